What follows belongs to an exercise in optimizing a design on an open flow for small area; a production flow would make more cautious choices.
Where RTL was checked, it was by simulation tests only, not by an equivalence proof against the original.
The runs stand in the order in which they began. Some may have run side by side, so a run need not build on the results above it, and the first need not be the original design.
Not every run is shown, and edits may drop behaviour that the tests do not exercise.
Only the layout flow was run in runs 9 and 10; the RTL was not checked for function there.
The clock cells of runs 4 to 14 come from the design's own scripts or RTL, not from TritonCTS.
The clock input has no modelled driver; a real chip could not lean on it and would need a root buffer or a full tree.
No activity file was given, so power comes from the tool's default toggle rates.

===== design/flow/design.v =====
`timescale 1ns / 1ps
module topTM1638(input clk_50M,
input wire rst,
output wire clk,
output wire stb,
output wire dio,
input wire [7:0] gio,
input wire [7:0] phut,
input wire [7:0] giay
						);
wire [3:0] ones1,tens1,hundreds1 ;
wire [3:0] ones2,tens2,hundreds2 ;
wire [3:0] ones3,tens3,hundreds3 ;
HexBcd   	hex_bcd1 (giay,ones1,tens1,hundreds1);
HexBcd 		hex_bcd2 (phut,ones2,tens2,hundreds2);
HexBcd 		hex_bcd3 (gio,ones3,tens3,hundreds3);
TM1638 tm (8'b11111111,ones1,tens1,4'd15,ones2,tens2,4'd15,ones3,tens3,clk_50M,rst,
							clk,
							stb,
							dio
							);
endmodule
module add3(in,out);
input [3:0] in;
output [3:0] out;
reg [3:0] out;
always @ (in)
case (in)
4'b0000: out <= 4'b0000;
4'b0001: out <= 4'b0001;
4'b0010: out <= 4'b0010;
4'b0011: out <= 4'b0011;
4'b0100: out <= 4'b0100;
4'b0101: out <= 4'b1000;
4'b0110: out <= 4'b1001;
4'b0111: out <= 4'b1010;
4'b1000: out <= 4'b1011;
4'b1001: out <= 4'b1100;
default: out <= 4'b0000;
endcase
endmodule
module HexBcd(
input [7:0] hex,
output wire [3:0] ones,
output wire [3:0] tens,
output wire [3:0] hundreds
);
wire [3:0] c1,c2,c3,c4,c5,c6,c7;
wire [3:0] d1,d2,d3,d4,d5,d6,d7;
assign d1 = {1'b0,hex[7:5]};
assign d2 = {c1[2:0],hex[4]};
assign d3 = {c2[2:0],hex[3]};
assign d4 = {c3[2:0],hex[2]};
assign d5 = {c4[2:0],hex[1]};
assign d6 = {1'b0,c1[3],c2[3],c3[3]};
assign d7 = {c6[2:0],c4[3]};
add3 m1(d1,c1);
add3 m2(d2,c2);
add3 m3(d3,c3);
add3 m4(d4,c4);
add3 m5(d5,c5);
add3 m6(d6,c6);
add3 m7(d7,c7);
assign ones = {c5[2:0],hex[0]};
assign tens = {c7[2:0],c5[3]};
assign hundreds = {c6[3],c7[3]};
endmodule
module TM1638(
input wire [7:0] led ,  
input wire [3:0] seg7,seg6,seg5,seg4,seg3,seg2,seg1,seg0 , 
input clkinput,
input rst,
output reg clk,
output reg stb,
output reg dio
);
function [7:0] sseg;
input [3:0] hex;
begin
case (hex)
4'h0: sseg[7:0] = 8'b0111111;
4'h1: sseg[7:0] = 8'b0000110;
4'h2: sseg[7:0] = 8'b1011011;
4'h3: sseg[7:0] = 8'b1001111;
4'h4: sseg[7:0] = 8'b1100110;
4'h5: sseg[7:0] = 8'b1101101;
4'h6: sseg[7:0] = 8'b1111101;
4'h7: sseg[7:0] = 8'b0000111;
4'h8: sseg[7:0] = 8'b1111111;
4'h9: sseg[7:0] = 8'b1101111;
4'hA: sseg[7:0] = 8'b1110111;
4'hB: sseg[7:0] = 8'b1111100;
4'hC: sseg[7:0] = 8'b1011000;
4'hD: sseg[7:0] = 8'b1011110;
4'hE: sseg[7:0] = 8'b1111001;
default : sseg[7:0] = 8'b0000000;  
endcase
end
endfunction
integer cs;
reg [7:0] command1, command2, command3;
wire [127:0] leddata;  
reg [127:0] leddatahold;
assign leddata[0*8+7:0*8+0] = sseg(seg0);
assign leddata[2*8+7:2*8+0] = sseg(seg1);
assign leddata[4*8+7:4*8+0] = sseg(seg2);
assign leddata[6*8+7:6*8+0] = sseg(seg3);
assign leddata[8*8+7:8*8+0] = sseg(seg4);
assign leddata[10*8+7:10*8+0] = sseg(seg5);
assign leddata[12*8+7:12*8+0] = sseg(seg6);
assign leddata[14*8+7:14*8+0] = sseg(seg7);
assign leddata[1*8+7:1*8+0] = led[0] ;
assign leddata[3*8+7:3*8+0] = led[1] ;
assign leddata[5*8+7:5*8+0] = led[2] ;
assign leddata[7*8+7:7*8+0] = led[3] ;
assign leddata[9*8+7:9*8+0] = led[4] ;
assign leddata[11*8+7:11*8+0] = led[5] ;
assign leddata[13*8+7:13*8+0] = led[6] ;
assign leddata[15*8+7:15*8+0] = led[7] ;
always @(posedge clkinput)
begin
if (rst)
begin
clk = 1 ;
stb = 1 ;
dio = 0 ;
cs = 0 ;
end
else
begin
if (cs==0)
begin
stb = 0;  
command1 =8'h40; command2 =8'hC0;command3 =8'h8F;
leddatahold=leddata ;
end
else if ((cs >=1)&&(cs<=16))
begin
dio = command1[0];
clk = ~clk ;
if (clk) command1=command1>>1 ;
end
else if (cs==17)
stb = 1;  
else if (cs==18)
stb = 0;  
else if ((cs >=19)&&(cs<=34))
begin
dio = command2[0];
clk = ~clk ;
if (clk) command2=command2>>1 ;
end
else if ((cs >=35)&&(cs<=290))
begin
dio = leddatahold[0];
clk = ~clk ;
if (clk) leddatahold=leddatahold>>1 ;
end
else if (cs==291)
stb = 1;  
else if (cs==292)
stb = 0;  
else if ((cs >=293)&&(cs<=308))
begin
dio = command3[0];
clk = ~clk ;
if (clk) command3=command3>>1 ;
end
else if (cs==309)
stb = 1;  
else if (cs==310)
cs = -1 ;  
cs=cs+1;
end
end
endmodule

===== design/flow/run.sh =====
#!/bin/bash
# synth_recipe.tcl (not shown) runs the flow's synth.tcl, then flattens the netlist and writes it again
# the make line also repeats each setting of config.mk as NAME=value (left out here)
make -C /OpenROAD-flow-scripts/flow DESIGN_CONFIG=/design/flow/config.mk WORK_HOME=/design/flow/orfs CLKGATE_MAP_FILE= SYNTH_SCRIPT=/design/flow/synth_recipe.tcl finish

===== design/flow/config.mk =====
export PLATFORM = sky130hd
export DESIGN_NAME = topTM1638
export DESIGN_NICKNAME = topTM1638
export VERILOG_FILES = /design/flow/design.v
export SDC_FILE = /design/flow/constraint.sdc
export NUM_CORES = 4
export LEC_CHECK = 0
export CAP_MARGIN = 20
export CORE_MARGIN = 2
export CORE_UTILIZATION = 40
export PLACE_DENSITY = 0.6
export SLEW_MARGIN = 20

===== design/flow/constraint.sdc =====
create_clock -name core_clock -period 10.0 [get_ports {clk_50M}]
set_input_delay 2.0000 -clock core_clock [delete_from_list [all_inputs] [get_ports {clk_50M}]]
set_output_delay 2.0000 -clock core_clock [all_outputs]
set_load 0.01 [all_outputs]

==> results of run 1 <==
[where the power goes]
group	switching (mW)	internal [mW]	total, mW
sequential	0.0157	0.880	0.896
combinational	0.218	0.144	0.362
clock	0.295	0.372	0.667
total	0.530	1.40	1.93
[routing by layer]
| layer | GRT usage (%) | share of wire, % | vias to the layer above |
|---|---|---|---|
| met5 | 0 | 0 | - |
| met4 | 3.60 | 0.79 | 0 |
| met3 | 2.92 | 3.5 | 15 |
| met2 | 22.7 | 43 | 163 |
| met1 | 23.7 | 52 | 3936 |
| li1 | - | - | 4170 |
[worst max-delay path by stage]
stage / to
floorplan: tm.leddatahold[0]
global placement: tm.leddatahold[115]
detailed placement: tm.leddatahold[115]
CTS: tm.leddatahold[115]
global route: tm.leddatahold[20]
finish: tm.leddatahold[115]
[cells in the mapped netlist (5+ instances only)]
cell type  number  share of area, %
ha_1           37               4.2
buf_1           5              0.17
nor4_1         13              0.74
a31oi_1        30               1.7
nor3b_1        12              0.82
and3b_1         8              0.64
nor4bb_1        9              0.82
o221ai_1        5              0.40
a21o_1          8              0.55
a221oi_1        5              0.40
a211oi_1        9              0.61
mux2i_1        13               1.2
inv_1          35               1.2
nand3_1        22               1.0
buf_2          34               1.5
dfxtp_1        35               6.4
or3_1          13              0.74
edfxtp_1      144                39
nand4_1         8              0.46
nor3_1         24               1.1
clkbuf_1       40               1.4
a22o_1         10              0.80
nand2b_1       38               2.2
nand3b_1        8              0.55
xnor2_1        15               1.2
nand2_1        79               2.7
o21ai_0        70               3.2
mux2_2          5              0.51
nor2_1         83               2.8
and2_1         92               5.2
o21a_1         16               1.1
nor2b_1        28               1.6
and3_1         12              0.68
a21oi_1        70               3.2
xor2_1          6              0.48
a311oi_1        8              0.64
[registers in the layout (all words and copies together), names as in the netlist]
name and count:
tm.command3 8, tm.clk 1, tm.command2 8, tm.dio 1, tm.cs 32, tm.command1 7, tm.leddatahold 121, tm.stb 1
[cells by family (layout without fill, tap and decap cells)]
logic type	Yosys count	in the layout	synth area share, %
multiplexers	18	18	1.70
AND/OR/NAND/NOR	477	477	24.2
buffers and inverters	117	103	4.43
AO/OA/AOI/OAI	299	299	18.1
adder cells (fa/ha/maj)	37	37	4.21
flip-flops	179	179	45.7
XOR/XNOR	21	21	1.67
[final cells by class]
type                       count  area, um2  share of cell area [%]
inverter                      36        135                    1.12
clock buffer                  18        429                    3.57
clock inverter                14        151                    1.26
multi-input combinational    852       5520                    45.9
tap                          341        427                    3.55
sequential                   179       5020                    41.8
timing repair buffer          35        333                    2.77
[critical path, delay by kind of cell]
kind | cells | cell delay (ns)
AOI/OAI and AO/OA | 5 | 1.70
adders and majority gates | 1 | 0.26
buffers and inverters | 1 | 0.94
and+or+nand+nor | 3 | 0.78
[stage by stage]
step                      hold slack, ns  std cells  utilization, %  power [mW]  cell area (um2)
after floorplan                    0.462       1148               -        1.20            11000
after global placement             0.484       1443            42.4        1.27            11400
after detailed placement           0.489       1443            42.4        1.27            11400
after CTS                          0.506       1475            44.6        1.94            12000
after global routing               0.511       1475            44.6        2.03            12000
final                              0.506       1475            44.6        1.93            12000
==> impl_results.md, run 1 <==
* Outcome: timing/DRC/antenna clean
* Starting Density at 40.8%
* Pleak at 4.17 nW
* CP most frequent cell: a21oi_1
* Syn Area/Cell at approximately 9.6 um2
* Yosys reg bits at 179
* Slew @ Worst Pin at 0.954 ns
* Most frequent cells in the layout: edfxtp_1 (144), and2_1 (92), nor2_1 (83)
* # setup viols final at 0
* Most common cell after layout, fill and taps aside: edfxtp_1
* Max-slew violation count at 0
* H-tree levels at 4
* Asr flop ratio synth at 0%
* Peak VDD IR at 0.000137 V
* Worst Setup Start Kind: primary input
* Root Driver: clkbuf_16
* GRT Total Usage at 15.6%
* # Post-CTS Setup Buffers at 0
* Layout cells sized above 1 at 5.47%
* Post-Place Worst Slack at 4.11 ns
* YS warnings at 2
* Post-cts hold buffer count at 0
* Worst r2r path cells at 7
* Worst Setup End Kind: register
* Post-synthesis instance total at 1148
* Core region area at around 0.027 mm2
* PD cells at approximately 160 mW/mm2
* Seq/Total Area, Yosys at between 40% and 50%
* HP Class: register to register
* Final-report hold violation count at 0
* Drt drc at 0
* Critical path, cell by cell: clkdlybuf4s50_1 -> or3b_2 -> o21a_1 -> o221ai_1 -> nor2_1 -> a21oi_1 -> ha_1 -> nor4_1 -> a2111oi_0 -> a21oi_1
* Clock tree buffer depth at 2
* Hold_sp: tm.command3[4]
* Post-route setup TNS at 0 ns
* Global-route wire length before repair at ~37 mm
* Maxcap violations at 0
* DIE HEIGHT at 170 um
* Crit Path Max Fanout at 25
* 1st-pass router iterations at 5
* ANT nets after route at 0
* Vias in the first global route at roughly 7500
* Mapped cell area at 0.0110 mm2
* Max stage delay on crit path at 0.94 ns
* Synth unique cells at 82
* WL final at 21.8 mm
* Syn_nets at about 1200
* First DRT Iteration DRCs at between 800 and 900
* Via Count at 8284
* Reg-to-reg critical path startpoint: tm.cs[11]
* Row count at 60
* Vias per cell at 5.62
* Global route total overflow at 0
* Crit path kind: primary input to register
* Cts bufs inserted at 17
* CTS sink cnt at 179
* Diodes inserted at 0
* CP max-delay cell: clkdlybuf4s50_1
* Setup crit start: giay[4]
* Reg-to-reg endpoint: tm.leddatahold[20]
* Fin crit share at 55.4%
* Initial antenna violation count at 0
* Largest net degree at the start of global routing at 84
* Total I/O pin count at 29
* Wire per inst at 14.8 um
* Die W at around 170 um
* Hold endpoint: tm.command3[3]
* Die Area at 0.0288 mm2
* CTS resizes at 0
* Fill cells at 2513
* Placed wire-length estimate at 13.6 mm
* Worst EP arrival at 5.69 ns
* R2R Setup Slk at 5.79 ns
* Skew-Pair Late Insertion Delay at 0.44 ns
* Min Tclk post-route at 5.54 ns
* CTS tree: done
* Post-synth EDFFs at 144
* P&R area growth vs syn at 9.31%
* Post-synth top flop: edfxtp_1
* Slew margin rel. at a little over a third
* Clock skew at 0.0186 ns
* Gpl congestion at 0.815
* Layout Nets at 1184
* CTS clk-pin slew, worst paths at 0.06 ns
* Hold path depth at 1
* IO buf count at 28
* Max Clock Freq at 181 MHz
* WP data required at 10.16 ns
* RSZ-0062 raised after global routing: false
* Final setup margin at roughly 4.5 ns
==> run 2, diff against run 1 <==
==> design/flow/design.v (replaced) <==
`timescale 1ns / 1ps
module topTM1638(input clk_50M,
input wire rst,
output wire clk,
output wire stb,
output wire dio,
input wire [7:0] gio,
input wire [7:0] phut,
input wire [7:0] giay
);
reg [8:0] e;
reg [7:0] h, m, s;
wire low = ~e[8] & ~e[7] & ~e[6] & ~e[5];    
wire e20 = low & e[4] & e[2];
always @(posedge clk_50M) begin
  if (rst) e <= 9'd220;
  else if (e20) e <= 9'd222;
  else e <= e + 9'd1;
  if ((low & ~e20) | (e == 9'd220)) begin
    h <= gio; m <= phut; s <= giay;
  end
end
wire [2:0] d = e[7:5];
wire [2:0] b = e[3:1];
reg [7:0] v;
always @* case (d)
  3'd0, 3'd1: v = h;
  3'd3, 3'd4: v = m;
  default:    v = s;
endcase
wire tens  = (d == 3'd0) | (d == 3'd3) | (d == 3'd6);
wire blank = (d == 3'd2) | (d == 3'd5);
function [3:0] add3(input [3:0] x);
  add3 = (x > 4'd4) ? x + 4'd3 : x;
endfunction
wire [3:0] c1 = add3({1'b0, v[7:5]});
wire [3:0] c2 = add3({c1[2:0], v[4]});
wire [3:0] c3 = add3({c2[2:0], v[3]});
wire [3:0] c4 = add3({c3[2:0], v[2]});
wire [3:0] c5 = add3({c4[2:0], v[1]});
wire [3:0] c6 = add3({1'b0, c1[3], c2[3], c3[3]});
wire [3:0] c7 = add3({c6[2:0], c4[3]});
wire [3:0] digit = tens ? {c7[2:0], c5[3]} : {c5[2:0], v[0]};
reg [6:0] seg;
always @* case (digit)
  4'd0: seg = 7'h3F; 4'd1: seg = 7'h06; 4'd2: seg = 7'h5B; 4'd3: seg = 7'h4F;
  4'd4: seg = 7'h66; 4'd5: seg = 7'h6D; 4'd6: seg = 7'h7D; 4'd7: seg = 7'h07;
  4'd8: seg = 7'h7F; default: seg = 7'h6F;
endcase
wire segbit  = ~blank & (b != 3'd7) & seg[b];
wire databit = e[4] ? (b == 3'd0) : segbit;
wire [7:0] el = e[7:0];
wire gap = (e == 9'd0) | (e == 9'd1) | (e == 9'd18) | (e == 9'd19) | (e == 9'd20)
         | (e == 9'd220) | (e == 9'd221) | (e == 9'd238) | (e == 9'd239);
wire cmdbit = (e >= 9'd2 && e <= 9'd9) | (e >= 9'd16 && e <= 9'd20)
            | (e == 9'd234) | (e == 9'd235) | (e >= 9'd252 && e <= 9'd255);
assign clk = e[0] | gap;
assign stb = (e == 9'd0) | (e == 9'd18) | (e == 9'd19) | (e == 9'd220) | (e == 9'd238);
assign dio = e[8] ? databit : cmdbit;
endmodule
==> run 2 against run 1 <==
- worst setup slack worse by 4.0 ns
- clock power down 81%
- wire length down 65%
- hold slack better by 0.039 ns
- still clean
- critical path depth up 20
- final cell count down 67%
- synthesized area down 72%
- die area down 71%
- first-iteration DRC count down 83%
==> impl_results.md, run 2 <==
* P&R area growth vs syn at 22.0% (was 9.31%)
* CP max-delay cell: a2111oi_0 (was clkdlybuf4s50_1)
* Max stage delay on crit path at 0.67 ns (was 0.94 ns)
* Final core occ at 51.0% (was 44.6%)
* HP Class: register to register (unchanged)
* Most common cell after layout, fill and taps aside: nor2_1 (was edfxtp_1)
* First DRT Iteration DRCs at 145 (was 874)
* Die Area at 0.00837 mm2 (was 0.0288 mm2)
* Max-slew violation count at 0 (unchanged)
* Post-DP Area at 0.00349 mm2 (was 0.0114 mm2)
* Syn Area/Cell at 8.65 um2 (was 9.58 um2)
* Delay-heaviest family, CP: compound AO/OA/AOI/OAI gates (unchanged)
* Combinational fraction of design power at 67.2% (was 18.8%)
* Layout cells sized above 1 at 16.7% (was 5.47%)
* Via Count at 2924 (was 8284)
* Wire per inst at 15.7 um (was 14.8 um)
* Seq/Total Area, Yosys at 29.4% (was 45.7%)
* Post-synthesis instance total at 354 (was 1148)
* Vias per cell at 5.99 (was 5.62)
* Clock power share at 13.4% (was 34.7%)
* Worst EP arrival at 7.49 ns (was 5.69 ns)
* Min Tclk post-route at 9.49 ns (was 5.54 ns)
* Layout Nets at 433 (was 1184)
* Fill cells at 676 (was 2513)
* PD cells at 250 mW/mm2 (was 160 mW/mm2)
* WL final at 7.67 mm (was 21.8 mm)
* Crit path kind: register to output port (was primary input to register)
* Area leader, netlist: edfxtp_1 (unchanged)
* Maxcap violations at 0 (unchanged)
* Most numerous cell in the Yosys netlist: nor2_1 (was edfxtp_1)
* Global route total overflow at 0 (unchanged)
* Cts bufs inserted at 5 (was 17)
* Placed wire-length estimate at 5.75 mm (was 13.6 mm)
* Sw Pwr at 0.396 mW (was 0.530 mW)
* IO buf count at 28 (unchanged)
* Peak VDD IR at 0.000107 V (was 0.000137 V)
* YS warnings at 1 (was 2)
* CTS clk-pin slew, worst paths at 0.07 ns (was 0.06 ns)
* Slew margin rel. at 51.9% (was 36.2%)
* Pleak at 1.42 nW (was 4.17 nW)
* Post-synth top area share at 23.5% (was 39.3%)
* Worst Setup End Kind: output port (was register)
* WP data required at 8.00 ns (was 10.16 ns)
* Fin area at 0.00374 mm2 (was 0.0120 mm2)
* 1st-pass router iterations at 4 (was 5)
* Core region area at 0.00733 mm2 (was 0.0270 mm2)
* Synth top area cells: edfxtp_1 (24%), ha_1 (7.8%), dfxtp_1 (5.9%), nor2_1 (4.4%), nand2_1 (3.9%) (was edfxtp_1 (39%), dfxtp_1 (6.4%), and2_1 (5.2%), ha_1 (4.2%), a21oi_1 (3.2%))
* Synth top cells by count: nor2_1 (36), nand2_1 (32), edfxtp_1 (24) (was edfxtp_1 (144), and2_1 (92), nor2_1 (83))
* Most frequent cells in the layout: nor2_1 (35), nand2_1 (31), clkdlybuf4s50_1 (28) (was edfxtp_1 (144), and2_1 (92), nor2_1 (83))
* Drt drc at 0 (unchanged)
* Mapped cell area at 0.00306 mm2 (was 0.0110 mm2)
* GRT Total Usage at 18.3% (was 15.6%)
* Synth unique cells at 76 (was 82)
* H-tree levels at 2 (was 4)
* Max reg flops at 9 (was 121)
* Global-route wire length before repair at 12.6 mm (was 37.4 mm)
* Outcome: timing/DRC/antenna clean (unchanged)
* CP most frequent cell: ha_1 (was a21oi_1)
* DIE HEIGHT at 91.5 um (was 170 um)
* Crit Path Max Fanout at 18 (was 25)
* Starting Density at 41.8% (was 40.8%)
* Post-cts hold buffer count at 0 (unchanged)
* Post-synth top flop: edfxtp_1 (unchanged)
* Internal power at 0.537 mW (was 1.40 mW)
* Reg power frac at 19.4% (was 46.5%)
* Vias in the first global route at 2670 (was 7472)
* ANT nets after route at 0 (unchanged)
* Root Driver: clkbuf_8 (was clkbuf_16)
* CTS tree: done (unchanged)
* Max Clock Freq at 105 MHz (was 181 MHz)
* Asr flop ratio synth at 0% (unchanged)
* Total I/O pin count at 29 (unchanged)
* Initial antenna violation count at 0 (unchanged)
* Fin crit share at 94.9% (was 55.4%)
* Gpl congestion at 0.920 (was 0.815)
* Clock skew at 0.00434 ns (was 0.0186 ns)
* Final-report hold violation count at 0 (unchanged)
* Skew-Pair Late Insertion Delay at 0.28 ns (was 0.44 ns)
* Diodes inserted at 0 (unchanged)
* Clock tree buffer depth at 2 (unchanged)
* Slew @ Worst Pin at 0.704 ns (was 0.954 ns)
* Worst Setup Start Kind: register (was primary input)
* Syn_nets at 399 (was 1211)
* Worst Path Buf+Inv at 3 (was 1)
* Die W at 91.5 um (was 170 um)
* Yosys reg bits at 33 (was 179)
* Largest net degree at the start of global routing at 25 (was 84)
* # setup viols final at 0 (unchanged)
* CTS sink cnt at 33 (was 179)
* Post-synth EDFFs at 24 (was 144)
* Row count at 31 (was 60)
* Switching Fraction at 42.5% (was 27.5%)
## run 2: cell count changes in the layout (fill, tap and decap cells not counted), sizes merged, moves of 25 or more
cell,previous run,this run
nor2,83,36
dfxtp,35,9
nor2b,28,3
nand2b,38,0
o21ai,71,16
nand2,79,33
a21oi,70,17
and2,92,9
edfxtp,144,24
## run 2: power by group through the flow
stage	sequential (mW)	combinational (mW)	clock, mW
final	0.181	0.626	0.125
after global routing	0.183	0.703	0.133
after CTS	0.181	0.580	0.129
after detailed placement	0.184	0.575	0
after global placement	0.184	0.569	0
after floorplan	0.176	0.458	0
## run 2: layer usage
| metal | GRT usage (%) | vias up | routed length, um |
|---|---|---|---|
| met5 | 0 | - | 0 |
| met4 | 6.06 | 0 | 122 |
| met3 | 2.32 | 10 | 349 |
| met2 | 29.6 | 77 | 3660 |
| met1 | 25.1 | 1405 | 3530 |
| li1 | - | 1432 | - |
## run 2: cell families after synthesis
logic type / after synthesis / share of synthesized area, %
mux: 16 / 5.88
compound gates: 106 / 26.0
flops: 33 / 29.4
buf+inv: 34 / 4.58
simple gates: 134 / 23.0
fa+ha+maj: 19 / 7.76
xor+xnor: 12 / 3.43
## run 2: final timing paths
path	start	end	slack (ns)	cells after the start
max	e[5]	dio	0.51	30
min	e[0]	e[0]	0.55	1
max reg2reg	e[2]	m[0]	8.08	5
min reg2reg	e[0]	e[0]	0.55	1
## run 2: final cells by class
cell class	count	area [um2]	area share, %
Timing Repair Buffer	41	390	10.4
Inverter	20	75.1	2.01
Multi-Input combinational cell	287	2120	56.9
Sequential cell	33	907	24.3
Clock inverter	3	46.3	1.24
Clock buffer	5	68.8	1.84
Tap cell	99	124	3.32
## run 2: worst register-to-register path, cell delays in order (launching register included)
cell and delay [ns]:
dfxtp_1 0.61, nand3_1 0.20, nor2_1 0.24, a22oi_1 0.11
nor3_2 0.11, buf_4 0.32
## run 2: repair_timing
action | 4_1_cts | 5_1_grt
resized for setup | 3 | 21
gates cloned | 0 | 0
setup buffers | 0 | 3
setup endpoints to repair | 1 | 1
## run 2: per-stage QoR
step,hold slack (ns),power (mW),setup TNS [ns],instances,setup slack [ns]
3_3_place_gp,0.532,0.753,0,477,0.458
2_1_floorplan,0.478,0.635,0,354,1.61
6_report,0.545,0.932,0,488,0.514
3_5_place_dp,0.530,0.758,0,477,0.101
4_1_cts,0.547,0.890,0,485,0.0132
5_1_grt,0.597,1.02,-0.0479,488,-0.0479
==> run 3, diff against run 2 <==
==> design/flow/design.v (replaced) <==
`timescale 1ns / 1ps
module topTM1638(input clk_50M,
input wire rst,
output wire clk,
output wire stb,
output reg dio,
input wire [7:0] gio,
input wire [7:0] phut,
input wire [7:0] giay
);
reg [8:0] a;
reg [7:0] h, m, s;
wire tail = a[8] & ~a[7] & ~a[6] & ~a[5];    
wire cs0  = tail & a[4] & a[2];              
wire [2:0] d = a[7:5];
wire [2:0] b = a[3:1];
reg [7:0] v;
always @* case (d)
  3'd0, 3'd1: v = h;
  3'd3, 3'd4: v = m;
  default:    v = s;
endcase
wire tens  = (d == 3'd0) | (d == 3'd3) | (d == 3'd6);
wire blank = (d == 3'd2) | (d == 3'd5);
function [3:0] add3(input [3:0] x);
  add3 = (x > 4'd4) ? x + 4'd3 : x;
endfunction
wire [3:0] c1 = add3({1'b0, v[7:5]});
wire [3:0] c2 = add3({c1[2:0], v[4]});
wire [3:0] c3 = add3({c2[2:0], v[3]});
wire [3:0] c4 = add3({c3[2:0], v[2]});
wire [3:0] c5 = add3({c4[2:0], v[1]});
wire [3:0] c6 = add3({1'b0, c1[3], c2[3], c3[3]});
wire [3:0] c7 = add3({c6[2:0], c4[3]});
wire [3:0] digit = tens ? {c7[2:0], c5[3]} : {c5[2:0], v[0]};
reg [6:0] seg;
always @* case (digit)
  4'd0: seg = 7'h3F; 4'd1: seg = 7'h06; 4'd2: seg = 7'h5B; 4'd3: seg = 7'h4F;
  4'd4: seg = 7'h66; 4'd5: seg = 7'h6D; 4'd6: seg = 7'h7D; 4'd7: seg = 7'h07;
  4'd8: seg = 7'h7F; default: seg = 7'h6F;
endcase
wire segbit  = ~blank & (b != 3'd7) & seg[b];
wire databit = a[4] ? (b == 3'd0) : segbit;
wire [7:0] al = a[7:0];
wire cmdbit = (al >= 8'd2 && al <= 8'd9) | (al >= 8'd16 && al <= 8'd19)
            | (al == 8'd234) | (al == 8'd235) | (al >= 8'd252);
always @(posedge clk_50M) begin
  if (rst) a <= 9'd276;
  else if (cs0) a <= 9'd478;
  else a <= a + 9'd1;
  if (tail) begin
    h <= gio; m <= phut; s <= giay;
  end
  if (rst) dio <= 1'b0;
  else if (!cs0) dio <= a[8] ? cmdbit : databit;
end
assign stb = (a == 9'd257) | (a == 9'd275) | (a == 9'd276) | (a == 9'd495);
assign clk = ~a[0] | stb;
endmodule
==> design/flow/flow/run.sh (new file) <==
#!/bin/bash
# Own layout flow: the standard ORFS flow (standard.sh), changed only in
#  - synthesis: the standard flow's synthesis script, but ABC maps the logic with an
#    area-oriented script (flow/abc.script) and Yosys's adder extraction is off
#    (half-adder cells would hide the logic from ABC);
#  - port buffers: the smallest buffer, sky130_fd_sc_hd__buf_1;
#  - clock tree: small clock buffers, no dummy loads;
#  - power recovery (downsizing of non-critical gates) after global routing.
# Each step's full output goes to a log file in this folder.
set -euo pipefail
W=$PWD
{
  head -n 1 "$W/synth_recipe.tcl"
  echo 'proc abc {args} { set i [lsearch -exact $args -script]; if {$i >= 0} { lset args [expr {$i + 1}] $::env(MY_ABC_SCRIPT) }; yosys abc {*}$args }'
  tail -n +2 "$W/synth_recipe.tcl"
} > "$W/my_synth.tcl"
sed -e "s#$W/synth_recipe.tcl#$W/my_synth.tcl#" "$W/standard.sh" > "$W/my_standard.sh"
export MY_ABC_SCRIPT="$W/flow/abc.script"
export ADDER_MAP_FILE=
export BUFFER_PORTS_ARGS="-buffer_cell sky130_fd_sc_hd__buf_1"
export CTS_ARGS="-sink_clustering_enable -repair_clock_nets -buf_list sky130_fd_sc_hd__clkbuf_4 -dont_use_dummy_load"
export RECOVER_POWER=100
bash "$W/my_standard.sh" synth > "$W/log_synth.txt" 2>&1
bash "$W/my_standard.sh" finish > "$W/log_finish.txt" 2>&1
==> design/flow/flow/abc.script (new file) <==
strash; &get -n; &deepsyn -T 30; &put; dch -f; map -a
==> design/flow/standard.sh (new file) <==
#!/bin/bash
# synth_recipe.tcl (not shown) runs the flow's synth.tcl, then flattens the netlist and writes it again
# the make line also repeats each setting of config.mk as NAME=value (left out here)
make -C /OpenROAD-flow-scripts/flow DESIGN_CONFIG=/design/flow/config.mk WORK_HOME=/design/flow/orfs CLKGATE_MAP_FILE= SYNTH_SCRIPT=/design/flow/synth_recipe.tcl "${@:-finish}"
removed: design/flow/run.sh
==> run 3 against run 2 <==
- still clean
- synthesized cell count is 39% lower
- global-route usage is 3.4 points lower
- via count is 49% lower
- total power is 53% lower
- wire length is 56% lower
- core utilization is 4.8 points lower
- register-to-register slack worse by 2.1 ns
- count of clock-buffer cells in the layout stayed put
- largest power group unchanged
- highest routed layer unchanged
==> impl_results.md, run 3 <==
* Combinational fraction of design power at 43.6% (was 67.2%)
* RSZ-0062 raised after global routing: false
* Via Count at 1498 (was 2924)
* Reg power frac at 42.2% (was 19.4%)
* CTS sink cnt at 34 (was 33)
* Multi-input gate area at 734 um2 (was 0.00212 mm2)
* Post-synth EDFFs at 24 (unchanged)
* Vias in the first global route at 1277 (was 2670)
* Final core occ at 46.2% (was 51.0%)
* Gpl congestion at 0.840 (was 0.920)
* Asr flop ratio synth at 0% (unchanged)
* Pleak at 0.672 nW (was 1.42 nW)
* Most numerous cell in the Yosys netlist: nor2_1 (unchanged)
* Syn Area/Cell at 8.25 um2 (was 8.65 um2)
* Seq/Total Area, Yosys at 51.4% (was 29.4%)
* Fin crit share at 46.9% (was 94.9%)
* Max-slew violation count at 0 (unchanged)
* Post-cts hold buffer count at 0 (unchanged)
* Crit path kind: register to output port (unchanged)
* Post-Synth Adder-Cell Area at 0% (was 7.76%)
* Fill cells at 446 (was 676)
* Most frequent cells in the layout: nor2_1 (48), clkinv_1 (36), buf_1 (27) (was nor2_1 (35), nand2_1 (31), clkdlybuf4s50_1 (28))
* Die Area at 0.00503 mm2 (was 0.00837 mm2)
* Worst Setup End Kind: output port (unchanged)
* Initial antenna violation count at 0 (unchanged)
* Slew @ Worst Pin at 0.826 ns (was 0.704 ns)
* Diodes inserted at 0 (unchanged)
* Placed wire-length estimate at 2.62 mm (was 5.75 mm)
* # setup viols final at 0 (unchanged)
* P&R area growth vs syn at 11.6% (was 22.0%)
* Total I/O pin count at 29 (unchanged)
* CTS resizes at 0 (was 3)
* CTS tree: done (unchanged)
* Largest net degree at the start of global routing at 27 (was 25)
* PD cells at 221 mW/mm2 (was 250 mW/mm2)
* Total power at 0.443 mW (was 0.932 mW)
* Outcome: timing/DRC/antenna clean (unchanged)
* Slew margin rel. at 44.6% (was 51.9%)
* Skew-Pair Late Insertion Delay at 0.32 ns (was 0.28 ns)
* Main combinational cell family by area after synthesis: compound AO/OA/AOI/OAI gates (unchanged)
* Global-route wire length before repair at 5.78 mm (was 12.6 mm)
* Max Clock Freq at 213 MHz (was 105 MHz)
* Sw Pwr at 0.177 mW (was 0.396 mW)
* CTS clk-pin slew, worst paths at 0.09 ns (was 0.07 ns)
* Post-route setup TNS at 0 ns (unchanged)
* Row count at 24 (was 31)
* Vias per cell at 4.96 (was 5.99)
* Global route total overflow at 0 (unchanged)
* Peak VDD IR at 0.000103 V (was 0.000107 V)
* Worst EP arrival at 2.69 ns (was 7.49 ns)
* # Post-CTS Setup Buffers at 0 (unchanged)
* WP data required at 8.00 ns (about the same)
* HP Class: register to register (unchanged)
* XOR/XNOR share of the synthesized area at 1.47% (was 3.43%)
* Drt drc at 0 (unchanged)
* Starting Density at 41.4% (was 41.8%)
* Synth top cells by count: nor2_1 (48), clkinv_1 (36), edfxtp_1 (24) (was nor2_1 (36), nand2_1 (32), edfxtp_1 (24))
* Delay-heaviest family, CP: simple AND/OR/NAND/NOR gates (was compound AO/OA/AOI/OAI gates)
* First DRT Iteration DRCs at 103 (was 145)
* CP most frequent cell: nor2_1 (was ha_1)
* YS warnings at 1 (unchanged)
* Post-synth top area share at 40.3% (was 23.5%)
* Worst Path Buf+Inv at 3 (unchanged)
* Synth top area cells: edfxtp_1 (40%), dfxtp_1 (11%), nor2_1 (10%), clkinv_1 (7.5%), o21ai_0 (5.6%) (was edfxtp_1 (24%), ha_1 (7.8%), dfxtp_1 (5.9%), nor2_1 (4.4%), nand2_1 (3.9%))
* Switching Fraction at 40.0% (was 42.5%)
* Syn_nets at 243 (was 399)
* Post-synth top flop: edfxtp_1 (unchanged)
* Clock tree buffer depth at 2 (unchanged)
* Clock skew at 0.0163 ns (was 0.00434 ns)
* Max stage delay on crit path at 0.46 ns (was 0.67 ns)
* CP max-delay cell: clkinv_1 (was a2111oi_0)
* Worst Setup Start Kind: register (unchanged)
* Internal power at 0.265 mW (was 0.537 mW)
* Wire per inst at 11.1 um (was 15.7 um)
* Synth unique cells at 23 (was 76)
* Final-report hold violation count at 0 (unchanged)
* GRT Total Usage at 14.9% (was 18.3%)
* DIE HEIGHT at 70.9 um (was 91.5 um)
* Max reg flops at 9 (unchanged)
* Synth Area in Compound Gates at 20.8% (was 26.0%)
* Cts bufs inserted at 5 (unchanged)
* Die W at 70.9 um (was 91.5 um)
* Layout cells sized above 1 at 3.20% (was 16.7%)
* Crit Path Max Fanout at 26 (was 18)
* Most common cell after layout, fill and taps aside: nor2_1 (unchanged)
* 1st-pass router iterations at 4 (unchanged)
* Post-synthesis instance total at 217 (was 354)
* WL final at 3.37 mm (was 7.67 mm)
* Simple-Gate Fraction of Synth Area at 18.7% (was 23.0%)
* Min Tclk post-route at 4.69 ns (was 9.49 ns)
* Layout Nets at 278 (was 433)
* Core region area at 0.00432 mm2 (was 0.00733 mm2)
* Mux share of post-synthesis cell area at 0% (was 5.88%)
* IO buf count at 28 (unchanged)
* Clock power share at 14.1% (was 13.4%)
* H-tree levels at 2 (unchanged)
* Critical path, cell by cell: nor2_1 -> clkinv_1 -> nor2_1 -> nand2_1 -> clkinv_1 -> nand2_1 -> nor2_1 -> a21oi_1 -> a21oi_1 -> buf_1
* Area leader, netlist: edfxtp_1 (unchanged)
* Sequential cell area at 921 um2 (was 907 um2)
* Maxcap violations at 0 (unchanged)
* Mapped cell area at 0.00179 mm2 (was 0.00306 mm2)
* Yosys reg bits at 34 (was 33)
* ANT nets after route at 0 (unchanged)
* Root Driver: clkbuf_4 (was clkbuf_8)
==> run 3: changes by cell type after synthesis, sizes merged, moves of 6 or more <==
cell	previous run	this run
clkinv	1	36
mux2i	6	0
ha	19	0
xnor2	8	0
nor2	36	48
nand2	33	19
and2	9	0
mux2	10	0
inv	19	0
a31oi	8	1
clkbuf	11	0
==> run 3: worst paths after layout <==
path	startpoint	to	slack, ns	depth (start not counted)
max	a[6]	stb	5.31	10
min	a[0]	a[0]	0.50	1
max reg2reg	a[6]	dio	5.94	24
min reg2reg	a[0]	a[0]	0.50	1
==> run 3: stage by stage <==
stage	hold slack, ns	setup slack (ns)	cells	area [um2]
floorplan	0.451	6.07	217	1790
global placement	0.475	5.70	297	1960
detailed placement	0.486	5.64	297	1960
CTS	0.500	5.27	302	2000
global route	0.523	4.94	302	2000
finish	0.499	5.31	302	2000
==> run 3: metal layers <==
layer	wire length, um	track usage, %	up-vias	share of wire [%]
met5	0	0	-	0
met4	61	6.92	0	1.8
met1	1760	21.9	638	52
met3	156	4.56	6	4.6
li1	-	-	822	-
met2	1380	19.8	32	41
==> run 3: final cells by class <==
type                       count  share of cell area [%]
timing repair buffer          28                    5.26
clock buffer                   5                    1.88
sequential                    34                    46.1
multi-input combinational    147                    36.8
inverter                      36                    6.76
tap                           52                    3.26
==> run 3: kinds of logic (layout without fill, tap and decap cells) <==
logic type      after synthesis  after routing
buf+inv                      36             69
xor+xnor                      3              3
flops                        34             34
compound gates               61             61
simple gates                 83             83
==> run 3: power by group through the flow <==
| stage | registers, mW | clock network, mW | logic (mW) |
|---|---|---|---|
| 3_5_place_dp | 0.190 | 0 | 0.193 |
| 3_3_place_gp | 0.191 | 0 | 0.194 |
| 2_1_floorplan | 0.187 | 0 | 0.155 |
| 4_1_cts | 0.187 | 0.0657 | 0.194 |
| 5_1_grt | 0.190 | 0.0719 | 0.224 |
| 6_report | 0.187 | 0.0625 | 0.193 |
==> run 4, diff against run 3 <==
==> design/flow/design.v (replaced) <==
`timescale 1ns / 1ps
module topTM1638(input clk_50M,
input wire rst,
output wire clk,
output wire stb,
output reg dio,
input wire [7:0] gio,
input wire [7:0] phut,
input wire [7:0] giay
);
reg [8:0] a;
reg [7:0] h, m, s;
wire tail = a[8] & ~a[7] & ~a[6] & ~a[5];    
wire cs0  = tail & a[4] & a[2];              
wire hi   = a[8] & a[7];                     
wire [8:0] t;
assign t[0] = 1'b1;
genvar i;
generate for (i = 1; i < 9; i = i + 1) begin : carry
  assign t[i] = t[i-1] & a[i-1];
end endgenerate
wire [8:0] inc = a ^ t;
always @(posedge clk_50M) begin
  a[8] <= rst | inc[8];
  a[7] <= ~rst & (cs0 | inc[7]);
  a[6] <= ~rst & (cs0 | inc[6]);
  a[5] <= ~rst & inc[5];
  a[4] <= rst | inc[4];
  a[3] <= ~rst & (cs0 | inc[3]);
  a[2] <= rst | inc[2];
  a[1] <= ~rst & (cs0 | inc[1]);
  a[0] <= ~rst & ~cs0 & ~a[0];
end
wire [2:0] d = a[7:5];      
wire [2:0] b = a[3:1];      
wire [7:0] v = (d[2] ~^ d[1]) ? (d[2] ? s : h) : m;    
wire tens  = (d == 3'd0) | (d == 3'd3) | (d == 3'd6);
wire blank = (d == 3'd2) | (d == 3'd5);
function [3:0] add3(input [3:0] x);
  add3 = (x > 4'd4) ? x + 4'd3 : x;
endfunction
wire [3:0] c1 = add3({1'b0, v[7:5]});
wire [3:0] c2 = add3({c1[2:0], v[4]});
wire [3:0] c3 = add3({c2[2:0], v[3]});
wire [3:0] c4 = add3({c3[2:0], v[2]});
wire [3:0] c5 = add3({c4[2:0], v[1]});
wire [3:0] c6 = add3({1'b0, c1[3], c2[3], c3[3]});
wire [3:0] c7 = add3({c6[2:0], c4[3]});
wire [3:0] g = tens ? {c7[2:0], c5[3]} : {c5[2:0], v[0]};
wire [6:0] seg;
assign seg[0] = g[3] | g[1] | (g[2] ~^ g[0]);
assign seg[1] = ~g[2] | (g[1] ~^ g[0]);
assign seg[2] = g[2] | ~g[1] | g[0];
assign seg[3] = g[3] | (~g[0] & ~(g[2] & ~g[1])) | (g[0] & (g[1] ^ g[2]));
assign seg[4] = ~g[0] & (~g[2] | g[1]);
assign seg[5] = (~g[1] & ~g[0]) | (g[2] & ~g[1]) | (g[2] & ~g[0]) | g[3];
assign seg[6] = g[3] | (g[2] ^ g[1]) | (g[1] & ~g[0]);
wire segbit  = ~blank & (b != 3'd7) & seg[b];
wire databit = a[4] ? (b == 3'd0) : segbit;
wire cmd_t = a[4] | (a[3] ? (~a[2] & ~a[1]) : (a[2] | a[1]));
wire cmd_h = a[4] ? (a[5] & a[3] & a[2]) : (a[3] & ~a[2] & a[1]);
wire cmdbit = a[7] ? cmd_h : cmd_t;
always @(posedge clk_50M) begin
  if (tail) begin
    h <= gio; m <= phut; s <= giay;
  end
  if (rst) dio <= 1'b0;
  else if (!cs0) dio <= a[8] ? cmdbit : databit;
end
assign stb = (tail & ((~a[4] & ~a[3] & ~a[2] & ~a[1] & a[0]) | (a[4] & (a[2] | (a[1] & a[0])))))
           | (hi & ~a[4] & a[3] & a[2] & a[1] & a[0]);
assign clk = ~a[0] | stb;
endmodule
--- a/design/flow/flow/run.sh
+++ b/design/flow/flow/run.sh
@@ -4,7 +4,7 @@
 #    area-oriented script (flow/abc.script) and Yosys's adder extraction is off
 #    (half-adder cells would hide the logic from ABC);
 #  - port buffers: the smallest buffer, sky130_fd_sc_hd__buf_1;
-#  - clock tree: small clock buffers, no dummy loads;
+#  - clock tree: one clock buffer drives all registers (flow/cts_pre.tcl);
 #  - power recovery (downsizing of non-critical gates) after global routing.
 # Each step's full output goes to a log file in this folder.
 set -euo pipefail
@@ -18,7 +18,9 @@
 export MY_ABC_SCRIPT="$W/flow/abc.script"
 export ADDER_MAP_FILE=
 export BUFFER_PORTS_ARGS="-buffer_cell sky130_fd_sc_hd__buf_1"
-export CTS_ARGS="-sink_clustering_enable -repair_clock_nets -buf_list sky130_fd_sc_hd__clkbuf_4 -dont_use_dummy_load"
+export PRE_CTS_TCL="$W/flow/cts_pre.tcl"
+export CLOCK_BUFFER=${CLOCK_BUFFER:-sky130_fd_sc_hd__clkbuf_8}
+export CLOCK_BUFFERS=${CLOCK_BUFFERS:-2}
 export RECOVER_POWER=100
 bash "$W/my_standard.sh" synth > "$W/log_synth.txt" 2>&1
 bash "$W/my_standard.sh" finish > "$W/log_finish.txt" 2>&1
==> design/flow/flow/abc.script (replaced) <==
strash; &get -n; &deepsyn -T 60; &dch -f; &nf -R 1000; &put
==> design/flow/flow/cts_pre.tcl (new file) <==
# Sourced before ORFS's clock tree synthesis (PRE_CTS_TCL): the design has few
# registers, so CLOCK_BUFFERS clock buffers of type CLOCK_BUFFER, each driving
# one group of registers (split by x position) from its centre, take the place
# of the clock tree, and clock_tree_synthesis is skipped. The clock port
# drives only these buffers.
set block [ord::get_db_block]
set master [[ord::get_db] findMaster $::env(CLOCK_BUFFER)]
set nbuf $::env(CLOCK_BUFFERS)
set clknet [$block findNet clk_50M]
set sinks {}
foreach it [$clknet getITerms] {
  set box [[$it getInst] getBBox]
  lappend sinks [list [expr {([$box xMin] + [$box xMax]) / 2}] [expr {([$box yMin] + [$box yMax]) / 2}] $it]
}
set sinks [lsort -integer -index 0 $sinks]
set n [llength $sinks]
for {set k 0} {$k < $nbuf} {incr k} {
  set group [lrange $sinks [expr {$k * $n / $nbuf}] [expr {($k + 1) * $n / $nbuf - 1}]]
  set inst [odb::dbInst_create $block $master clkbuf_${k}_clk_50M]
  set net [odb::dbNet_create $block clknet_${k}_clk_50M]
  $net setSigType CLOCK
  set sx 0
  set sy 0
  foreach s $group {
    set sx [expr {$sx + [lindex $s 0]}]
    set sy [expr {$sy + [lindex $s 1]}]
    set it [lindex $s 2]
    $it disconnect
    $it connect $net
  }
  [$inst findITerm A] connect $clknet
  [$inst findITerm X] connect $net
  $inst setLocation [expr {$sx / [llength $group]}] [expr {$sy / [llength $group]}]
  $inst setPlacementStatus PLACED
  puts "clock buffer [$inst getName] ([$master getName]) drives [llength $group] clock pins"
}
proc clock_tree_synthesis {args} {
  puts "clock_tree_synthesis skipped: clock buffers placed by cts_pre.tcl"
}
==> run 4 against run 3 <==
- maximum frequency increased by 0.63%
- still clean
- synthesized cell count is 19% lower
- critical path depth rose by 7
- global-route usage is 1.7 points higher
- highest routed layer unchanged
- core utilization increased by 0.53 points
- clock skew is 0.0027 ns higher
- critical endpoint is now dio
==> impl_results.md, run 4 <==
* Vias per cell at 5.71 (was 4.96)
* Post-route setup TNS at 0 ns (unchanged)
* # Post-CTS Setup Buffers at 0 (unchanged)
* Worst Setup Start Kind: register (unchanged)
* Fin crit share at 46.6% (was 46.9%)
* Row count at 23 (was 24)
* Crit Path Max Fanout at 10 (was 26)
* CTS clk-pin slew, worst paths at 0.11 ns (was 0.09 ns)
* Syn_nets at 201 (was 243)
* Most common cell after layout, fill and taps aside: nor2_1 (unchanged)
* Seq/Total Area, Yosys at 54.7% (was 51.4%)
* Post-synth top area share at 42.8% (was 40.3%)
* Post-synth top flop: edfxtp_1 (unchanged)
* Max Clock Freq at 214 MHz (was 213 MHz)
* Main combinational cell family by area after synthesis: compound AO/OA/AOI/OAI gates (unchanged)
* Skew-Pair Late Insertion Delay at 0.17 ns (was 0.32 ns)
* GRT Total Usage at 16.5% (was 14.9%)
* Via Count at 1461 (was 1498)
* Core region area at 0.00403 mm2 (was 0.00432 mm2)
* Synth Area in Compound Gates at 22.4% (was 20.8%)
* IO buf count at 28 (unchanged)
* Wire per inst at 13.9 um (was 11.1 um)
* Diodes inserted at 0 (unchanged)
* Post-synthesis instance total at 175 (was 217)
* Post-Synth Adder-Cell Area at 0% (unchanged)
* XOR/XNOR share of the synthesized area at 3.12% (was 1.47%)
* Most frequent cells in the layout: nor2_1 (30), buf_1 (27), edfxtp_1 (24) (was nor2_1 (48), clkinv_1 (36), buf_1 (27))
* Global-route wire length before repair at 6.11 mm (was 5.78 mm)
* Critical path, cell by cell: or2_0 -> nand2_1 -> o21ai_0 -> nand2_1 -> o21ai_0 -> a21oi_1 -> nor4b_1 -> a211oi_1 -> a21boi_0 -> a21oi_1 -> nor2_1 -> a311oi_1 -> mux2_1 -> o21ai_0 -> a21oi_1 -> a211oi_1 -> nor3_1 (was nor2_1 -> clkinv_1 -> nor2_1 -> nand2_1 -> clkinv_1 -> nand2_1 -> nor2_1 -> a21oi_1 -> a21oi_1 -> buf_1)
* DIE HEIGHT at 68.9 um (was 70.9 um)
* Min Tclk post-route at 4.66 ns (was 4.69 ns)
* WP data required at 10.05 ns (was 8.00 ns)
* Layout cells sized above 1 at 0.971% (was 3.20%)
* Most numerous cell in the Yosys netlist: nor2_1 (unchanged)
* Mux share of post-synthesis cell area at 0.669% (was 0%)
* Delay-heaviest family, CP: compound AO/OA/AOI/OAI gates (was simple AND/OR/NAND/NOR gates)
* 1st-pass router iterations at 4 (unchanged)
* Synth unique cells at 35 (was 23)
* Clock skew at 0.0191 ns (was 0.0163 ns)
* Fill cells at 411 (was 446)
* Gpl congestion at 0.862 (was 0.840)
* Final core occ at 46.7% (was 46.2%)
* Post-synth EDFFs at 24 (unchanged)
* First DRT Iteration DRCs at 83 (was 103)
* Mapped cell area at 0.00168 mm2 (was 0.00179 mm2)
* RSZ-0062 raised after global routing: false (unchanged)
* Die Area at 0.00475 mm2 (was 0.00503 mm2)
* Max reg flops at 9 (unchanged)
* Final-report hold violation count at 0 (unchanged)
* CP max-delay cell: a311oi_1 (was clkinv_1)
* Slew margin rel. at 16.8% (was 44.6%)
* Worst Setup End Kind: register (was output port)
* Max-slew violation count at 0 (unchanged)
* Initial antenna violation count at 0 (unchanged)
* HP Class: register to register (unchanged)
* Yosys reg bits at 34 (unchanged)
* Total I/O pin count at 29 (unchanged)
* ANT nets after route at 0 (unchanged)
* Worst Path Buf+Inv at 0 (was 3)
* WL final at 3.56 mm (was 3.37 mm)
* Worst EP arrival at 4.71 ns (was 2.69 ns)
* Starting Density at 41.8% (was 41.4%)
* Max stage delay on crit path at 0.49 ns (was 0.46 ns)
* Drt drc at 0 (unchanged)
* CTS resizes at 0 (unchanged)
* Crit path kind: register to register (was register to output port)
* Asr flop ratio synth at 0% (unchanged)
* Synth top cells by count: nor2_1 (30), edfxtp_1 (24), nand2_1 (20) (was nor2_1 (48), clkinv_1 (36), edfxtp_1 (24))
* Post-cts hold buffer count at 0 (unchanged)
* Slew @ Worst Pin at 1.25 ns (was 0.826 ns)
* Hold slack at 0.558 ns (was 0.499 ns)
* Area leader, netlist: edfxtp_1 (unchanged)
* Largest net degree at the start of global routing at 26 (was 27)
* Placed wire-length estimate at 2.74 mm (was 2.62 mm)
* Synth top area cells: edfxtp_1 (43%), dfxtp_1 (12%), nor2_1 (6.7%), a21oi_1 (5.3%), nand2_1 (4.5%) (was edfxtp_1 (40%), dfxtp_1 (11%), nor2_1 (10%), clkinv_1 (7.5%), o21ai_0 (5.6%))
* # setup viols final at 0 (unchanged)
* Global route total overflow at 0 (unchanged)
* Die W at 68.9 um (was 70.9 um)
* P&R area growth vs syn at 11.8% (was 11.6%)
* Outcome: timing/DRC/antenna clean (unchanged)
* Layout Nets at 234 (was 278)
* Maxcap violations at 0 (unchanged)
* Simple-Gate Fraction of Synth Area at 18.6% (was 18.7%)
* YS warnings at 1 (unchanged)
* Vias in the first global route at 1353 (was 1277)
* Syn Area/Cell at 9.62 um2 (was 8.25 um2)
==> run 4: worst paths after layout <==
check	startpoint	endpoint	slack, ns	cells after the start
worst max-delay path	a[7]	dio	5.34	17
worst min-delay path	a[8]	a[8]	0.56	2
worst max register to register	a[7]	dio	5.34	17
worst min register to register	a[8]	a[8]	0.56	2
==> run 4: logic make-up after synthesis <==
| logic type | after synthesis |
|---|---|
| buffers and inverters | 2 |
| AND/OR/NAND/NOR | 72 |
| multiplexers | 1 |
| AO/OA/AOI/OAI | 60 |
| flip-flops | 34 |
| XOR/XNOR | 6 |
==> run 4: layout make-up <==
class / instances / area [um2] / area share, %
sequential: 34 / 921 / 48.9
timing repair buffer: 29 / 109 / 5.78
multi-input combinational: 139 / 756 / 40.1
buffer: 2 / 27.5 / 1.46
tap: 50 / 62.6 / 3.32
inverter: 2 / 7.51 / 0.399
==> run 4: metal layers <==
layer	track usage [%]	share of wire (%)	vias to the layer above	routed length (um)
met2	28.4	49	49	1740
met3	0.974	4.3	4	154
met1	23.6	46	682	1630
met5	0	0	-	0
met4	2.45	1.0	0	36
li1	-	-	726	-
==> run 4: worst min-delay path: cells and delay by family, from the launching register on <==
kind | cells | cell delay [ns]
flops | 1 | 0.37
compound gates | 1 | 0.10
simple gates | 1 | 0.05
==> run 4: stage by stage <==
stage / instance area [um2] / instances / setup WS (ns)
after floorplan: 1680 / 175 / 4.55
after global placement: 1860 / 254 / 5.77
after detailed placement: 1860 / 254 / 5.45
after CTS: 1890 / 256 / 5.42
after global routing: 1880 / 256 / 4.75
final: 1880 / 256 / 5.34
Power of run 4 is not shown: the default activity estimate is doubtful for this run.
==> run 5, diff against run 4 <==
--- a/design/flow/flow/run.sh
+++ b/design/flow/flow/run.sh
@@ -19,8 +19,8 @@
 export ADDER_MAP_FILE=
 export BUFFER_PORTS_ARGS="-buffer_cell sky130_fd_sc_hd__buf_1"
 export PRE_CTS_TCL="$W/flow/cts_pre.tcl"
-export CLOCK_BUFFER=${CLOCK_BUFFER:-sky130_fd_sc_hd__clkbuf_8}
-export CLOCK_BUFFERS=${CLOCK_BUFFERS:-2}
+export CLOCK_BUFFER=${CLOCK_BUFFER:-sky130_fd_sc_hd__clkbuf_16}
+export CLOCK_BUFFERS=${CLOCK_BUFFERS:-1}
 export RECOVER_POWER=100
 bash "$W/my_standard.sh" synth > "$W/log_synth.txt" 2>&1
 bash "$W/my_standard.sh" finish > "$W/log_finish.txt" 2>&1
==> run 5 against run 4 <==
- maximum frequency shrank 0.13%
- worst setup slack lost 0.0061 ns
- cell area shrank 0.13%
- critical endpoint unchanged
- largest cell class unchanged
==> impl_results.md, run 5 <==
* Asr flop ratio synth at 0% (unchanged)
* Post-route setup TNS at 0 ns (unchanged)
* 1st-pass router iterations at 4 (unchanged)
* Min Tclk post-route at 4.67 ns (was 4.66 ns)
* WP data required at 10.06 ns (was 10.05 ns)
* Synth Area in Compound Gates at 22.4% (unchanged)
* Mux share of post-synthesis cell area at 0.669% (unchanged)
* # Post-CTS Setup Buffers at 0 (unchanged)
* Maxcap violations at 0 (unchanged)
* Most numerous cell in the Yosys netlist: nor2_1 (unchanged)
* WL final at 3.54 mm (was 3.56 mm)
* Post-Synth Adder-Cell Area at 0% (unchanged)
* Placed wire-length estimate at 2.74 mm (unchanged)
* Initial antenna violation count at 0 (unchanged)
* Sequential cell area at 921 um2 (unchanged)
* Simple-Gate Fraction of Synth Area at 18.6% (unchanged)
* Syn Area/Cell at 9.62 um2 (unchanged)
* Crit Path Max Fanout at 10 (unchanged)
* Vias per cell at 5.68 (was 5.71)
* Global route total overflow at 0 (unchanged)
* XOR/XNOR share of the synthesized area at 3.12% (unchanged)
* DIE HEIGHT at 68.9 um (unchanged)
* YS warnings at 1 (unchanged)
* Syn_nets at 201 (unchanged)
* CTS clk-pin slew, worst paths at 0.12 ns (was 0.11 ns)
* Core region area at 0.00403 mm2 (unchanged)
* Die W at 68.9 um (unchanged)
* First DRT Iteration DRCs at 86 (was 83)
* Clock skew at 0.00972 ns (was 0.0191 ns)
* Final-report hold violation count at 0 (unchanged)
* IO buf count at 28 (unchanged)
* P&R area growth vs syn at 11.7% (was 11.8%)
* Starting Density at 41.8% (unchanged)
* # setup viols final at 0 (unchanged)
* Most common cell after layout, fill and taps aside: nor2_1 (unchanged)
* Global-route wire length before repair at 6.07 mm (was 6.11 mm)
* Vias in the first global route at 1335 (was 1353)
* Die Area at 0.00475 mm2 (unchanged)
* Worst Setup End Kind: register (unchanged)
* Via Count at 1449 (was 1461)
* Wire per inst at 13.9 um (about the same)
* CTS resizes at 0 (unchanged)
* Synth top cells by count: nor2_1 (30), edfxtp_1 (24), nand2_1 (20) (unchanged)
* Seq/Total Area, Yosys at 54.7% (unchanged)
* Post-synth top flop: edfxtp_1 (unchanged)
* Max-slew violation count at 0 (unchanged)
* Layout Nets at 233 (was 234)
* Fill cells at 413 (was 411)
* Total I/O pin count at 29 (unchanged)
* Most frequent cells in the layout: nor2_1 (30), buf_1 (27), edfxtp_1 (24) (unchanged)
* Mapped cell area at 0.00168 mm2 (unchanged)
* Synth top area cells: edfxtp_1 (43%), dfxtp_1 (12%), nor2_1 (6.7%), a21oi_1 (5.3%), nand2_1 (4.5%) (unchanged)
* Crit path kind: register to register (unchanged)
* Slew margin rel. at 15.7% (was 16.8%)
* Skew-Pair Late Insertion Delay at 0.18 ns (was 0.17 ns)
* Post-synth top area share at 42.8% (unchanged)
* Multi-input gate area at 756 um2 (unchanged)
* Gpl congestion at 0.862 (unchanged)
* Post-synth EDFFs at 24 (unchanged)
* Worst Setup Start Kind: register (unchanged)
* GRT Total Usage at 16.4% (was 16.5%)
* Diodes inserted at 0 (unchanged)
* Synth unique cells at 35 (unchanged)
* Post-synthesis instance total at 175 (unchanged)
* Max reg flops at 9 (unchanged)
* Yosys reg bits at 34 (unchanged)
* HP Class: register to register (unchanged)
* Fin crit share at 46.7% (was 46.6%)
* Largest net degree at the start of global routing at 35 (was 26)
* ANT nets after route at 0 (unchanged)
* Area leader, netlist: edfxtp_1 (unchanged)
* Worst EP arrival at 4.73 ns (was 4.71 ns)
* Outcome: timing/DRC/antenna clean (unchanged)
* Post-cts hold buffer count at 0 (unchanged)
* Main combinational cell family by area after synthesis: compound AO/OA/AOI/OAI gates (unchanged)
* Slew @ Worst Pin at 1.26 ns (was 1.25 ns)
* Max Clock Freq at 214 MHz (about the same)
* Drt drc at 0 (unchanged)
* Layout cells sized above 1 at 0.488% (was 0.971%)
* Row count at 23 (unchanged)
* RSZ-0062 raised after global routing: false (unchanged)
## run 5: changes by cell type in the layout (fill, tap and decap cells not counted)
cell	previous run	this run
clkbuf_16	0	1
clkbuf_8	2	0
## run 5: layer usage
layer | up-vias | share of wire [%] | GRT usage [%]
met5 | - | 0 | 0
met4 | 0 | 0.48 | 2.21
met3 | 2 | 3.8 | 0.812
met2 | 39 | 49 | 27.8
met1 | 686 | 47 | 23.8
li1 | 722 | - | -
## run 5: cells by family after synthesis
logic type | after synthesis
simple gates | 72
compound gates | 60
xor+xnor | 6
buf+inv | 2
mux | 1
flops | 34
## run 5: critical path: stages, from the launching register on
cell and delay [ns]:
dfxtp_1 0.47, or2_0 0.48, nand2_1 0.31, o21ai_0 0.37, nand2_1 0.12, o21ai_0 0.35
a21oi_1 0.16, nor4b_1 0.34, a211oi_1 0.14, a21boi_0 0.17, a21oi_1 0.18, nor2_1 0.05
a311oi_1 0.49, mux2_1 0.38, o21ai_0 0.15, a21oi_1 0.09, a211oi_1 0.21, nor3_1 0.07
## run 5: worst paths after layout
kind         from  endpoint  slack, ns  depth (start not counted)
max          a[7]       dio       5.33                         17
min          a[8]      a[8]       0.56                          2
max reg2reg  a[7]       dio       5.33                         17
min reg2reg  a[8]      a[8]       0.56                          2
## run 5: area by class of cell
type / instances / share of cell area [%]
inverters: 2 / 0.399
flip-flops and latches: 34 / 49.0
repair buffers: 29 / 5.79
plain buffers: 1 / 1.33
multi-input cells: 139 / 40.2
well taps: 50 / 3.33
## run 5: through the flow
stage,hold WS (ns),area [um2],util [%],std cells,worst slack [ns]
CTS,0.538,1890,46.9,255,5.42
detailed placement,0.540,1860,46.3,254,5.45
floorplan,0.482,1680,-,175,4.55
finish,0.562,1880,46.7,255,5.33
global route,0.611,1880,46.7,255,4.75
global placement,0.545,1860,46.3,254,5.77
Power of run 5 is not shown: the default activity estimate is doubtful for this run.
==> run 6, diff against run 5 <==
--- a/design/flow/flow/run.sh
+++ b/design/flow/flow/run.sh
@@ -19,8 +19,8 @@
 export ADDER_MAP_FILE=
 export BUFFER_PORTS_ARGS="-buffer_cell sky130_fd_sc_hd__buf_1"
 export PRE_CTS_TCL="$W/flow/cts_pre.tcl"
-export CLOCK_BUFFER=${CLOCK_BUFFER:-sky130_fd_sc_hd__clkbuf_16}
-export CLOCK_BUFFERS=${CLOCK_BUFFERS:-1}
+export CLOCK_BUFFER=sky130_fd_sc_hd__clkbuf_16
+export CLOCK_BUFFERS=1
 export RECOVER_POWER=100
 bash "$W/my_standard.sh" synth > "$W/log_synth.txt" 2>&1
 bash "$W/my_standard.sh" finish > "$W/log_finish.txt" 2>&1
==> run 6 against run 5 <==
- worst setup slack is the same
- wire length is the same
- die area is the same
- synthesized area is the same
- clock skew is the same
- synthesized cell count is the same
- sequential cell count is the same
==> impl_results.md, run 6 <==
* Most numerous cell in the Yosys netlist: nor2_1 (unchanged)
* Gpl congestion at 0.862 (unchanged)
* GRT Total Usage at 16.4% (unchanged)
* Die W at 68.9 um (unchanged)
* CTS resizes at 0 (unchanged)
* Diodes inserted at 0 (unchanged)
* Worst EP arrival at 4.73 ns (about the same)
* Outcome: timing/DRC/antenna clean (unchanged)
* Crit Path Max Fanout at 10 (unchanged)
* Max Clock Freq at 214 MHz (unchanged)
* WP data required at 10.06 ns (about the same)
* Post-route setup TNS at 0 ns (unchanged)
* Synth top cells by count: nor2_1 (30), edfxtp_1 (24), nand2_1 (20) (unchanged)
* WL final at 3.54 mm (unchanged)
* Setup crit start: a[7] (unchanged)
* Min Tclk post-route at 4.67 ns (unchanged)
* Largest net degree at the start of global routing at 35 (unchanged)
* 1st-pass router iterations at 4 (unchanged)
* # setup viols final at 0 (unchanged)
* First DRT Iteration DRCs at 86 (unchanged)
* Mapped cell area at 0.00168 mm2 (unchanged)
* RSZ-0062 raised after global routing: false (unchanged)
* Reg-to-reg endpoint: dio (unchanged)
* Layout cells sized above 1 at 0.488% (unchanged)
* Worst Setup Start Kind: register (unchanged)
* Post-synth top flop: edfxtp_1 (unchanged)
* Global route total overflow at 0 (unchanged)
* Fin crit share at 46.7% (unchanged)
* Skew-Pair Late Insertion Delay at 0.18 ns (about the same)
* DIE HEIGHT at 68.9 um (unchanged)
* Initial antenna violation count at 0 (unchanged)
* Max reg flops at 9 (unchanged)
* Global-route wire length before repair at 6.07 mm (unchanged)
* Row count at 23 (unchanged)
* Worst Setup End Kind: register (unchanged)
* Synth unique cells at 35 (unchanged)
* Vias in the first global route at 1335 (unchanged)
* CTS clk-pin slew, worst paths at 0.12 ns (about the same)
* Via Count at 1449 (unchanged)
* IO buf count at 28 (unchanged)
* Starting Density at 41.8% (unchanged)
* Synth top area cells: edfxtp_1 (43%), dfxtp_1 (12%), nor2_1 (6.7%), a21oi_1 (5.3%), nand2_1 (4.5%) (unchanged)
* ANT nets after route at 0 (unchanged)
* Most frequent cells in the layout: nor2_1 (30), buf_1 (27), edfxtp_1 (24) (unchanged)
* Post-synth top area share at 42.8% (unchanged)
* Asr flop ratio synth at 0% (unchanged)
* Placed wire-length estimate at 2.74 mm (unchanged)
* Layout Nets at 233 (unchanged)
* Most common cell after layout, fill and taps aside: nor2_1 (unchanged)
* R2R Setup Slk at 5.33 ns (about the same)
* P&R area growth vs syn at 11.7% (unchanged)
* Clock skew at 0.00972 ns (unchanged)
* YS warnings at 1 (unchanged)
* # Post-CTS Setup Buffers at 0 (unchanged)
* Worst r2r path cells at 17 (unchanged)
* Syn Area/Cell at 9.62 um2 (unchanged)
* Critical Path End: dio (unchanged)
* Vias per cell at 5.68 (unchanged)
* Final-report hold violation count at 0 (unchanged)
* Seq/Total Area, Yosys at 54.7% (unchanged)
* Slew margin rel. at 15.7% (unchanged)
* Crit path kind: register to register (unchanged)
* Die Area at 0.00475 mm2 (unchanged)
* Post-synth EDFFs at 24 (unchanged)
* Yosys reg bits at 34 (unchanged)
* Wire per inst at 13.9 um (unchanged)
* Total I/O pin count at 29 (unchanged)
* Slew @ Worst Pin at 1.26 ns (unchanged)
* Reg-to-reg critical path startpoint: a[7] (unchanged)
* Post-cts hold buffer count at 0 (unchanged)
* Syn_nets at 201 (unchanged)
* HP Class: register to register (unchanged)
* Area leader, netlist: edfxtp_1 (unchanged)
* Core region area at 0.00403 mm2 (unchanged)
* Drt drc at 0 (unchanged)
* Post-synthesis instance total at 175 (unchanged)
* Max-slew violation count at 0 (unchanged)
* Maxcap violations at 0 (unchanged)
## run 6: cell counts after synthesis
Identical to the previous run, type by type.
## run 6: metrics by stage
| step | hold slack [ns] | setup WS, ns | utilization, % | area [um2] | cells |
|---|---|---|---|---|---|
| floorplan | 0.482 | 4.55 | - | 1680 | 175 |
| global placement | 0.545 | 5.77 | 46.3 | 1860 | 254 |
| detailed placement | 0.540 | 5.45 | 46.3 | 1860 | 254 |
| CTS | 0.538 | 5.42 | 46.9 | 1890 | 255 |
| global route | 0.611 | 4.75 | 46.7 | 1880 | 255 |
| finish | 0.562 | 5.33 | 46.7 | 1880 | 255 |
## run 6: how the worst min path moves through the flow
stage          start    to  cells after the start
2_1_floorplan   a[8]  a[8]                      2
3_3_place_gp    a[6]  a[6]                      2
3_5_place_dp    a[8]  a[8]                      2
4_1_cts         a[8]  a[8]                      2
5_1_grt          dio   dio                      2
6_report        a[8]  a[8]                      2
## run 6: critical path, stage by stage (launching register included)
cell and delay [ns]:
dfxtp_1 0.47, or2_0 0.48, nand2_1 0.31, o21ai_0 0.37
nand2_1 0.12, o21ai_0 0.35, a21oi_1 0.16, nor4b_1 0.34
a211oi_1 0.14, a21boi_0 0.17, a21oi_1 0.18, nor2_1 0.05
a311oi_1 0.49, mux2_1 0.38, o21ai_0 0.15, a21oi_1 0.09
a211oi_1 0.21, nor3_1 0.07
## run 6: logic make-up (layout without fill, tap and decap cells)
| family | after synthesis | after routing | share of synthesized area (%) |
|---|---|---|---|
| xor gates and xnor gates | 6 | 6 | 3.12 |
| and+or+nand+nor | 72 | 72 | 18.6 |
| muxes | 1 | 1 | 0.669 |
| AOI/OAI and AO/OA | 60 | 60 | 22.4 |
| DFF | 34 | 34 | 54.7 |
| buffers and inverters | 2 | 32 | 0.446 |
## run 6: routing by layer
layer,GRT usage (%),wire length (um)
met1,23.8,1660
met5,0,0
met3,0.812,133
met4,2.21,17
met2,27.8,1730
## run 6: final cells by class
type | instances | area (um2)
inverters | 2 | 7.51
repair buffers | 29 | 109
fillers | 413 | 2150
plain buffers | 1 | 25.0
multi-input cells | 139 | 756
flip-flops and latches | 34 | 921
well taps | 50 | 62.6
Power of run 6 is not shown: the default activity estimate is doubtful for this run.
==> run 7, diff against run 6 <==
--- a/design/flow/flow/run.sh
+++ b/design/flow/flow/run.sh
@@ -19,8 +19,8 @@
 export ADDER_MAP_FILE=
 export BUFFER_PORTS_ARGS="-buffer_cell sky130_fd_sc_hd__buf_1"
 export PRE_CTS_TCL="$W/flow/cts_pre.tcl"
-export CLOCK_BUFFER=sky130_fd_sc_hd__clkbuf_16
-export CLOCK_BUFFERS=1
+export CLOCK_BUFFER=sky130_fd_sc_hd__clkbuf_8
+export CLOCK_BUFFERS=2
 export RECOVER_POWER=100
 bash "$W/my_standard.sh" synth > "$W/log_synth.txt" 2>&1
 bash "$W/my_standard.sh" finish > "$W/log_finish.txt" 2>&1
==> design/flow/flow/abc.script (replaced) <==
strash; &get -n; &deepsyn -T 300; &dch -f; &nf -R 1000; &put
==> run 7 against run 6 <==
- still clean on timing, DRC and antenna
- register-to-register slack is essentially flat
- hold slack lost 0.0039 ns
- critical path depth is the same
- synthesized cell count is the same
- via count grew 0.83%
- final cell count grew 0.39%
- wire length grew 0.48%
- maximum frequency grew 0.13%
- clock skew grew 0.0093 ns
- cell area grew 0.13%
- die area is the same
- critical endpoint unchanged
- largest cell class unchanged
==> impl_results.md, run 7 <==
* Outcome: timing/DRC/antenna clean (unchanged)
* CTS clk-pin slew, worst paths at 0.11 ns (was 0.12 ns)
* Area leader, netlist: edfxtp_1 (unchanged)
* RSZ-0062 raised after global routing: false (unchanged)
* Most common cell after layout, fill and taps aside: nor2_1 (unchanged)
* Mapped cell area at 0.00168 mm2 (unchanged)
* Layout Nets at 234 (was 233)
* Most numerous cell in the Yosys netlist: nor2_1 (unchanged)
* Wire per inst at 13.9 um (about the same)
* Post-synth top area share at 42.8% (unchanged)
* Crit path kind: register to register (unchanged)
* Syn_nets at 201 (unchanged)
* Min Tclk post-route at 4.66 ns (was 4.67 ns)
* Die W at 68.9 um (unchanged)
* GRT Total Usage at 16.5% (was 16.4%)
* Syn Area/Cell at 9.62 um2 (unchanged)
* # Post-CTS Setup Buffers at 0 (unchanged)
* Delay-heaviest family, CP: compound AO/OA/AOI/OAI gates (unchanged)
* Diodes inserted at 0 (unchanged)
* Max reg flops at 9 (unchanged)
* Final-report hold violation count at 0 (unchanged)
* Max Clock Freq at 214 MHz (about the same)
* Worst Path Buf+Inv at 0 (unchanged)
* Crit Path Max Fanout at 10 (unchanged)
* DRT met1 WL at 1.63 mm (was 1.66 mm)
* Post-synthesis instance total at 175 (unchanged)
* Critical path, cell by cell: or2_0 -> nand2_1 -> o21ai_0 -> nand2_1 -> o21ai_0 -> a21oi_1 -> nor4b_1 -> a211oi_1 -> a21boi_0 -> a21oi_1 -> nor2_1 -> a311oi_1 -> mux2_1 -> o21ai_0 -> a21oi_1 -> a211oi_1 -> nor3_1 (unchanged)
* Final core occ at 46.7% (about the same)
* Synth top cells by count: nor2_1 (30), edfxtp_1 (24), nand2_1 (20) (unchanged)
* Yosys reg bits at 34 (unchanged)
* Clock skew at 0.0191 ns (was 0.00972 ns)
* Total I/O pin count at 29 (unchanged)
* WP data required at 10.05 ns (was 10.06 ns)
* Maxcap violations at 0 (unchanged)
* Met2 WL at 1.74 mm (was 1.73 mm)
* Die Area at 0.00475 mm2 (unchanged)
* Asr flop ratio synth at 0% (unchanged)
* Post-cts hold buffer count at 0 (unchanged)
* DIE HEIGHT at 68.9 um (unchanged)
* Initial antenna violation count at 0 (unchanged)
* Seq/Total Area, Yosys at 54.7% (unchanged)
* Worst EP arrival at 4.71 ns (was 4.73 ns)
* Vias per cell at 5.71 (was 5.68)
* Synth unique cells at 35 (unchanged)
* CP max-delay cell: a311oi_1 (unchanged)
* Global-route wire length before repair at 6.11 mm (was 6.07 mm)
* WL final at 3.56 mm (was 3.54 mm)
* Fin crit share at 46.6% (was 46.7%)
* Post-route setup TNS at 0 ns (unchanged)
* ANT nets after route at 0 (unchanged)
* P&R area growth vs syn at 11.8% (was 11.7%)
* Global route total overflow at 0 (unchanged)
* Layout cells sized above 1 at 0.971% (was 0.488%)
* YS warnings at 1 (unchanged)
* Post-Place Worst Slack at 5.45 ns (unchanged)
* 1st-pass router iterations at 4 (unchanged)
* WL met3 at 154 um (was 133 um)
* Worst Setup End Kind: register (unchanged)
* Post-synth EDFFs at 24 (unchanged)
* Via Count at 1461 (was 1449)
* Max-slew violation count at 0 (unchanged)
* DR top layer: met4 (unchanged)
* Largest net degree at the start of global routing at 26 (was 35)
* IO buf count at 28 (unchanged)
* Skew-Pair Late Insertion Delay at 0.17 ns (was 0.18 ns)
* Slew margin rel. at 16.8% (was 15.7%)
* Post-synth top flop: edfxtp_1 (unchanged)
* Starting Density at 41.8% (unchanged)
* Max stage delay on crit path at 0.49 ns (about the same)
* Synth top area cells: edfxtp_1 (43%), dfxtp_1 (12%), nor2_1 (6.7%), a21oi_1 (5.3%), nand2_1 (4.5%) (unchanged)
* Final setup margin at 5.34 ns (was 5.33 ns)
* Placed wire-length estimate at 2.74 mm (unchanged)
* Most frequent cells in the layout: nor2_1 (30), buf_1 (27), edfxtp_1 (24) (unchanged)
* CTS resizes at 0 (unchanged)
* First DRT Iteration DRCs at 83 (was 86)
* Drt drc at 0 (unchanged)
* Vias in the first global route at 1353 (was 1335)
* Slew @ Worst Pin at 1.25 ns (was 1.26 ns)
* Row count at 23 (unchanged)
* Worst Setup Start Kind: register (unchanged)
* Gpl congestion at 0.862 (unchanged)
* HP Class: register to register (unchanged)
* # setup viols final at 0 (unchanged)
* Core region area at 0.00403 mm2 (unchanged)
==> run 7: changes by cell type in the layout (fill, tap and decap cells not counted) <==
| cell | change |
|---|---|
| clkbuf_16 | -1 |
| clkbuf_8 | +2 |
==> run 7: area by class of cell <==
cell class	instances	area [um2]
Multi-Input combinational cell	139	756
Fill cell	411	2150
Inverter	2	7.51
Timing Repair Buffer	29	109
Sequential cell	34	921
Buffer	2	27.5
Tap cell	50	62.6
==> run 7: final timing paths <==
path / from / endpoint / slack, ns / depth (start not counted)
min: a[8] / a[8] / 0.56 / 2
max reg2reg: a[7] / dio / 5.34 / 17
max: a[7] / dio / 5.34 / 17
min reg2reg: a[8] / a[8] / 0.56 / 2
==> run 7: per-layer routing <==
layer  track usage (%)  up-vias
met5                 0        -
met4              2.45        0
met3             0.974        4
met2              28.4       49
met1              23.6      682
li1                  -      726
==> run 7: tightest hold or removal path, delay by kind of cell (launching register included) <==
| kind | cells | cell delay, ns |
|---|---|---|
| AO/OA/AOI/OAI | 1 | 0.10 |
| flip-flops | 1 | 0.37 |
| AND/OR/NAND/NOR | 1 | 0.05 |
==> run 7: stage by stage <==
step / hold WS, ns / cell area, um2 / std cells
after global placement: 0.545 / 1860 / 254
final: 0.558 / 1880 / 256
after CTS: 0.538 / 1890 / 256
after floorplan: 0.482 / 1680 / 175
after detailed placement: 0.540 / 1860 / 254
after global routing: 0.610 / 1880 / 256
==> run 7: cells by family (layout without fill, tap and decap cells) <==
logic type      Yosys count  after routing  share of synthesized area, %
buf+inv                   2             33                         0.446
flops                    34             34                          54.7
xor+xnor                  6              6                          3.12
mux                       1              1                         0.669
compound gates           60             60                          22.4
simple gates             72             72                          18.6
Power of run 7 is not shown: the default activity estimate is doubtful for this run.
==> run 8, diff against run 7 <==
--- a/design/flow/flow/run.sh
+++ b/design/flow/flow/run.sh
@@ -19,8 +19,8 @@
 export ADDER_MAP_FILE=
 export BUFFER_PORTS_ARGS="-buffer_cell sky130_fd_sc_hd__buf_1"
 export PRE_CTS_TCL="$W/flow/cts_pre.tcl"
-export CLOCK_BUFFER=sky130_fd_sc_hd__clkbuf_8
-export CLOCK_BUFFERS=2
+export CLOCK_BUFFER=sky130_fd_sc_hd__buf_12
+export CLOCK_BUFFERS=1
 export RECOVER_POWER=100
 bash "$W/my_standard.sh" synth > "$W/log_synth.txt" 2>&1
 bash "$W/my_standard.sh" finish > "$W/log_finish.txt" 2>&1
==> design/flow/flow/abc.script (replaced) <==
strash; &get -n; &deepsyn -T 60; &dch -f; &nf -R 1000; &put
==> run 8 against run 7 <==
- sequential cell count is the same
- via count decreased by 0.48%
- critical path depth did not move
- critical endpoint unchanged
==> impl_results.md, run 8 <==
* Crit Path Max Fanout at 10 (unchanged)
* Die W at 68.9 um (unchanged)
* Row count at 23 (unchanged)
* Via Count at 1454 (was 1461)
* Seq/Total Area, Yosys at 54.7% (unchanged)
* # setup viols final at 0 (unchanged)
* Post-synth top flop: edfxtp_1 (unchanged)
* Crit path kind: register to register (unchanged)
* Most common cell after layout, fill and taps aside: nor2_1 (unchanged)
* Post-synthesis instance total at 175 (unchanged)
* Post-synth top area share at 42.8% (unchanged)
* Hold slack at 0.562 ns (was 0.558 ns)
* Most frequent cells in the layout: nor2_1 (30), buf_1 (27), edfxtp_1 (24) (unchanged)
* Synth unique cells at 35 (unchanged)
* Min Tclk post-route at 4.65 ns (was 4.66 ns)
* Max Clock Freq at 215 MHz (was 214 MHz)
* Starting Density at 41.8% (unchanged)
* Met2 WL at 1.69 mm (was 1.74 mm)
* P&R area growth vs syn at 11.4% (was 11.8%)
* Vias in the first global route at 1330 (was 1353)
* Synth Area in Compound Gates at 22.4% (unchanged)
* Yosys reg bits at 34 (unchanged)
* Gpl congestion at 0.862 (unchanged)
* CTS resizes at 0 (unchanged)
* CTS clk-pin slew, worst paths at 0.12 ns (was 0.11 ns)
* Worst Setup End Kind: register (unchanged)
* Maxcap violations at 0 (unchanged)
* Worst EP arrival at 4.69 ns (was 4.71 ns)
* Worst Setup Start Kind: register (unchanged)
* YS warnings at 1 (unchanged)
* 1st-pass router iterations at 4 (unchanged)
* Fin crit share at 46.5% (was 46.6%)
* Layout Nets at 233 (was 234)
* Global route total overflow at 0 (unchanged)
* Die Area at 0.00475 mm2 (unchanged)
* Synth top area cells: edfxtp_1 (43%), dfxtp_1 (12%), nor2_1 (6.7%), a21oi_1 (5.3%), nand2_1 (4.5%) (unchanged)
* Core region area at 0.00403 mm2 (unchanged)
* Initial antenna violation count at 0 (unchanged)
* ANT nets after route at 0 (unchanged)
* Mux share of post-synthesis cell area at 0.669% (unchanged)
* Most numerous cell in the Yosys netlist: nor2_1 (unchanged)
* Syn_nets at 201 (unchanged)
* Total I/O pin count at 29 (unchanged)
* Clock skew at 0.00566 ns (was 0.0191 ns)
* DRT met1 WL at 1.64 mm (was 1.63 mm)
* Diodes inserted at 0 (unchanged)
* Layout cells sized above 1 at 0.488% (was 0.971%)
* Post-synth EDFFs at 24 (unchanged)
* GRT Total Usage at 16.4% (was 16.5%)
* Asr flop ratio synth at 0% (unchanged)
* WL final at 3.51 mm (was 3.56 mm)
* Mapped cell area at 0.00168 mm2 (unchanged)
* Post-Synth Adder-Cell Area at 0% (unchanged)
* Vias per cell at 5.70 (was 5.71)
* Outcome: timing/DRC/antenna clean (unchanged)
* First DRT Iteration DRCs at 83 (unchanged)
* Synth top cells by count: nor2_1 (30), edfxtp_1 (24), nand2_1 (20) (unchanged)
* Largest net degree at the start of global routing at 35 (was 26)
* Skew-Pair Late Insertion Delay at 0.15 ns (was 0.17 ns)
* Area leader, netlist: edfxtp_1 (unchanged)
* Simple-Gate Fraction of Synth Area at 18.6% (unchanged)
* Final-report hold violation count at 0 (unchanged)
* Main combinational cell family by area after synthesis: compound AO/OA/AOI/OAI gates (unchanged)
* Drt drc at 0 (unchanged)
* Max-slew violation count at 0 (unchanged)
* # Post-CTS Setup Buffers at 0 (unchanged)
* Post-cts hold buffer count at 0 (unchanged)
* Slew @ Worst Pin at 1.26 ns (was 1.25 ns)
* Post-route setup TNS at 0 ns (unchanged)
* RSZ-0062 raised after global routing: false (unchanged)
* DIE HEIGHT at 68.9 um (unchanged)
* Placed wire-length estimate at 2.74 mm (unchanged)
* Max reg flops at 9 (unchanged)
* Slew margin rel. at 16.1% (was 16.8%)
* WP data required at 10.04 ns (was 10.05 ns)
* WL met3 at 148 um (was 154 um)
* Global-route wire length before repair at 6.05 mm (was 6.11 mm)
* Fill cells at 413 (was 411)
* Syn Area/Cell at 9.62 um2 (unchanged)
* HP Class: register to register (unchanged)
* Wire per inst at 13.8 um (was 13.9 um)
* XOR/XNOR share of the synthesized area at 3.12% (unchanged)
* IO buf count at 28 (unchanged)
* DR top layer: met4 (unchanged)
-- run 8: cell count changes in the layout (fill, tap and decap cells not counted), sizes merged --
cell / change
buf: +1
clkbuf: -2
-- run 8: kinds of logic (layout without fill, tap and decap cells) --
group                  count (synthesis)  after routing
AO/OA/AOI/OAI                         60             60
XOR/XNOR                               6              6
buffers and inverters                  2             32
flip-flops                            34             34
multiplexers                           1              1
AND/OR/NAND/NOR                       72             72
-- run 8: worst max-delay path: stages (launching register included) --
cell,delay (ns)
dfxtp_1,0.47
or2_0,0.48
nand2_1,0.32
o21ai_0,0.37
nand2_1,0.12
o21ai_0,0.35
a21oi_1,0.16
nor4b_1,0.33
a211oi_1,0.13
a21boi_0,0.17
a21oi_1,0.18
nor2_1,0.05
a311oi_1,0.49
mux2_1,0.38
o21ai_0,0.15
a21oi_1,0.09
a211oi_1,0.21
nor3_1,0.07
-- run 8: final cells by class --
class / count / area, um2 / area share [%]
Timing Repair Buffer: 29 / 109 / 5.80
Sequential cell: 34 / 921 / 49.1
Buffer: 1 / 20.0 / 1.07
Multi-Input combinational cell: 139 / 756 / 40.3
Tap cell: 50 / 62.6 / 3.34
Inverter: 2 / 7.51 / 0.400
-- run 8: metal layers --
layer	GRT usage, %	up-vias
met3	0.812	4
met1	23.9	679
met4	2.45	0
li1	-	724
met5	0	-
met2	27.5	47
-- run 8: final timing paths --
path         from  endpoint  slack (ns)  cells past startpoint
max          a[7]       dio        5.35                     17
min reg2reg  a[8]      a[8]        0.56                      2
min          a[8]      a[8]        0.56                      2
max reg2reg  a[7]       dio        5.35                     17
-- run 8: stage by stage --
stage / worst slack (ns) / utilization (%) / area, um2 / cells
6_report: 5.35 / 46.6 / 1880 / 255
5_1_grt: 4.75 / 46.6 / 1880 / 255
4_1_cts: 5.42 / 46.8 / 1880 / 255
3_5_place_dp: 5.45 / 46.3 / 1860 / 254
3_3_place_gp: 5.77 / 46.3 / 1860 / 254
2_1_floorplan: 4.55 / - / 1680 / 175
Power of run 8 is not shown: the default activity estimate is doubtful for this run.
==> run 9, diff against run 8 <==
--- a/design/flow/design.v
+++ b/design/flow/design.v
@@ -29,7 +29,7 @@
   a[3] <= ~rst & (cs0 | inc[3]);
   a[2] <= rst | inc[2];
   a[1] <= ~rst & (cs0 | inc[1]);
-  a[0] <= ~rst & ~cs0 & ~a[0];
+  a[0] <= rst | (~cs0 & ~a[0]);
 end
 wire [2:0] d = a[7:5];      
 wire [2:0] b = a[3:1];      
@@ -57,7 +57,7 @@
 assign seg[6] = g[3] | (g[2] ^ g[1]) | (g[1] & ~g[0]);
 wire segbit  = ~blank & (b != 3'd7) & seg[b];
 wire databit = a[4] ? (b == 3'd0) : segbit;
-wire cmd_t = a[4] | (a[3] ? (~a[2] & ~a[1]) : (a[2] | a[1]));
+wire cmd_t = a[4] ? ~(a[2] & a[0]) : (a[3] ? (~a[2] & ~a[1]) : (a[2] | a[1]));
 wire cmd_h = a[4] ? (a[5] & a[3] & a[2]) : (a[3] & ~a[2] & a[1]);
 wire cmdbit = a[7] ? cmd_h : cmd_t;
 always @(posedge clk_50M) begin
@@ -65,7 +65,7 @@
     h <= gio; m <= phut; s <= giay;
   end
   if (rst) dio <= 1'b0;
-  else if (!cs0) dio <= a[8] ? cmdbit : databit;
+  else dio <= a[8] ? cmdbit : databit;
 end
 assign stb = (tail & ((~a[4] & ~a[3] & ~a[2] & ~a[1] & a[0]) | (a[4] & (a[2] | (a[1] & a[0])))))
            | (hi & ~a[4] & a[3] & a[2] & a[1] & a[0]);
==> run 9 against run 8 <==
- still clean on timing, DRC and antenna
- critical path depth grew 1
- sequential share of layout area decreased by 1.3 points
- global-route usage decreased by 1.3 points
- hold slack hardly changed
- via count rose by 2.1%
- wire length up 5.0%
- critical endpoint is now dio
- largest cell class unchanged
==> impl_results.md, run 9 <==
* Outcome: timing/DRC/antenna clean (unchanged)
* Slew margin rel. at 12.9% (was 16.1%)
* Most numerous cell in the Yosys netlist: edfxtp_1 (was nor2_1)
* # setup viols final at 0 (unchanged)
* Max-slew violation count at 0 (unchanged)
* P&R area growth vs syn at 11.0% (was 11.4%)
* Drt drc at 0 (unchanged)
* CTS resizes at 0 (unchanged)
* R2R Setup Slk at 5.16 ns (was 5.35 ns)
* Synth unique cells at 36 (was 35)
* Die Area at 0.00488 mm2 (was 0.00475 mm2)
* Post-synth EDFFs at 24 (unchanged)
* Asr flop ratio synth at 0% (unchanged)
* Syn Area/Cell at 9.76 um2 (was 9.62 um2)
* Wire per inst at 14.3 um (was 13.8 um)
* Syn_nets at 204 (was 201)
* Crit Path Max Fanout at 11 (was 10)
* Worst Setup End Kind: register (unchanged)
* Die W at 69.9 um (was 68.9 um)
* Fin crit share at 48.4% (was 46.5%)
* Synth top cells by count: edfxtp_1 (24), nor2_1 (22), nand2_1 (21) (was nor2_1 (30), edfxtp_1 (24), nand2_1 (20))
* Global-route wire length before repair at 6.33 mm (was 6.05 mm)
* Final-report hold violation count at 0 (unchanged)
* Worst EP arrival at 4.87 ns (was 4.69 ns)
* Vias in the first global route at 1419 (was 1330)
* Post-synth top flop: edfxtp_1 (unchanged)
* Max Clock Freq at 207 MHz (was 215 MHz)
* Layout Nets at 236 (was 233)
* CTS clk-pin slew, worst paths at 0.12 ns (about the same)
* First DRT Iteration DRCs at 116 (was 83)
* Gpl congestion at 0.867 (was 0.862)
* Met2 Use GR at 25.9% (was 27.5%)
* YS warnings at 1 (unchanged)
* Layout cells sized above 1 at 0.481% (was 0.488%)
* Routing usage on met1 at 22.0% (was 23.9%)
* DIE HEIGHT at 69.9 um (was 68.9 um)
* Row count at 23 (unchanged)
* Via Count at 1485 (was 1454)
* Worst Setup Start Kind: register (unchanged)
* Most frequent cells in the layout: buf_1 (27), edfxtp_1 (24), nor2_1 (22) (was nor2_1 (30), buf_1 (27), edfxtp_1 (24))
* Post-cts hold buffer count at 0 (unchanged)
* RSZ-0062 raised after global routing: false (unchanged)
* Diodes inserted at 0 (unchanged)
* Starting Density at 42.5% (was 41.8%)
* GRT Total Usage at 15.1% (was 16.4%)
* Mapped cell area at 0.00174 mm2 (was 0.00168 mm2)
* Crit path kind: register to register (unchanged)
* Reg-to-reg endpoint: dio (unchanged)
* Yosys reg bits at 34 (unchanged)
* Area leader, netlist: edfxtp_1 (unchanged)
* Fill cells at 403 (was 413)
* Post-route setup TNS at 0 ns (unchanged)
* Max reg flops at 9 (unchanged)
* Vias per cell at 5.76 (was 5.70)
* Critical Path End: dio (unchanged)
* # Post-CTS Setup Buffers at 0 (unchanged)
* Slew @ Worst Pin at 1.31 ns (was 1.26 ns)
* Reg-to-reg critical path startpoint: a[6] (was a[7])
* Most common cell after layout, fill and taps aside: buf_1 (was nor2_1)
* WP data required at 10.03 ns (was 10.04 ns)
* 1st-pass router iterations at 4 (unchanged)
* Setup crit start: a[6] (was a[7])
* Synth top area cells: edfxtp_1 (41%), dfxtp_1 (12%), a21oi_1 (5.8%), nor2_1 (4.8%), nand2_1 (4.5%) (was edfxtp_1 (43%), dfxtp_1 (12%), nor2_1 (6.7%), a21oi_1 (5.3%), nand2_1 (4.5%))
* HP Class: register to register (unchanged)
* Largest net degree at the start of global routing at 35 (unchanged)
* Post-synth top area share at 41.5% (was 42.8%)
* Skew-Pair Late Insertion Delay at 0.15 ns (about the same)
* Global route total overflow at 0 (unchanged)
* Initial antenna violation count at 0 (unchanged)
* Placed wire-length estimate at 2.84 mm (was 2.74 mm)
* Min Tclk post-route at 4.84 ns (was 4.65 ns)
* ANT nets after route at 0 (unchanged)
* Seq/Total Area, Yosys at 53.0% (was 54.7%)
* GR peak layer: met2 (unchanged)
* Post-synthesis instance total at 178 (was 175)
* Maxcap violations at 0 (unchanged)
* Total I/O pin count at 29 (unchanged)
* Worst r2r path cells at 18 (was 17)
* Clock skew at 0.00667 ns (was 0.00566 ns)
* Met3 usage at 0.722% (was 0.812%)
* IO buf count at 28 (unchanged)
* WL final at 3.69 mm (was 3.51 mm)
* Core region area at 0.00409 mm2 (was 0.00403 mm2)
-- run 9: cell types whose count changed after synthesis, moves of 4 or more --
cell,previous run,this run
a221oi_1,0,4
and3_1,1,5
a22o_1,1,5
a31oi_1,1,6
o21ai_0,15,10
nand2b_1,1,5
nor2_1,30,22
-- run 9: metrics by stage --
step                      util, %  cells  cell area [um2]  hold WS (ns)  worst slack, ns
final                        47.2    258             1930         0.562             5.16
after global routing         47.2    258             1930         0.610             4.49
after CTS                    47.3    258             1930         0.545             5.21
after detailed placement     46.8    257             1910         0.546             5.22
after global placement       46.8    257             1910         0.543             5.54
after floorplan                 -    178             1740         0.483             5.89
-- run 9: logic make-up (layout without fill, tap and decap cells) --
logic type      count (synthesis)  in the layout  synth area share (%)
simple gates                   70             70                  18.7
compound gates                 65             65                  24.6
flops                          34             34                  53.0
xor+xnor                        6              6                  3.03
buf+inv                         3             33                 0.648
-- run 9: final cells by class --
class | count | area, um2 | area share, %
Sequential cell | 34 | 921 | 47.8
Multi-Input combinational cell | 141 | 805 | 41.7
Timing Repair Buffer | 29 | 109 | 5.65
Tap cell | 50 | 62.6 | 3.24
Buffer | 1 | 20.0 | 1.04
Inverter | 3 | 11.3 | 0.584
-- run 9: how the worst min path moves through the flow --
stage	startpoint	endpoint	slack, ns	cells past startpoint
floorplan	a[8]	a[8]	0.48	2
global placement	a[8]	a[8]	0.54	2
detailed placement	a[8]	a[8]	0.55	2
CTS	a[8]	a[8]	0.55	2
global route	a[8]	a[8]	0.61	2
finish	a[8]	a[8]	0.56	2
-- run 9: layer usage --
layer / share of wire [%] / up-vias
met4: 1.0 / 0
met2: 47 / 31
met1: 48 / 703
met5: 0 / -
met3: 3.7 / 4
li1: - / 747
-- run 9: worst max-delay path: stages (launching register included) --
cell and delay (ns):
dfxtp_1 0.42, nor2_1 0.56, nor2_1 0.32, a21oi_1 0.55
nand2b_1 0.28, nand2_1 0.08, nand2_1 0.10, nor2_1 0.06
a22oi_1 0.21, a21boi_0 0.36, nor2_1 0.13, o31ai_1 0.54
or4b_1 0.50, o211ai_1 0.11, a31oi_1 0.06, o21ai_0 0.09
o21ai_0 0.10, o311ai_0 0.11, a221oi_1 0.14
Power of run 9 is not shown: the default activity estimate is doubtful for this run.
==> run 10, diff against run 9 <==
--- a/design/flow/design.v
+++ b/design/flow/design.v
@@ -29,24 +29,14 @@
   a[3] <= ~rst & (cs0 | inc[3]);
   a[2] <= rst | inc[2];
   a[1] <= ~rst & (cs0 | inc[1]);
-  a[0] <= rst | (~cs0 & ~a[0]);
+  a[0] <= ~rst & ~cs0 & ~a[0];
 end
 wire [2:0] d = a[7:5];      
 wire [2:0] b = a[3:1];      
 wire [7:0] v = (d[2] ~^ d[1]) ? (d[2] ? s : h) : m;    
 wire tens  = (d == 3'd0) | (d == 3'd3) | (d == 3'd6);
 wire blank = (d == 3'd2) | (d == 3'd5);
-function [3:0] add3(input [3:0] x);
-  add3 = (x > 4'd4) ? x + 4'd3 : x;
-endfunction
-wire [3:0] c1 = add3({1'b0, v[7:5]});
-wire [3:0] c2 = add3({c1[2:0], v[4]});
-wire [3:0] c3 = add3({c2[2:0], v[3]});
-wire [3:0] c4 = add3({c3[2:0], v[2]});
-wire [3:0] c5 = add3({c4[2:0], v[1]});
-wire [3:0] c6 = add3({1'b0, c1[3], c2[3], c3[3]});
-wire [3:0] c7 = add3({c6[2:0], c4[3]});
-wire [3:0] g = tens ? {c7[2:0], c5[3]} : {c5[2:0], v[0]};
+wire [3:0] g = tens ? (v / 8'd10) % 8'd10 : v % 8'd10;
 wire [6:0] seg;
 assign seg[0] = g[3] | g[1] | (g[2] ~^ g[0]);
 assign seg[1] = ~g[2] | (g[1] ~^ g[0]);
@@ -57,7 +47,7 @@
 assign seg[6] = g[3] | (g[2] ^ g[1]) | (g[1] & ~g[0]);
 wire segbit  = ~blank & (b != 3'd7) & seg[b];
 wire databit = a[4] ? (b == 3'd0) : segbit;
-wire cmd_t = a[4] ? ~(a[2] & a[0]) : (a[3] ? (~a[2] & ~a[1]) : (a[2] | a[1]));
+wire cmd_t = a[4] | (a[3] ? (~a[2] & ~a[1]) : (a[2] | a[1]));
 wire cmd_h = a[4] ? (a[5] & a[3] & a[2]) : (a[3] & ~a[2] & a[1]);
 wire cmdbit = a[7] ? cmd_h : cmd_t;
 always @(posedge clk_50M) begin
@@ -65,7 +55,7 @@
     h <= gio; m <= phut; s <= giay;
   end
   if (rst) dio <= 1'b0;
-  else dio <= a[8] ? cmdbit : databit;
+  else if (!cs0) dio <= a[8] ? cmdbit : databit;
 end
 assign stb = (tail & ((~a[4] & ~a[3] & ~a[2] & ~a[1] & a[0]) | (a[4] & (a[2] | (a[1] & a[0])))))
            | (hi & ~a[4] & a[3] & a[2] & a[1] & a[0]);
==> run 10 against run 9 <==
- still clean on timing, DRC and antenna
- critical path type unchanged
- sequential cell count is the same
- clock skew shrank 0.0012 ns
- die area shrank 2.2%
- highest routed layer unchanged
- critical endpoint is now dio
- hold slack lost 0.057 ns
- cell area shrank 2.1%
- via count shrank 6.5%
==> impl_results.md, run 10 <==
* Diodes inserted at 0 (unchanged)
* DIE HEIGHT at 69.1 um (was 69.9 um)
* Max stage delay on crit path at 0.54 ns (was 0.56 ns)
* Layout cells sized above 1 at 0.495% (was 0.481%)
* Synth top cells by count: edfxtp_1 (24), nor2_1 (24), a21oi_1 (16) (was edfxtp_1 (24), nor2_1 (22), nand2_1 (21))
* P&R area growth vs syn at 11.3% (was 11.0%)
* ANT nets after route at 0 (unchanged)
* Asr flop ratio synth at 0% (unchanged)
* Core region area at 0.00403 mm2 (was 0.00409 mm2)
* WP data required at 10.07 ns (was 10.03 ns)
* Drt drc at 0 (unchanged)
* Post-cts hold buffer count at 0 (unchanged)
* Fin crit share at 49.5% (was 48.4%)
* Most frequent cells in the layout: buf_1 (27), nor2_1 (24), edfxtp_1 (24) (was buf_1 (27), edfxtp_1 (24), nor2_1 (22))
* Placed wire-length estimate at 2.70 mm (was 2.84 mm)
* Synth unique cells at 34 (was 36)
* PD cells at 335 mW/mm2
* Gpl congestion at 0.763 (was 0.867)
* Reg-to-reg critical path startpoint: a[6] (unchanged)
* Outcome: timing/DRC/antenna clean (unchanged)
* Vias per cell at 5.51 (was 5.76)
* Syn_nets at 198 (was 204)
* YS warnings at 1 (unchanged)
* Slew @ Worst Pin at 1.35 ns (was 1.31 ns)
* Worst EP arrival at 5.03 ns (was 4.87 ns)
* Clock skew at 0.00550 ns (was 0.00667 ns)
* Setup crit start: a[6] (unchanged)
* WL final at 3.52 mm (was 3.69 mm)
* Slew margin rel. at 10.1% (was 12.9%)
* Initial antenna violation count at 0 (unchanged)
* Hold_sp: dio (was a[8])
* Worst Setup End Kind: register (unchanged)
* Min Tclk post-route at 4.95 ns (was 4.84 ns)
* Crit path kind: register to register (unchanged)
* 1st-pass router iterations at 4 (unchanged)
* Via Count at 1389 (was 1485)
* Die Area at 0.00478 mm2 (was 0.00488 mm2)
* CTS clk-pin slew, worst paths at 0.12 ns (about the same)
* Mapped cell area at 0.00170 mm2 (was 0.00174 mm2)
* Post-synthesis instance total at 172 (was 178)
* Critical path, cell by cell: or2_0 -> nand2_1 -> o21ai_0 -> nand2_1 -> nor2_1 -> o21ai_0 -> o22ai_1 -> a21oi_1 -> nor2_1 -> nor2_1 -> a31o_1 -> a222oi_1 -> nor3_1 -> a21oi_1 -> nand2_1 -> a221oi_1 -> a221oi_1 -> nor4_1 (was nor2_1 -> nor2_1 -> a21oi_1 -> nand2b_1 -> nand2_1 -> nand2_1 -> nor2_1 -> a22oi_1 -> a21boi_0 -> nor2_1 -> o31ai_1 -> or4b_1 -> o211ai_1 -> a31oi_1 -> o21ai_0 -> o21ai_0 -> o311ai_0 -> a221oi_1)
* Worst Setup Start Kind: register (unchanged)
* CTS resizes at 0 (unchanged)
* CP max-delay cell: a222oi_1 (was nor2_1)
* Row count at 23 (unchanged)
* Die W at 69.1 um (was 69.9 um)
* Global-route wire length before repair at 6.11 mm (was 6.33 mm)
* Starting Density at 42.1% (was 42.5%)
* Post-route setup TNS at 0 ns (unchanged)
* Post-synth EDFFs at 24 (unchanged)
* IO buf count at 28 (unchanged)
* Max Clock Freq at 202 MHz (was 207 MHz)
* Post-synth top area share at 42.5% (was 41.5%)
* Layout Nets at 230 (was 236)
* HP Class: register to register (unchanged)
* Post-synth top flop: edfxtp_1 (unchanged)
* First DRT Iteration DRCs at 85 (was 116)
* Synth top area cells: edfxtp_1 (43%), dfxtp_1 (12%), nor2_1 (5.3%), a21oi_1 (4.7%), o21ai_0 (3.8%) (was edfxtp_1 (41%), dfxtp_1 (12%), a21oi_1 (5.8%), nor2_1 (4.8%), nand2_1 (4.5%))
* Global route total overflow at 0 (unchanged)
* Peak VDD IR at 0.000132 V
* Pleak at ~0.64 nW
* Total I/O pin count at 29 (unchanged)
* Seq/Total Area, Yosys at 54.3% (was 53.0%)
* Yosys reg bits at 34 (unchanged)
* GRT Total Usage at 14.7% (was 15.1%)
* Total power at roughly 0.63 mW
* Final-report hold violation count at 0 (unchanged)
* Most common cell after layout, fill and taps aside: buf_1 (unchanged)
* Vias in the first global route at 1307 (was 1419)
* Sequential cell area at 921 um2 (unchanged)
* Max reg flops at 9 (unchanged)
* Skew-Pair Late Insertion Delay at 0.15 ns (about the same)
* Crit Path Max Fanout at 10 (was 11)
* Area leader, netlist: edfxtp_1 (unchanged)
* RSZ-0062 raised after global routing: false (unchanged)
* Maxcap violations at 0 (unchanged)
* Syn Area/Cell at 9.86 um2 (was 9.76 um2)
* Largest net degree at the start of global routing at 35 (unchanged)
* Fill cells at 402 (was 403)
* Max-slew violation count at 0 (unchanged)
* # setup viols final at 0 (unchanged)
* Multi-input gate area at 763 um2 (was 805 um2)
* Wire per inst at 14.0 um (was 14.3 um)
* # Post-CTS Setup Buffers at 0 (unchanged)
==> run 10: final cells by class <==
class                      instances  share of cell area (%)
multi-input combinational        135                    40.5
inverter                           3                   0.597
timing repair buffer              29                    5.77
buffer                             1                    1.06
tap                               50                    3.32
sequential                        34                    48.8
==> run 10: worst paths after layout <==
check | endpoint | slack [ns] | cells after the start
worst max-delay path | dio | 5.05 | 18
worst min-delay path | dio | 0.50 | 2
worst max register to register | dio | 5.05 | 18
worst min register to register | dio | 0.50 | 2
==> run 10: cells by family (layout without fill, tap and decap cells) <==
| group | Yosys count | in the layout | synth area share (%) |
|---|---|---|---|
| AOI/OAI and AO/OA | 62 | 62 | 23.8 |
| muxes | 1 | 1 | 0.664 |
| xor gates and xnor gates | 4 | 4 | 2.07 |
| and+or+nand+nor | 68 | 68 | 18.5 |
| buffers and inverters | 3 | 33 | 0.664 |
| DFF | 34 | 34 | 54.3 |
==> run 10: layer usage <==
metal | wire [um] | GRT usage [%] | share of wire [%] | vias to the layer above
li1 | - | - | - | 720
met1 | 1770 | 21.7 | 50 | 638
met2 | 1640 | 25.3 | 47 | 27
met3 | 86 | 0.585 | 2.4 | 4
met4 | 24 | 0.871 | 0.68 | 0
met5 | 0 | 0 | 0 | -
==> run 10: report_power, final <==
part | switching (mW) | internal [mW] | total [mW] | leakage (nW)
sequential | 0.0310 | 0.197 | 0.228 | 0.317
clock | 0.0329 | 0.0164 | 0.0493 | 0.00940
combinational | 0.224 | 0.131 | 0.355 | 0.317
==> run 10: critical path, delay by kind of cell, from the launching register on <==
kind / cells / cell delay, ns
and+or+nand+nor: 9 / 1.91
DFF: 1 / 0.52
AOI/OAI and AO/OA: 9 / 2.43
==> run 10: metrics by stage <==
| stage | utilization, % | cells | setup WS [ns] | hold slack, ns | area (um2) |
|---|---|---|---|---|---|
| 4_1_cts | 46.9 | 252 | 5.20 | 0.496 | 1890 |
| 6_report | 46.8 | 252 | 5.05 | 0.505 | 1890 |
| 5_1_grt | 46.8 | 252 | 4.50 | 0.540 | 1890 |
| 3_5_place_dp | 46.4 | 251 | 5.20 | 0.497 | 1870 |
| 3_3_place_gp | 46.4 | 251 | 5.68 | 0.497 | 1870 |
| 2_1_floorplan | - | 172 | 5.62 | 0.487 | 1700 |
==> run 11, diff against run 10 <==
--- a/design/flow/design.v
+++ b/design/flow/design.v
@@ -36,7 +36,17 @@
 wire [7:0] v = (d[2] ~^ d[1]) ? (d[2] ? s : h) : m;    
 wire tens  = (d == 3'd0) | (d == 3'd3) | (d == 3'd6);
 wire blank = (d == 3'd2) | (d == 3'd5);
-wire [3:0] g = tens ? (v / 8'd10) % 8'd10 : v % 8'd10;
+function [3:0] add3(input [3:0] x);
+  add3 = (x > 4'd4) ? x + 4'd3 : x;
+endfunction
+wire [3:0] c1 = add3({1'b0, v[7:5]});
+wire [3:0] c2 = add3({c1[2:0], v[4]});
+wire [3:0] c3 = add3({c2[2:0], v[3]});
+wire [3:0] c4 = add3({c3[2:0], v[2]});
+wire [3:0] c5 = add3({c4[2:0], v[1]});
+wire [3:0] c6 = add3({1'b0, c1[3], c2[3], c3[3]});
+wire [3:0] c7 = add3({c6[2:0], c4[3]});
+wire [3:0] g = tens ? {c7[2:0], c5[3]} : {c5[2:0], v[0]};
 wire [6:0] seg;
 assign seg[0] = g[3] | g[1] | (g[2] ~^ g[0]);
 assign seg[1] = ~g[2] | (g[1] ~^ g[0]);
--- a/design/flow/config.mk
+++ b/design/flow/config.mk
@@ -7,6 +7,6 @@
 export LEC_CHECK = 0
 export CAP_MARGIN = 20
 export CORE_MARGIN = 2
-export CORE_UTILIZATION = 40
-export PLACE_DENSITY = 0.6
+export CORE_UTILIZATION = 65
+export PLACE_DENSITY = 0.8
 export SLEW_MARGIN = 20
==> run 11 against run 10 <==
- still clean on timing, DRC and antenna
- hold slack gained 0.053 ns
- register-to-register slack gained 0.41 ns
- clock skew is 0.0016 ns lower
- critical path depth down 1
- sequential cell count did not move
- first-iteration DRC count shrank 39%
- synthesized cell count rose by 1.7%
- final cell count fell by 6.7%
- worst setup slack improved by 0.41 ns
- wire length is 9.2% lower
- sequential share of layout area is 0.96 points higher
- maximum frequency is 9.1% higher
- critical path type unchanged
==> impl_results.md, run 11 <==
* Most common cell after layout, fill and taps aside: nor2_1 (was buf_1)
* Seq/Total Area, Yosys at 54.7% (was 54.3%)
* Maxcap violations at 0 (unchanged)
* Placed wire-length estimate at 2.46 mm (was 2.70 mm)
* Die Area at 0.00301 mm2 (was 0.00478 mm2)
* Max stage delay on crit path at 0.50 ns (was 0.54 ns)
* # Post-CTS Setup Buffers at 0 (unchanged)
* Die W at 54.9 um (was 69.1 um)
* P&R area growth vs syn at 9.88% (was 11.3%)
* Multi-input gate area at 756 um2 (was 763 um2)
* Main combinational cell family by area after synthesis: compound AO/OA/AOI/OAI gates (unchanged)
* Syn_nets at 201 (was 198)
* XOR/XNOR share of the synthesized area at 3.12% (was 2.07%)
* Clock skew at 0.00386 ns (was 0.00550 ns)
* Layout cells sized above 1 at 0.488% (was 0.495%)
* DIE HEIGHT at 54.9 um (was 69.1 um)
* CTS resizes at 0 (unchanged)
* Synth top cells by count: nor2_1 (30), edfxtp_1 (24), nand2_1 (20) (was edfxtp_1 (24), nor2_1 (24), a21oi_1 (16))
* 1st-pass router iterations at 5 (was 4)
* # setup viols final at 0 (unchanged)
* Fin crit share at 45.4% (was 49.5%)
* IO buf count at 28 (unchanged)
* Syn Area/Cell at 9.62 um2 (was 9.86 um2)
* Min Tclk post-route at 4.54 ns (was 4.95 ns)
* Starting Density at 68.0% (was 42.1%)
* WL final at 3.20 mm (was 3.52 mm)
* Crit Path Max Fanout at 10 (unchanged)
* Diodes inserted at 0 (unchanged)
* CP max-delay cell: a311oi_1 (was a222oi_1)
* Slew @ Worst Pin at 1.20 ns (was 1.35 ns)
* YS warnings at 1 (unchanged)
* Layout Nets at 233 (was 230)
* First DRT Iteration DRCs at 52 (was 85)
* Mapped cell area at 0.00168 mm2 (was 0.00170 mm2)
* Yosys reg bits at 34 (unchanged)
* Max reg flops at 9 (unchanged)
* Simple-Gate Fraction of Synth Area at 18.6% (was 18.5%)
* Total I/O pin count at 29 (unchanged)
* ANT nets after route at 0 (unchanged)
* Final-report hold violation count at 0 (unchanged)
* CTS clk-pin slew, worst paths at 0.12 ns (about the same)
* Synth Area in Compound Gates at 22.4% (was 23.8%)
* Worst Setup End Kind: register (unchanged)
* Drt drc at 0 (unchanged)
* Initial antenna violation count at 0 (unchanged)
* Post-cts hold buffer count at 0 (unchanged)
* Post-synth top flop: edfxtp_1 (unchanged)
* Worst EP arrival at 4.58 ns (was 5.03 ns)
* Most numerous cell in the Yosys netlist: nor2_1
* Global-route wire length before repair at 4.77 mm (was 6.11 mm)
* HP Class: register to register (unchanged)
* GRT Total Usage at 21.3% (was 14.7%)
* Vias per cell at 5.97 (was 5.51)
* Mux share of post-synthesis cell area at 0.669% (was 0.664%)
* Wire per inst at 13.6 um (was 14.0 um)
* Global route total overflow at 0 (unchanged)
* Post-route setup TNS at 0 ns (unchanged)
* Skew-Pair Late Insertion Delay at 0.15 ns (about the same)
* WP data required at 10.03 ns (was 10.07 ns)
* Largest net degree at the start of global routing at 35 (unchanged)
* RSZ-0062 raised after global routing: false (unchanged)
* Gpl congestion at 0.841 (was 0.763)
* Area leader, netlist: edfxtp_1 (unchanged)
* Max Clock Freq at 220 MHz (was 202 MHz)
* Row count at 18 (was 23)
* Core region area at 0.00248 mm2 (was 0.00403 mm2)
* Worst Setup Start Kind: register (unchanged)
* Sequential cell area at 921 um2 (unchanged)
* Synth top area cells: edfxtp_1 (43%), dfxtp_1 (12%), nor2_1 (6.7%), a21oi_1 (5.3%), nand2_1 (4.5%) (was edfxtp_1 (43%), dfxtp_1 (12%), nor2_1 (5.3%), a21oi_1 (4.7%), o21ai_0 (3.8%))
* Max-slew violation count at 0 (unchanged)
* Worst Path Buf+Inv at 0 (unchanged)
* Post-Synth Adder-Cell Area at 0% (unchanged)
* Crit path kind: register to register (unchanged)
* Post-synth top area share at 42.8% (was 42.5%)
* Synth unique cells at 35 (was 34)
* Vias in the first global route at 1148 (was 1307)
* Critical path, cell by cell: or2_0 -> nand2_1 -> o21ai_0 -> nand2_1 -> o21ai_0 -> a21oi_1 -> nor4b_1 -> a211oi_1 -> a21boi_0 -> a21oi_1 -> nor2_1 -> a311oi_1 -> mux2_1 -> o21ai_0 -> a21oi_1 -> a211oi_1 -> nor3_1 (was or2_0 -> nand2_1 -> o21ai_0 -> nand2_1 -> nor2_1 -> o21ai_0 -> o22ai_1 -> a21oi_1 -> nor2_1 -> nor2_1 -> a31o_1 -> a222oi_1 -> nor3_1 -> a21oi_1 -> nand2_1 -> a221oi_1 -> a221oi_1 -> nor4_1)
* Outcome: timing/DRC/antenna clean (unchanged)
* Slew margin rel. at 20.1% (was 10.1%)
* Most frequent cells in the layout: nor2_1 (30), buf_1 (27), edfxtp_1 (24) (was buf_1 (27), nor2_1 (24), edfxtp_1 (24))
* Via Count at 1402 (was 1389)
* Post-synthesis instance total at 175 (was 172)
* Post-synth EDFFs at 24 (unchanged)
* Delay-heaviest family, CP: compound AO/OA/AOI/OAI gates (unchanged)
* Asr flop ratio synth at 0% (unchanged)
* Fill cells at 185 (was 402)
-- run 11: cells by family after synthesis --
logic type | after synthesis
flops | 34
buf+inv | 2
mux | 1
compound gates | 60
xor+xnor | 6
simple gates | 72
-- run 11: worst paths after layout --
| path | endpoint | startpoint | slack (ns) | depth (start not counted) |
|---|---|---|---|---|
| min reg2reg | a[8] | a[8] | 0.56 | 2 |
| max | dio | a[6] | 5.46 | 17 |
| min | a[8] | a[8] | 0.56 | 2 |
| max reg2reg | dio | a[6] | 5.46 | 17 |
-- run 11: through the flow --
step           cells  setup WS (ns)  utilization, %  area (um2)  hold slack (ns)
2_1_floorplan    175           4.55               -        1680            0.482
3_3_place_gp     234           5.79            74.2        1840            0.529
3_5_place_dp     234           5.49            74.2        1840            0.537
4_1_cts          235           5.48            75.1        1860            0.537
5_1_grt          235           5.00            74.7        1850            0.583
6_report         235           5.46            74.7        1850            0.558
-- run 11: routing by layer --
layer | GRT usage (%) | vias up | share of wire, %
met1 | 29.0 | 629 | 46
met3 | 0.538 | 2 | 4.3
met2 | 39.5 | 46 | 49
li1 | - | 725 | -
met4 | 2.03 | 0 | 0.25
met5 | 0 | - | 0
-- run 11: area by class of cell --
type / instances / area share [%]
Buffer: 1 / 1.08
Inverter: 2 / 0.406
Multi-Input combinational cell: 139 / 40.8
Sequential cell: 34 / 49.8
Tap cell: 30 / 2.03
Timing Repair Buffer: 29 / 5.88
-- run 11: worst min-delay path: stages, from the launching register on --
cell and delay (ns):
dfxtp_1 0.38, o21ai_0 0.09, nand2_1 0.05
Power of run 11 is not shown: the default activity estimate is doubtful for this run.
==> run 12, diff against run 11 <==
==> design/flow/config.mk (replaced) <==
export PLATFORM = sky130hd
export DESIGN_NAME = topTM1638
export DESIGN_NICKNAME = topTM1638
export VERILOG_FILES = /design/flow/design.v
export SDC_FILE = /design/flow/constraint.sdc
export NUM_CORES = 4
export LEC_CHECK = 0
export CAP_MARGIN = 0
export CORE_MARGIN = 2
export CORE_UTILIZATION = 40
export PLACE_DENSITY = 0.6
export SLEW_MARGIN = 0
==> run 12 against run 11 <==
- core utilization decreased by 28 points
- via count rose by 3.7%
- final cell count is 8.5% higher
- die area rose by 57%
- worst setup slack got worse by 0.11 ns
- first-iteration DRC count is 60% higher
- critical path depth unchanged
- synthesized area unchanged
- critical path type unchanged
- highest routed layer unchanged
==> impl_results.md, run 12 <==
* Slew @ Worst Pin at 1.26 ns (was 1.20 ns)
* Reg-to-reg endpoint: dio (unchanged)
* Initial antenna violation count at 0 (unchanged)
* Global-route wire length before repair at 6.05 mm (was 4.77 mm)
* Hold endpoint: a[8] (unchanged)
* IO buf count at 28 (unchanged)
* Final Non-Filler Cells at 255 (was 235)
* Max stage delay on crit path at 0.49 ns (was 0.50 ns)
* Total I/O pin count at 29 (unchanged)
* Min Tclk post-route at 4.65 ns (was 4.54 ns)
* Setup crit start: a[7] (was a[6])
* ANT nets after route at 0 (unchanged)
* Fill cells at 413 (was 185)
* CTS clk-pin slew, worst paths at 0.12 ns (about the same)
* Crit Path Max Fanout at 10 (unchanged)
* Syn Area/Cell at 9.62 um2 (unchanged)
* Max Clock Freq at 215 MHz (was 220 MHz)
* P&R area growth vs syn at 11.4% (was 9.88%)
* Diodes inserted at 0 (unchanged)
* Worst Path Buf+Inv at 0 (unchanged)
* Synth top cells by count: nor2_1 (30), edfxtp_1 (24), nand2_1 (20) (unchanged)
* Multi-input gate area at 756 um2 (unchanged)
* Seq/Total Area, Yosys at 54.7% (unchanged)
* Most numerous cell in the Yosys netlist: nor2_1 (unchanged)
* Max-slew violation count at 0 (unchanged)
* Synth unique cells at 35 (unchanged)
* Post-synthesis instance total at 175 (unchanged)
* Post-Place Worst Slack at 5.45 ns (was 5.49 ns)
* Hold path depth at 2 (unchanged)
* Die Area at 0.00475 mm2 (was 0.00301 mm2)
* R2R Setup Slk at 5.35 ns (was 5.46 ns)
* Placed wire-length estimate at 2.74 mm (was 2.46 mm)
* Vias per cell at 5.70 (was 5.97)
* Global route total overflow at 0 (unchanged)
* Placed cell count at 254 (was 234)
* Worst Setup Start Kind: register (unchanged)
* Most frequent cells in the layout: nor2_1 (30), buf_1 (27), edfxtp_1 (24) (unchanged)
* # Post-CTS Setup Buffers at 0 (unchanged)
* Via Count at 1454 (was 1402)
* Delay-heaviest family, CP: compound AO/OA/AOI/OAI gates (unchanged)
* Final-report hold violation count at 0 (unchanged)
* Post-synth EDFFs at 24 (unchanged)
* Yosys reg bits at 34 (unchanged)
* Row count at 23 (was 18)
* 1st-pass router iterations at 4 (was 5)
* Syn_nets at 201 (unchanged)
* RSZ-0062 raised after global routing: false (unchanged)
* Drt drc at 0 (unchanged)
* Layout Nets at 233 (unchanged)
* YS warnings at 1 (unchanged)
* GRT Total Usage at 16.4% (was 21.3%)
* Most common cell after layout, fill and taps aside: nor2_1 (unchanged)
* Worst Setup End Kind: register (unchanged)
* Worst EP arrival at 4.69 ns (was 4.58 ns)
* Asr flop ratio synth at 0% (unchanged)
* Core region area at 0.00403 mm2 (was 0.00248 mm2)
* Maxcap violations at 0 (unchanged)
* Outcome: timing/DRC/antenna clean (unchanged)
* Post-synth top area share at 42.8% (unchanged)
* Sequential cell area at 921 um2 (unchanged)
* Wire per inst at 13.8 um (was 13.6 um)
* Skew-Pair Late Insertion Delay at 0.15 ns (about the same)
* Starting Density at 41.8% (was 68.0%)
* CTS resizes at 0 (unchanged)
* Max reg flops at 9 (unchanged)
* First DRT Iteration DRCs at 83 (was 52)
* Post-synth top flop: edfxtp_1 (unchanged)
* # setup viols final at 0 (unchanged)
* DIE HEIGHT at 68.9 um (was 54.9 um)
* Critical path, cell by cell: or2_0 -> nand2_1 -> o21ai_0 -> nand2_1 -> o21ai_0 -> a21oi_1 -> nor4b_1 -> a211oi_1 -> a21boi_0 -> a21oi_1 -> nor2_1 -> a311oi_1 -> mux2_1 -> o21ai_0 -> a21oi_1 -> a211oi_1 -> nor3_1 (unchanged)
* Post-route setup TNS at 0 ns (unchanged)
* Hold_sp: a[8] (unchanged)
* CP max-delay cell: a311oi_1 (unchanged)
* Crit path kind: register to register (unchanged)
* Gpl congestion at 0.862 (was 0.841)
* Area leader, netlist: edfxtp_1 (unchanged)
* Post-cts hold buffer count at 0 (unchanged)
* HP Class: register to register (unchanged)
* Worst r2r path cells at 17 (unchanged)
* Final setup margin at 5.35 ns (was 5.46 ns)
* Reg-to-reg critical path startpoint: a[7] (was a[6])
* Synth top area cells: edfxtp_1 (43%), dfxtp_1 (12%), nor2_1 (6.7%), a21oi_1 (5.3%), nand2_1 (4.5%) (unchanged)
* Slew margin rel. at 16.1% (was 20.1%)
* Clock skew at 0.00566 ns (was 0.00386 ns)
* Mapped cell area at 0.00168 mm2 (unchanged)
* WL final at 3.51 mm (was 3.20 mm)
* Vias in the first global route at 1330 (was 1148)
* Largest net degree at the start of global routing at 35 (unchanged)
* Fin crit share at 46.5% (was 45.4%)
* Die W at 68.9 um (was 54.9 um)
* WP data required at 10.04 ns (was 10.03 ns)
* Layout cells sized above 1 at 0.488% (unchanged)
-- run 12: cell counts in the layout (fill, tap and decap cells not counted) --
Identical to the previous run, type by type.
-- run 12: stage by stage --
stage / util, % / hold slack, ns / cell area [um2]
finish: 46.6 / 0.562 / 1880
global route: 46.6 / 0.612 / 1880
CTS: 46.8 / 0.538 / 1880
detailed placement: 46.3 / 0.540 / 1860
global placement: 46.3 / 0.545 / 1860
floorplan: - / 0.482 / 1680
-- run 12: worst register-to-register path: stages (launching register included) --
cell and delay (ns):
dfxtp_1 0.47, or2_0 0.48, nand2_1 0.32, o21ai_0 0.37, nand2_1 0.12, o21ai_0 0.35
a21oi_1 0.16, nor4b_1 0.34, a211oi_1 0.13, a21boi_0 0.17, a21oi_1 0.18, nor2_1 0.05
a311oi_1 0.49, mux2_1 0.38, o21ai_0 0.15, a21oi_1 0.09, a211oi_1 0.21, nor3_1 0.07
-- run 12: metal layers --
| metal | wire length, um | track usage, % | up-vias |
|---|---|---|---|
| met5 | 0 | 0 | - |
| met4 | 33 | 2.45 | 0 |
| met3 | 148 | 0.812 | 4 |
| met2 | 1690 | 27.5 | 47 |
| met1 | 1640 | 23.9 | 679 |
| li1 | - | - | 724 |
-- run 12: cell families after synthesis --
logic type / share of synthesized area (%)
AO/OA/AOI/OAI: 22.4
XOR/XNOR: 3.12
buffers and inverters: 0.446
flip-flops: 54.7
multiplexers: 0.669
AND/OR/NAND/NOR: 18.6
-- run 12: how the worst max path moves through the flow --
| stage | end | depth (start not counted) |
|---|---|---|
| global route | dio | 18 |
| global placement | dio | 17 |
| finish | dio | 17 |
| detailed placement | dio | 17 |
| CTS | dio | 17 |
| floorplan | clk | 4 |
-- run 12: area by class of cell --
| cell class | count | area share (%) |
|---|---|---|
| timing repair buffer | 29 | 5.80 |
| inverter | 2 | 0.400 |
| multi-input combinational | 139 | 40.3 |
| buffer | 1 | 1.07 |
| tap | 50 | 3.34 |
| sequential | 34 | 49.1 |
Power of run 12 is not shown: the default activity estimate is doubtful for this run.
==> run 13, diff against run 12 <==
--- a/design/flow/config.mk
+++ b/design/flow/config.mk
@@ -5,8 +5,9 @@
 export SDC_FILE = /design/flow/constraint.sdc
 export NUM_CORES = 4
 export LEC_CHECK = 0
-export CAP_MARGIN = 0
+export CAP_MARGIN = 20
 export CORE_MARGIN = 2
 export CORE_UTILIZATION = 40
+export GPL_TIMING_DRIVEN = 0
 export PLACE_DENSITY = 0.6
-export SLEW_MARGIN = 0
+export SLEW_MARGIN = 20
==> run 13 against run 12 <==
- still clean on timing, DRC and antenna
- worst setup slack worse by 0.21 ns
- wire length is 5.3% lower
- via count is 3.8% lower
- register-to-register slack worse by 0.21 ns
- core utilization is 0.093 points higher
- synthesized cell count stayed put
- synthesized area stayed put
- critical endpoint unchanged
==> impl_results.md, run 13 <==
* Outcome: timing/DRC/antenna clean (unchanged)
* Area leader, netlist: edfxtp_1 (unchanged)
* Gpl congestion at 0.836 (was 0.862)
* CTS clk-pin slew, worst paths at 0.12 ns (about the same)
* YS warnings at 1 (unchanged)
* Post-route setup TNS at 0 ns (unchanged)
* XOR/XNOR share of the synthesized area at 3.12% (unchanged)
* Largest net degree at the start of global routing at 35 (unchanged)
* Initial antenna violation count at 0 (unchanged)
* Vias in the first global route at 1293 (was 1330)
* Die Area at 0.00475 mm2 (unchanged)
* Fin crit share at 48.6% (was 46.5%)
* Max reg flops at 9 (unchanged)
* Most numerous cell in the Yosys netlist: nor2_1 (unchanged)
* Crit Path Max Fanout at 10 (unchanged)
* Asr flop ratio synth at 0% (unchanged)
* Synth top area cells: edfxtp_1 (43%), dfxtp_1 (12%), nor2_1 (6.7%), a21oi_1 (5.3%), nand2_1 (4.5%) (unchanged)
* Placed cell count at 255 (was 254)
* HP Class: register to register (unchanged)
* Worst Setup Start Kind: register (unchanged)
* Synth unique cells at 35 (unchanged)
* First DRT Iteration DRCs at 114 (was 83)
* GRT Total Usage at 15.1% (was 16.4%)
* Fin area at 0.00188 mm2 (about the same)
* Post-synth top flop: edfxtp_1 (unchanged)
* Most common cell after layout, fill and taps aside: nor2_1 (unchanged)
* Slew margin rel. at 8.37% (was 16.1%)
* RSZ-0062 raised after global routing: false (unchanged)
* Layout Nets at 234 (was 233)
* Maxcap violations at 0 (unchanged)
* Wire per inst at 13.0 um (was 13.8 um)
* Starting Density at 41.8% (unchanged)
* # setup viols final at 0 (unchanged)
* Max-slew violation count at 0 (unchanged)
* P&R area growth vs syn at 11.6% (was 11.4%)
* Synth Area in Compound Gates at 22.4% (unchanged)
* Syn_nets at 201 (unchanged)
* IO buf count at 28 (unchanged)
* Min Tclk post-route at 4.86 ns (was 4.65 ns)
* Post-synth top area share at 42.8% (unchanged)
* WP data required at 10.03 ns (was 10.04 ns)
* # Post-CTS Setup Buffers at 0 (unchanged)
* Main combinational cell family by area after synthesis: compound AO/OA/AOI/OAI gates (unchanged)
* 1st-pass router iterations at 4 (unchanged)
* Simple-Gate Fraction of Synth Area at 18.6% (unchanged)
* Global-route wire length before repair at 5.67 mm (was 6.05 mm)
* Yosys reg bits at 34 (unchanged)
* Post-DP Area at 0.00188 mm2 (was 0.00186 mm2)
* WL final at 3.33 mm (was 3.51 mm)
* Vias per cell at 5.46 (was 5.70)
* Skew-Pair Late Insertion Delay at 0.15 ns (about the same)
* Layout cells sized above 1 at 0.485% (was 0.488%)
* Via Count at 1399 (was 1454)
* Post-Synth Adder-Cell Area at 0% (unchanged)
* Fill cells at 390 (was 413)
* Row count at 23 (unchanged)
* Final-report hold violation count at 0 (unchanged)
* Slew @ Worst Pin at 1.37 ns (was 1.26 ns)
* Syn Area/Cell at 9.62 um2 (unchanged)
* Post-synth EDFFs at 24 (unchanged)
* Seq/Total Area, Yosys at 54.7% (unchanged)
* Mux share of post-synthesis cell area at 0.669% (unchanged)
* Global route total overflow at 0 (unchanged)
* DIE HEIGHT at 68.9 um (unchanged)
* Max Clock Freq at 206 MHz (was 215 MHz)
* Post-synthesis instance total at 175 (unchanged)
* Synth top cells by count: nor2_1 (30), edfxtp_1 (24), nand2_1 (20) (unchanged)
* Clock skew at 0.00319 ns (was 0.00566 ns)
* Diodes inserted at 0 (unchanged)
* Mapped cell area at 0.00168 mm2 (unchanged)
* Worst Setup End Kind: register (unchanged)
* Crit path kind: register to register (unchanged)
* Most frequent cells in the layout: nor2_1 (30), buf_1 (27), edfxtp_1 (24) (unchanged)
* Total I/O pin count at 29 (unchanged)
* Placed wire-length estimate at 2.60 mm (was 2.74 mm)
* Post-cts hold buffer count at 0 (unchanged)
* CTS resizes at 0 (unchanged)
* Die W at 68.9 um (unchanged)
* ANT nets after route at 0 (unchanged)
* Drt drc at 0 (unchanged)
* Core region area at 0.00403 mm2 (unchanged)
* Final Non-Filler Cells at 256 (was 255)
* Worst EP arrival at 4.90 ns (was 4.69 ns)
## run 13: cell counts after synthesis
No cell type changed its count.
## run 13: path summary, 6_finish.rpt
| check | slack [ns] | end | cells after the start | start |
|---|---|---|---|---|
| max | 5.14 | dio | 17 | a[6] |
| min | 0.52 | a[8] | 2 | a[8] |
| max reg2reg | 5.14 | dio | 17 | a[6] |
| min reg2reg | 0.52 | a[8] | 2 | a[8] |
## run 13: layout make-up
class	count	area (um2)	share of cell area (%)
plain buffers	1	20.0	1.07
inverters	2	7.51	0.399
multi-input cells	139	756	40.2
flip-flops and latches	34	921	49.0
well taps	50	62.6	3.33
repair buffers	30	113	5.99
## run 13: critical path, cell delays in order, from the launching register on
cell and delay [ns]:
dfxtp_1 0.47, or2_0 0.54, nand2_1 0.35, o21ai_0 0.50, nand2_1 0.18, o21ai_0 0.22, a21oi_1 0.17, nor4b_1 0.30
a211oi_1 0.12, a21boi_0 0.17, a21oi_1 0.17, nor2_1 0.05, a311oi_1 0.52, mux2_1 0.37, o21ai_0 0.18, a21oi_1 0.10
a211oi_1 0.24, nor3_1 0.09
## run 13: cell families (layout without fill, tap and decap cells)
logic type / Yosys count / count (layout)
buf+inv: 2 / 33
flops: 34 / 34
xor+xnor: 6 / 6
compound gates: 60 / 60
mux: 1 / 1
simple gates: 72 / 72
## run 13: stage by stage
| step | hold slack (ns) | utilization [%] | worst slack (ns) |
|---|---|---|---|
| floorplan | 0.482 | - | 4.55 |
| global placement | 0.504 | 46.0 | 3.72 |
| detailed placement | 0.508 | 46.6 | 5.11 |
| CTS | 0.508 | 47.1 | 5.10 |
| global route | 0.549 | 46.6 | 4.56 |
| finish | 0.521 | 46.6 | 5.14 |
## run 13: layer usage
layer  global-route usage, %  up-vias  routed length, um
met4                    1.47        0                 24
met2                    25.7       34               1550
met3                   0.487        2                115
met5                       0        -                  0
li1                        -      730                  -
met1                    22.4      633               1630
Power of run 13 is not shown: the default activity estimate is doubtful for this run.
==> run 14, diff against run 13 <==
--- a/design/flow/flow/run.sh
+++ b/design/flow/flow/run.sh
@@ -1,8 +1,10 @@
 #!/bin/bash
 # Own layout flow: the standard ORFS flow (standard.sh), changed only in
 #  - synthesis: the standard flow's synthesis script, but ABC maps the logic with an
-#    area-oriented script (flow/abc.script) and Yosys's adder extraction is off
-#    (half-adder cells would hide the logic from ABC);
+#    area-oriented script (flow/abc.script: deepsyn, area mapping, then
+#    don't-care-based resubstitution with mfs3) and Yosys's adder extraction
+#    is off (half-adder cells would hide the logic from ABC); should that ABC
+#    run fail, synthesis runs again with flow/abc_safe.script (no mfs3);
 #  - port buffers: the smallest buffer, sky130_fd_sc_hd__buf_1;
 #  - clock tree: one clock buffer drives all registers (flow/cts_pre.tcl);
 #  - power recovery (downsizing of non-critical gates) after global routing.
@@ -22,5 +24,8 @@
 export CLOCK_BUFFER=sky130_fd_sc_hd__buf_12
 export CLOCK_BUFFERS=1
 export RECOVER_POWER=100
-bash "$W/my_standard.sh" synth > "$W/log_synth.txt" 2>&1
+if ! bash "$W/my_standard.sh" synth > "$W/log_synth.txt" 2>&1; then
+  export MY_ABC_SCRIPT="$W/flow/abc_safe.script"
+  bash "$W/my_standard.sh" synth > "$W/log_synth_safe.txt" 2>&1
+fi
 bash "$W/my_standard.sh" finish > "$W/log_finish.txt" 2>&1
==> design/flow/flow/abc.script (replaced) <==
strash; &get -n; &deepsyn -T 60; &dch -f; &nf -R 1000; &put; mfs3 -aez -H 8 -R 4 -K 8; mfs3 -aerz -H 8 -K 8; mfs3 -aez -H 8 -R 4 -K 8; mfs3 -aerz -H 8 -K 8; topo
==> design/flow/flow/abc_safe.script (new file) <==
strash; &get -n; &deepsyn -T 60; &dch -f; &nf -R 1000; &put
--- a/design/flow/config.mk
+++ b/design/flow/config.mk
@@ -8,6 +8,5 @@
 export CAP_MARGIN = 20
 export CORE_MARGIN = 2
 export CORE_UTILIZATION = 40
-export GPL_TIMING_DRIVEN = 0
 export PLACE_DENSITY = 0.6
 export SLEW_MARGIN = 20
==> run 14 against run 13 <==
- worst setup slack better by 0.14 ns
- register-to-register slack better by 0.14 ns
- core utilization is 0.30 points lower
- critical path depth is 3 higher
- die area is 2.0% lower
- clock skew is 0.0051 ns higher
- synthesized cell count is 2.9% lower
- sequential cell count stayed put
==> impl_results.md, run 14 <==
* Mapped cell area at 0.00165 mm2 (was 0.00168 mm2)
* Fill cells at 382 (was 390)
* Slew margin rel. at 14.5% (was 8.37%)
* Critical path depth at 20 (was 17)
* Final-report hold violation count at 0 (unchanged)
* Worst EP arrival at 4.76 ns (was 4.90 ns)
* # Post-CTS Setup Buffers at 0 (unchanged)
* Placed wire-length estimate at 2.62 mm (was 2.60 mm)
* Outcome: timing/DRC/antenna clean (unchanged)
* R2R Setup Slk at 5.27 ns (was 5.14 ns)
* Most frequent cells in the layout: nor2_1 (28), buf_1 (27), edfxtp_1 (24) (was nor2_1 (30), buf_1 (27), edfxtp_1 (24))
* Gpl congestion at 0.915 (was 0.836)
* Delay-heaviest family, CP: compound AO/OA/AOI/OAI gates (unchanged)
* Skew-Pair Late Insertion Delay at 0.15 ns (about the same)
* Worst Setup End Kind: register (unchanged)
* ANT nets after route at 0 (unchanged)
* Max stage delay on crit path at 0.48 ns (was 0.54 ns)
* Post-synthesis instance total at 170 (was 175)
* Setup crit start: a[7] (was a[6])
* Max Clock Freq at 212 MHz (was 206 MHz)
* WP data required at 10.03 ns (about the same)
* Hold slack at 0.563 ns (was 0.521 ns)
* Vias in the first global route at 1193 (was 1293)
* Reg-to-reg critical path startpoint: a[7] (was a[6])
* IO buf count at 28 (unchanged)
* Diodes inserted at 0 (unchanged)
* Crit path kind: register to register (unchanged)
* Synth top cells by count: nor2_1 (28), edfxtp_1 (24), nand2_1 (21) (was nor2_1 (30), edfxtp_1 (24), nand2_1 (20))
* Global-route wire length before repair at 5.57 mm (was 5.67 mm)
* Post-cts hold buffer count at 0 (unchanged)
* Asr flop ratio synth at 0% (unchanged)
* Vias per cell at 5.61 (was 5.46)
* Yosys reg bits at 34 (unchanged)
* Hold path depth at 2 (unchanged)
* Area leader, netlist: edfxtp_1 (unchanged)
* CP max-delay cell: a311oi_1 (was or2_0)
* # setup viols final at 0 (unchanged)
* Drt drc at 0 (unchanged)
* Most numerous cell in the Yosys netlist: nor2_1 (unchanged)
* Core region area at 0.00397 mm2 (was 0.00403 mm2)
* Slew @ Worst Pin at 1.28 ns (was 1.37 ns)
* YS warnings at 1 (unchanged)
* CTS clk-pin slew, worst paths at 0.12 ns (about the same)
* Largest net degree at the start of global routing at 35 (unchanged)
* P&R area growth vs syn at 11.6% (about the same)
* Max-slew violation count at 0 (unchanged)
* DIE HEIGHT at 68.2 um (was 68.9 um)
* Post-synth EDFFs at 24 (unchanged)
* Row count at 23 (unchanged)
* Reg-to-reg endpoint: dio (unchanged)
* First DRT Iteration DRCs at 109 (was 114)
* GRT Total Usage at 15.2% (was 15.1%)
* Worst Setup Start Kind: register (unchanged)
* Post-route setup TNS at 0 ns (unchanged)
* Maxcap violations at 0 (unchanged)
* Syn Area/Cell at 9.70 um2 (was 9.62 um2)
* Synth top area cells: edfxtp_1 (44%), dfxtp_1 (12%), nor2_1 (6.4%), a21oi_1 (5.5%), o21ai_0 (4.9%) (was edfxtp_1 (43%), dfxtp_1 (12%), nor2_1 (6.7%), a21oi_1 (5.3%), nand2_1 (4.5%))
* Layout Nets at 228 (was 234)
* Max reg flops at 9 (unchanged)
* Crit Path Max Fanout at 10 (unchanged)
* Min Tclk post-route at 4.73 ns (was 4.86 ns)
* Worst r2r path cells at 20 (was 17)
* Post-synth top flop: edfxtp_1 (unchanged)
* Seq/Total Area, Yosys at 55.8% (was 54.7%)
* RSZ-0062 raised after global routing: false (unchanged)
* WL final at 3.44 mm (was 3.33 mm)
* Die Area at 0.00465 mm2 (was 0.00475 mm2)
* HP Class: register to register (unchanged)
* Die W at 68.2 um (was 68.9 um)
* Wire per inst at 13.7 um (was 13.0 um)
* Via Count at 1402 (was 1399)
* Syn_nets at 196 (was 201)
* Starting Density at 41.5% (was 41.8%)
* Final core occ at 46.3% (was 46.6%)
* Layout cells sized above 1 at 0.500% (was 0.485%)
* Initial antenna violation count at 0 (unchanged)
* Clock skew at 0.00832 ns (was 0.00319 ns)
* Fin crit share at 47.3% (was 48.6%)
* Critical Path End: dio (unchanged)
* Global route total overflow at 0 (unchanged)
* Worst Path Buf+Inv at 1 (was 0)
* CP most frequent cell: nand2_1
* Critical path, cell by cell: or2_0 -> nand2_1 -> o21ai_0 -> clkinv_1 -> o21ai_0 -> nand2_1 -> nand2_1 -> nand2_1 -> a21oi_1 -> nor3_1 -> a211oi_1 -> nor2_1 -> a21oi_1 -> nor2_1 -> a311oi_1 -> mux2_1 -> o21ai_0 -> a21oi_1 -> a211oi_1 -> nor3_1 (was or2_0 -> nand2_1 -> o21ai_0 -> nand2_1 -> o21ai_0 -> a21oi_1 -> nor4b_1 -> a211oi_1 -> a21boi_0 -> a21oi_1 -> nor2_1 -> a311oi_1 -> mux2_1 -> o21ai_0 -> a21oi_1 -> a211oi_1 -> nor3_1)
* Synth unique cells at 33 (was 35)
* CTS resizes at 0 (unchanged)
* Most common cell after layout, fill and taps aside: nor2_1 (unchanged)
* Total I/O pin count at 29 (unchanged)
* Post-synth top area share at 43.7% (was 42.8%)
* 1st-pass router iterations at 4 (unchanged)
## run 14: changes by cell type in the layout (fill, tap and decap cells not counted)
cell and change:
nand3_1 -2, xor2_1 +1, o21a_1 -1, nor2_1 -2
a211o_1 -1, o211ai_1 +1, nand2b_1 +1, nand2_1 +1
o21ai_0 +1, clkbuf_1 -1, nor4b_1 -1, a22o_1 -1
and2_0 -1, xnor2_1 -1
## run 14: routing by layer
layer	vias to the layer above	track usage, %	wire length, um
met1	657	21.9	1560
met2	45	26.2	1650
met4	0	1.25	27
li1	698	-	-
met5	-	0	0
met3	2	1.15	198
## run 14: cell families (layout without fill, tap and decap cells)
group / after synthesis / in the layout / synth area share, %
and+or+nand+nor: 68 / 68 / 17.7
AOI/OAI and AO/OA: 59 / 59 / 22.2
DFF: 34 / 34 / 55.8
xor gates and xnor gates: 6 / 6 / 3.19
buffers and inverters: 2 / 32 / 0.455
muxes: 1 / 1 / 0.683
## run 14: worst reg2reg max path: stages (launching register included)
cell      delay, ns
dfxtp_1        0.46
or2_0          0.47
nand2_1        0.30
o21ai_0        0.39
clkinv_1       0.19
o21ai_0        0.19
nand2_1        0.09
nand2_1        0.12
nand2_1        0.06
a21oi_1        0.20
nor3_1         0.09
a211oi_1       0.34
nor2_1         0.13
a21oi_1        0.14
nor2_1         0.06
a311oi_1       0.48
mux2_1         0.37
o21ai_0        0.14
a21oi_1        0.09
a211oi_1       0.21
nor3_1         0.07
## run 14: per-stage QoR
stage	area (um2)	setup WS, ns	cells
floorplan	1650	4.56	170
CTS	1850	5.27	250
global placement	1830	5.69	249
global route	1840	4.65	250
detailed placement	1830	5.27	249
finish	1840	5.27	250
## run 14: area by class of cell
cell class | count | area, um2 | share of cell area (%)
tap | 50 | 62.6 | 3.40
sequential | 34 | 921 | 50.0
buffer | 1 | 20.0 | 1.09
inverter | 2 | 7.51 | 0.408
multi-input combinational | 134 | 721 | 39.2
timing repair buffer | 29 | 109 | 5.91
## run 14: worst min path at each step
stage	from	endpoint	slack [ns]
2_1_floorplan	a[8]	a[8]	0.48
3_3_place_gp	a[8]	a[8]	0.54
3_5_place_dp	a[8]	a[8]	0.55
4_1_cts	a[8]	a[8]	0.54
5_1_grt	dio	dio	0.61
6_report	a[8]	a[8]	0.56
Power of run 14 is not shown: the default activity estimate is doubtful for this run.

[static timing again, ports no longer ideal]
The results above use ideal ports. As a check the final layouts listed here were re-extracted and re-timed, cells and wires unchanged.
Step 1 (the two cells are an assumption about what drives the block):
set clk [get_ports {clk_50M}]
set_driving_cell -lib_cell sky130_fd_sc_hd__clkbuf_16 $clk
set_driving_cell -lib_cell sky130_fd_sc_hd__buf_2 [delete_from_list [all_inputs] $clk]
Step 2 times the ports against the registers' clock, not the clock port: input delays grow and output delays shrink by t, the midpoint of the rising clock arrivals with the driver on.
Three values: no drivers, after step 1, after step 2; two values: the first two.
| run | t, ns | setup slack, ns | worst setup path at the end | worst data-port slew with drivers (ns) |
|---|---|---|---|---|
| run 1 | 0.472 | 4.464 / 4.486 / 4.015 | input to register | 0.05 |
| run 2 | 0.308 | 0.514 / 0.485 / 0.793 | register to output | 0.03 |
| run 3 | 0.343 | 5.306 / 5.280 / 5.623 | register to output | 0.03 |
| run 4 | 0.188 | 5.336 / 5.336 / 5.336 | register to register | 0.04 |
| run 5 | 0.205 | 5.330 / 5.330 / 5.330 | register to register | 0.04 |
| run 6 | 0.205 | 5.330 / 5.330 / 5.330 | register to register | 0.04 |
| run 7 | 0.188 | 5.336 / 5.336 / 5.336 | register to register | 0.04 |
| run 8 | 0.178 | 5.349 / 5.349 / 5.349 | register to register | 0.04 |
| run 9 | 0.180 | 5.158 / 5.158 / 5.158 | register to register | 0.03 |
| run 10 | 0.178 | 5.046 / 5.045 / 5.045 | register to register | 0.03 |
| run 11 | 0.175 | 5.457 / 5.457 / 5.457 | register to register | 0.03 |
| run 12 | 0.178 | 5.349 / 5.349 / 5.349 | register to register | 0.04 |
| run 13 | 0.182 | 5.135 / 5.125 / 5.135 | register to register | 0.03 |
| run 14 | 0.180 | 5.274 / 5.274 / 5.274 | register to register | 0.03 |
After both steps every run listed still meets setup and hold. The setup slack of run 1, which loses most, moves by +0.022 ns with the drivers and by -0.449 ns with both steps.
